Background: an optimization exercise with open tools, aiming at small area and a short achievable clock period. Do not read the settings as production practice.
Function was checked by simulation only, so behaviour that the tests miss may differ from the original.
Runs are listed by start time; runs that overlapped did not see each other's results, and the first one shown may already differ from the original design.
Some runs may be left out. An edit can pass the tests and still lose a function that they never use.
Power is estimated from default activity; no workload was simulated.

==> design/flow/design.v <==
module mac #(
	parameter DW = 32,
	parameter NMAX = 64
) (
	input [DW-1:0]	data,
	input [DW-1:0] 	weight,
	output[DW-1:0]	result,
	output 					cnt_c,
	input 					ena,
	input 					clk,
	input 					rst_n
);
reg [DW-1:0]	partial_sum;
reg [5:0]			cnt;
wire [2*DW-1:0] product = data * weight;
wire [2*DW-1:0] partial_sum_nxt = partial_sum + product;
assign cnt_c = (cnt == (NMAX));
assign result = cnt_c ? partial_sum[DW-1:0] : 'b0;
always@(posedge clk) begin
	if (~rst_n) partial_sum <= 'b0;
	else if (cnt_c == 1'b1) partial_sum <= 'b0;
	else if (ena == 1'b1) partial_sum <= partial_sum_nxt[DW-1:0];
end
always@(posedge clk) begin
	if (~rst_n) cnt <= 'b0;
	else if (~ena) cnt <= 'b0;
	else begin
		if (cnt_c == 1'b1) cnt <= 'b0;
		else cnt <= cnt + 6'b1;
	end
end
endmodule
module relu#(
	parameter DW = 32,
	parameter POX=3
)(
	input [POX-1:0][DW-1:0] data,
	output[POX-1:0][DW-1:0] result
);
genvar i;
generate
	for(i = 0; i < POX; i++) begin
		assign result[i] = data[i][DW-1] ? 'b0 : data[i];
	end
endgenerate
endmodule
module mac_bank#(
	parameter DW = 32,
	parameter POX= 3,
	parameter NMAX= 9
)(
	input [POX-1:0][DW-1:0] data,
	input [DW-1:0]	weight,
	output [POX-1:0][DW-1:0] result,
	output [POX-1:0]		cnt_c,
	input 					clk,
	input 					rst_n,
	input 					ena
);
genvar i;
generate 
	for (i = 0; i < POX; i++) begin : macs
		mac#(.DW(DW),.NMAX(NMAX)) u_mac(
							 .clk,
							 .rst_n,
							 .ena,
							 .data(data[i]),
							 .weight,
							 .result(result[i]),
							 .cnt_c(cnt_c[i])
						 );
	end
endgenerate
endmodule
module dwpe #(
	parameter DW = 32,
	parameter POX = 16,
	parameter KSIZE = 3
)(
	input 					clk,
	input 					rst_n,
	input 					dwpe_ena,
	input [POX-1:0][DW-1:0] pixel_array,
	input [DW-1:0]	weight,
	output[POX-1:0][DW-1:0] result,
	output[POX-1:0]		result_valid
);
wire [POX-1:0][DW-1:0] mac_result;
mac_bank#(.DW(DW),
				 .POX(POX),
				 .NMAX(KSIZE**2)
				 ) u_mac_bank (
										 .clk,
										 .rst_n,
										 .ena(dwpe_ena),
										 .data(pixel_array),
										 .weight(weight),
										 .result(mac_result),
										 .cnt_c(result_valid)
									 );
relu#(.DW(DW),
		 .POX(POX)
		 ) u_relu (
						 .data(mac_result),
						 .result
					 );
endmodule
module dwpe_top #(
	parameter DW = 32,
	parameter POX = 5,
	parameter KSIZE = 3
)(
	input 					clk,
	input 					rst_n,
	input 					dwpe_ena,
	input [POX*DW-1:0]		pixel_array,
	input [DW-1:0]			weight,
	output[POX*DW-1:0]		result,
	output[POX-1:0]			result_valid
);
dwpe #(
	.DW(DW),
	.POX(POX),
	.KSIZE(KSIZE)
) u_dwpe (
	.clk,
	.rst_n,
	.dwpe_ena,
	.pixel_array(pixel_array),
	.weight,
	.result(result),
	.result_valid(result_valid)
);
endmodule
==> design/flow/run.sh <==
#!/bin/bash
# synth_recipe.tcl (not shown) runs the flow's synth.tcl, then flattens the netlist and writes it again
# the make line also repeats each setting of config.mk as NAME=value (left out here)
make -C /OpenROAD-flow-scripts/flow DESIGN_CONFIG=/design/flow/config.mk WORK_HOME=/design/flow/orfs CLKGATE_MAP_FILE= SYNTH_SCRIPT=/design/flow/synth_recipe.tcl finish
==> design/flow/config.mk <==
export PLATFORM = sky130hd
export DESIGN_NAME = dwpe_top
export DESIGN_NICKNAME = dwpe_top
export VERILOG_FILES = /design/flow/design.v
export SDC_FILE = /design/flow/constraint.sdc
export NUM_CORES = 4
export LEC_CHECK = 0
export CAP_MARGIN = 20
export CORE_MARGIN = 2
export CORE_UTILIZATION = 40
export PLACE_DENSITY = 0.6
export SLEW_MARGIN = 20
==> design/flow/constraint.sdc <==
create_clock -name core_clock -period 9.0 [get_ports {clk}]
set_input_delay 1.8000 -clock core_clock [delete_from_list [all_inputs] [get_ports {clk}]]
set_output_delay 1.8000 -clock core_clock [all_outputs]
set_load 0.01 [all_outputs]
==> results of run 1 <==
==> registers in the layout, indices dropped and copies added, names as in the netlist <==
| register | flops |
|---|---|
| u_dwpe.u_mac_bank.macs.u_mac.partial_sum | 160 |
| u_dwpe.u_mac_bank.macs.u_mac.cnt | 30 |
==> kinds of logic (layout without fill, tap and decap cells) <==
family	after synthesis	in the layout	synth area share, %
compound gates	388	388	2.89
xor+xnor	460	460	4.41
fa+ha+maj	2820	2820	56.6
buf+inv	3046	3491	12.6
flops	190	190	4.16
mux	112	112	1.23
other cells	1	15	0.00410
simple gates	3256	3256	18.2
==> metal layers <==
layer | global-route usage, % | vias up | routed length (um)
li1 | - | 30300 | -
met5 | 0 | - | 32
met1 | 32.9 | 35400 | 120000
met4 | 7.16 | 6 | 8310
met2 | 42.2 | 1620 | 136000
met3 | 2.57 | 297 | 11400
==> worst max path at each step <==
stage | endpoint | slack [ns] | start
after floorplan | u_dwpe.u_mac_bank.macs[3].u_mac.partial_sum[31] | 0.004 | weight[0]
after global placement | u_dwpe.u_mac_bank.macs[0].u_mac.partial_sum[31] | -0.30 | pixel_array[13]
after detailed placement | u_dwpe.u_mac_bank.macs[2].u_mac.partial_sum[30] | -0.35 | weight[3]
after CTS | u_dwpe.u_mac_bank.macs[2].u_mac.partial_sum[30] | 0.30 | weight[3]
after global routing | u_dwpe.u_mac_bank.macs[2].u_mac.partial_sum[29] | 0.02 | pixel_array[80]
final | u_dwpe.u_mac_bank.macs[3].u_mac.partial_sum[31] | 0.34 | pixel_array[113]
==> worst reg2reg max path: stages, from the launching register on <==
cell and delay, ns:
dfxtp_1 0.33, inv_1 0.11, fa_1 0.53, fa_1 0.55, inv_1 0.05, fa_1 0.49, inv_1 0.06, fa_1 0.54
inv_1 0.06, fa_1 0.49, fa_1 0.48, fa_1 0.53, inv_1 0.06, fa_1 0.48, inv_1 0.05, ha_1 0.28
buf_4 0.16, nand3_1 0.09, a21boi_0 0.14, a211oi_2 0.19, nand2_1 0.11, or4_4 0.49, a41o_1 0.26, a31oi_1 0.20
xnor2_1 0.15, a21oi_1 0.08
==> Yosys cell counts, types with 3 or more instances <==
| cell | number |
|---|---|
| inv_1 | 2466 |
| or3_1 | 10 |
| a211o_1 | 3 |
| and3_1 | 12 |
| nand3_1 | 32 |
| a21boi_0 | 4 |
| ha_1 | 630 |
| xnor2_1 | 353 |
| o22ai_1 | 15 |
| buf_4 | 10 |
| a211oi_1 | 23 |
| o21ai_1 | 5 |
| nor4b_1 | 5 |
| nand4_1 | 12 |
| buf_1 | 32 |
| a41o_1 | 3 |
| o211ai_1 | 7 |
| a31oi_1 | 20 |
| a31o_2 | 4 |
| mux2i_1 | 111 |
| fa_1 | 2190 |
| nand2_1 | 1180 |
| nor4_1 | 5 |
| o21bai_1 | 25 |
| and2_1 | 1602 |
| nor2b_1 | 9 |
| or2_2 | 4 |
| a221o_1 | 3 |
| a21oi_1 | 109 |
| a21o_1 | 61 |
| nor3_1 | 119 |
| o21a_1 | 16 |
| xor2_1 | 107 |
| nand2b_1 | 7 |
| clkbuf_1 | 536 |
| o21ai_2 | 4 |
| dfxtp_1 | 190 |
| o21ai_0 | 47 |
| nor2_1 | 252 |
| o31ai_1 | 5 |
==> repair_timing <==
| item | 4_1_cts | 5_1_grt |
|---|---|---|
| resized for setup | 0 | 4 |
| endpoints found under the setup margin | 0 | 6 |
| hold endpoints to repair | 0 | 0 |
==> final cells by class <==
cell class                      count  share of cell area [%]
Multi-Input combinational cell   7041                    73.8
Timing Repair Buffer              992                    9.33
Inverter                         2467                    8.97
Sequential cell                   190                    3.68
Tap cell                         3009                    3.65
Clock buffer                       19                   0.439
Clock inverter                     13                   0.116
Antenna cell                       10                  0.0242
==> through the flow <==
step / instance area (um^2) / util [%] / instances / setup slack, ns
2_1_floorplan: 91500 / - / 10300 / 0.00363
6_report: 103000 / 45.4 / 13700 / 0.339
5_1_grt: 103000 / 45.4 / 13700 / 0.0159
3_3_place_gp: 103000 / 45.2 / 13700 / -0.297
4_1_cts: 103000 / 45.4 / 13700 / 0.305
3_5_place_dp: 103000 / 45.2 / 13700 / -0.347
==> out/results.txt, run 1 <==
Tcrit/Tclk final: 96.2%
Residual DRC count: 0
Largest net degree at the start of global routing: 80
DRT Wirelength: 275,000 um
GP Congestion: 0.908
RSZ-0062 raised after global routing: false
Crit-path slowest cell: clkdlybuf4s50_1
Multi-input logic area: 76,200 um^2
Cts bufs inserted: 17
Hold Crit Start: u_dwpe.u_mac_bank.macs[1].u_mac.partial_sum[25]
R2R Setup Slk: 1.93 ns
Worst Path Buf+Inv: 7
Final Critical Period: 8.66 ns
H-tree level count: 4
Drt first pass iters: 5
Area share of the largest cell type after synthesis: 48.0%
Most common cell after layout, fill and taps aside: inv_1
Commonest non-fill, non-tap cells in the layout: 2,466 x inv_1, 2,190 x fa_1, 1,602 x and2_1, 1,179 x nand2_1, 630 x ha_1
CTS tree: built
Fmax: 115 MHz
GRT Total Usage: 24.6%
Reg area: 3800 um^2
ANT nets after route: 0
Reg2reg start: u_dwpe.u_mac_bank.macs[3].u_mac.partial_sum[21]
Synth area leaders: fa_1 48%, and2_1 11%, inv_1 10%, ha_1 8.6%, nand2_1 4.8%
Total gr overflow: 0
CP max stage delay: 0.58 ns
Wire per inst: 20.0 um
Final Hold Vio Count: 0
Arrival time at the worst endpoint: 9.14 ns
WHS: 0.456 ns
# Max-Cap Violations: 0
Share of layout cells above drive strength 1: 6.86%
Post-synth EDFFs: 0
Hold buffers post-CTS: 0
Vias per std cell: 4.92
Number of global-route vias before repair: 76,200
Setup violators final: 0
Clock buffer depth: 2
Clk latency of the worst-skew pair: 0.60 ns
Num Clock Sinks: 190
Worst Path Required: 9.48 ns
Largest area contributor in the netlist: fa_1
Area grow syn2layout: 12.9%
Startpoint types: input pin
Io pins: 360
Initial DRC count: 3,861
Post-synthesis register bit count: 190
Top_reg_cell synth: dfxtp_1
Starting density of the core: 40.2%
Die Y: 482 um
Nets@finish: 13,700
Post-CTS Setup Inserts: 0
Worst path most repeated cell: fa_1
Worst Hold End: u_dwpe.u_mac_bank.macs[1].u_mac.partial_sum[25]
Die area: 232,000 um^2
WP depth: 27
Worst Hold Path Cells: 2
HP Class: flop to flop
Mapped Cells: 10,300
Reg-to-reg endpoint: u_dwpe.u_mac_bank.macs[3].u_mac.partial_sum[31]
Mapped Area: 91,400 um^2
Syn Area/Cell: 8.90 um^2
Layout fillers: 22,000
Post-DP HPWL: 232,000 um
Status: no timing/DRC/antenna violations
Worst-Margin Slew: 1.08 ns
Post-synth ARST share: 0%
Clk Tree Root Cell: clkbuf_16
Port buffer count: 354
Crit path max-delay family: adder cells
Core area: 227,000 um^2
CTS clk-pin slew, worst paths: 0.09 ns
Synth warnings: 1
Setup Crit Path Kind: input pin to flop
Worst slew margin: 27.7%
Critical path endpoint category: flop
Worst-case reg-to-reg path depth: 25
CP max FO: 9
Setup TNS: 0 ns
Max-slew violations: 0
Register area share after synthesis: 4.16%
Row Count: 175
First-pass GRT wire length: 440,000 um
Antenna violations before repair: 17
Die width: 482 um
Final Skew: 0.0169 ns
Via count: 67,600
Synth cell types: 76
Power of run 1 is not shown: default switching activity piles up to over one toggle a cycle in this logic, so the estimate is an artifact.
==> inputs of run 2 (changes only) <==
==> design/flow/design.v (replaced) <==
module mac #(
	parameter DW = 32
) (
	input  [DW-1:0]   data,
	input  [DW/2-1:0] one,
	input  [DW/2-1:0] two,
	input  [DW/2-1:0] neg,
	input             keep,
	input             cnt_c,
	output [DW-1:0]   result,
	input             clk
);
reg  [DW-1:0] st0;
reg  [DW-1:0] st1;
wire [DW-1:0] fb0 = st0 & {DW{keep}};
wire [DW-1:0] fb1 = st1 & {DW{keep}};
wire [DW-1:0] nx0;
wire [DW-1:0] nx1;
wire [DW-1:0] pp [0:DW/2-1];
genvar j, k;
generate
	for (j = 0; j < DW/2; j = j + 1) begin : rows
		for (k = 0; k < DW - 2*j; k = k + 1) begin : bits
			if (k == 0)
				assign pp[j][k] = (one[j] & data[k]) ^ neg[j];
			else
				assign pp[j][k] = ((one[j] & data[k]) | (two[j] & data[k-1])) ^ neg[j];
		end
		if (j > 0)
			assign pp[j][DW-1:DW-2*j] = 'b0;
	end
endgenerate
wire s0, k0, s1, k1, s2, k2, s3, k3, s4, k4, s5, k5, s6, k6, s7, k7, s8, k8, s9, k9, s10, k10, s11, k11, s12, k12, s13, k13, s14, k14, s15, k15, s16, k16, s17, k17, s18, k18, s19, k19, s20, k20, s21, k21, s22, k22, s23, k23, s24, k24, s25, k25, s26, k26, s27, k27, s28, k28, s29, k29, s30, k30, s31, k31, s32, k32, s33, k33, s34, k34, s35, k35, s36, k36, s37, k37, s38, k38, s39, k39, s40, k40, s41, k41, s42, k42, s43, k43, s44, k44, s45, k45, s46, k46, s47, k47, s48, k48, s49, k49, s50, k50, s51, k51, s52, k52, s53, k53, s54, k54, s55, k55, s56, k56, s57, k57, s58, k58, s59, k59, s60, k60, s61, k61, s62, k62, s63, k63, s64, k64, s65, k65, s66, k66, s67, k67, s68, k68, s69, k69, s70, k70, s71, k71, s72, k72, s73, k73, s74, k74, s75, k75, s76, k76, s77, k77, s78, k78, s79, k79, s80, k80, s81, k81, s82, k82, s83, k83, s84, k84, s85, k85, s86, k86, s87, k87, s88, k88, s89, k89, s90, k90, s91, k91, s92, k92, s93, k93, s94, k94, s95, k95, s96, k96, s97, k97, s98, k98, s99, k99, s100, k100, s101, k101, s102, k102, s103, k103, s104, k104, s105, k105, s106, k106, s107, k107, s108, k108, s109, k109, s110, k110, s111, k111, s112, k112, s113, k113, s114, k114, s115, k115, s116, k116, s117, k117, s118, k118, s119, k119, s120, k120, s121, k121, s122, k122, s123, k123, s124, k124, s125, k125, s126, k126, s127, k127, s128, k128, s129, k129, s130, k130, s131, k131, s132, k132, s133, k133, s134, k134, s135, k135, s136, k136, s137, k137, s138, k138, s139, k139, s140, k140, s141, k141, s142, k142, s143, k143, s144, k144, s145, k145, s146, k146, s147, k147, s148, k148, s149, k149, s150, k150, s151, k151, s152, k152, s153, k153, s154, k154, s155, k155, s156, k156, s157, k157, s158, k158, s159, k159, s160, k160, s161, k161, s162, k162, s163, k163, s164, k164, s165, k165, s166, k166, s167, k167, s168, k168, s169, k169, s170, k170, s171, k171, s172, k172, s173, k173, s174, k174, s175, k175, s176, k176, s177, k177, s178, k178, s179, k179, s180, k180, s181, k181, s182, k182, s183, k183, s184, k184, s185, k185, s186, k186, s187, k187, s188, k188, s189, k189, s190, k190, s191, k191, s192, k192, s193, k193, s194, k194, s195, k195, s196, k196, s197, k197, s198, k198, s199, k199, s200, k200, s201, k201, s202, k202, s203, k203, s204, k204, s205, k205, s206, k206, s207, k207, s208, k208, s209, k209, s210, k210, s211, k211, s212, k212, s213, k213, s214, k214, s215, k215, s216, k216, s217, k217, s218, k218, s219, k219, s220, k220, s221, k221, s222, k222, s223, k223, s224, k224, s225, k225, s226, k226, s227, k227, s228, k228, s229, k229, s230, k230, s231, k231, s232, k232, s233, k233, s234, k234, s235, k235, s236, k236, s237, k237, s238, k238, s239, k239, s240, k240, s241, k241, s242, k242, s243, k243, s244, k244, s245, k245, s246, k246, s247, k247, s248, k248, s249, k249, s250, k250, s251, k251, s252, k252, s253, k253, s254, k254, s255, k255, s256, s257, s258, s259, s260, s261, s262, s263, s264, s265, s266, s267, s268, s269, s270, s271;
  fa u_fa0 (.a(neg[0]), .b(fb0[0]), .c(fb1[0]), .s(s0), .co(k0));
  assign nx0[0] = pp[0][0];
  assign nx1[0] = s0;
  fa u_fa1 (.a(fb0[1]), .b(fb1[1]), .c(pp[0][1]), .s(s1), .co(k1));
  assign nx0[1] = k0;
  assign nx1[1] = s1;
  fa u_fa2 (.a(neg[1]), .b(fb0[2]), .c(fb1[2]), .s(s2), .co(k2));
  fa u_fa3 (.a(pp[0][2]), .b(pp[1][0]), .c(s2), .s(s3), .co(k3));
  assign nx0[2] = k1;
  assign nx1[2] = s3;
  fa u_fa4 (.a(fb0[3]), .b(fb1[3]), .c(pp[0][3]), .s(s4), .co(k4));
  fa u_fa5 (.a(pp[1][1]), .b(k2), .c(s4), .s(s5), .co(k5));
  assign nx0[3] = k3;
  assign nx1[3] = s5;
  fa u_fa6 (.a(neg[2]), .b(fb0[4]), .c(fb1[4]), .s(s6), .co(k6));
  fa u_fa7 (.a(pp[0][4]), .b(pp[1][2]), .c(pp[2][0]), .s(s7), .co(k7));
  fa u_fa8 (.a(s6), .b(k4), .c(s7), .s(s8), .co(k8));
  assign nx0[4] = k5;
  assign nx1[4] = s8;
  fa u_fa9 (.a(fb0[5]), .b(fb1[5]), .c(pp[0][5]), .s(s9), .co(k9));
  fa u_fa10 (.a(pp[1][3]), .b(pp[2][1]), .c(k6), .s(s10), .co(k10));
  fa u_fa11 (.a(k7), .b(s9), .c(s10), .s(s11), .co(k11));
  assign nx0[5] = k8;
  assign nx1[5] = s11;
  fa u_fa12 (.a(neg[3]), .b(fb0[6]), .c(fb1[6]), .s(s12), .co(k12));
  fa u_fa13 (.a(pp[0][6]), .b(pp[1][4]), .c(pp[2][2]), .s(s13), .co(k13));
  fa u_fa14 (.a(pp[3][0]), .b(s12), .c(k9), .s(s14), .co(k14));
  fa u_fa15 (.a(s13), .b(k10), .c(s14), .s(s15), .co(k15));
  assign nx0[6] = k11;
  assign nx1[6] = s15;
  fa u_fa16 (.a(fb0[7]), .b(fb1[7]), .c(pp[0][7]), .s(s16), .co(k16));
  fa u_fa17 (.a(pp[1][5]), .b(pp[2][3]), .c(pp[3][1]), .s(s17), .co(k17));
  fa u_fa18 (.a(k12), .b(k13), .c(s16), .s(s18), .co(k18));
  fa u_fa19 (.a(s17), .b(k14), .c(s18), .s(s19), .co(k19));
  assign nx0[7] = k15;
  assign nx1[7] = s19;
  fa u_fa20 (.a(neg[4]), .b(fb0[8]), .c(fb1[8]), .s(s20), .co(k20));
  fa u_fa21 (.a(pp[0][8]), .b(pp[1][6]), .c(pp[2][4]), .s(s21), .co(k21));
  fa u_fa22 (.a(pp[3][2]), .b(pp[4][0]), .c(s20), .s(s22), .co(k22));
  fa u_fa23 (.a(k16), .b(k17), .c(s21), .s(s23), .co(k23));
  fa u_fa24 (.a(s22), .b(k18), .c(s23), .s(s24), .co(k24));
  assign nx0[8] = k19;
  assign nx1[8] = s24;
  fa u_fa25 (.a(fb0[9]), .b(fb1[9]), .c(pp[0][9]), .s(s25), .co(k25));
  fa u_fa26 (.a(pp[1][7]), .b(pp[2][5]), .c(pp[3][3]), .s(s26), .co(k26));
  fa u_fa27 (.a(pp[4][1]), .b(k20), .c(k21), .s(s27), .co(k27));
  fa u_fa28 (.a(s25), .b(s26), .c(k22), .s(s28), .co(k28));
  fa u_fa29 (.a(s27), .b(k23), .c(s28), .s(s29), .co(k29));
  assign nx0[9] = k24;
  assign nx1[9] = s29;
  fa u_fa30 (.a(neg[5]), .b(fb0[10]), .c(fb1[10]), .s(s30), .co(k30));
  fa u_fa31 (.a(pp[0][10]), .b(pp[1][8]), .c(pp[2][6]), .s(s31), .co(k31));
  fa u_fa32 (.a(pp[3][4]), .b(pp[4][2]), .c(pp[5][0]), .s(s32), .co(k32));
  fa u_fa33 (.a(s30), .b(k25), .c(k26), .s(s33), .co(k33));
  fa u_fa34 (.a(s31), .b(s32), .c(k27), .s(s34), .co(k34));
  fa u_fa35 (.a(s33), .b(k28), .c(s34), .s(s35), .co(k35));
  assign nx0[10] = k29;
  assign nx1[10] = s35;
  fa u_fa36 (.a(fb0[11]), .b(fb1[11]), .c(pp[0][11]), .s(s36), .co(k36));
  fa u_fa37 (.a(pp[1][9]), .b(pp[2][7]), .c(pp[3][5]), .s(s37), .co(k37));
  fa u_fa38 (.a(pp[4][3]), .b(pp[5][1]), .c(k30), .s(s38), .co(k38));
  fa u_fa39 (.a(k31), .b(k32), .c(s36), .s(s39), .co(k39));
  fa u_fa40 (.a(s37), .b(s38), .c(k33), .s(s40), .co(k40));
  fa u_fa41 (.a(s39), .b(k34), .c(s40), .s(s41), .co(k41));
  assign nx0[11] = k35;
  assign nx1[11] = s41;
  fa u_fa42 (.a(neg[6]), .b(fb0[12]), .c(fb1[12]), .s(s42), .co(k42));
  fa u_fa43 (.a(pp[0][12]), .b(pp[1][10]), .c(pp[2][8]), .s(s43), .co(k43));
  fa u_fa44 (.a(pp[3][6]), .b(pp[4][4]), .c(pp[5][2]), .s(s44), .co(k44));
  fa u_fa45 (.a(pp[6][0]), .b(s42), .c(k36), .s(s45), .co(k45));
  fa u_fa46 (.a(k37), .b(s43), .c(s44), .s(s46), .co(k46));
  fa u_fa47 (.a(k38), .b(s45), .c(k39), .s(s47), .co(k47));
  fa u_fa48 (.a(s46), .b(k40), .c(s47), .s(s48), .co(k48));
  assign nx0[12] = k41;
  assign nx1[12] = s48;
  fa u_fa49 (.a(fb0[13]), .b(fb1[13]), .c(pp[0][13]), .s(s49), .co(k49));
  fa u_fa50 (.a(pp[1][11]), .b(pp[2][9]), .c(pp[3][7]), .s(s50), .co(k50));
  fa u_fa51 (.a(pp[4][5]), .b(pp[5][3]), .c(pp[6][1]), .s(s51), .co(k51));
  fa u_fa52 (.a(k42), .b(k43), .c(k44), .s(s52), .co(k52));
  fa u_fa53 (.a(s49), .b(s50), .c(s51), .s(s53), .co(k53));
  fa u_fa54 (.a(k45), .b(s52), .c(k46), .s(s54), .co(k54));
  fa u_fa55 (.a(s53), .b(k47), .c(s54), .s(s55), .co(k55));
  assign nx0[13] = k48;
  assign nx1[13] = s55;
  fa u_fa56 (.a(neg[7]), .b(fb0[14]), .c(fb1[14]), .s(s56), .co(k56));
  fa u_fa57 (.a(pp[0][14]), .b(pp[1][12]), .c(pp[2][10]), .s(s57), .co(k57));
  fa u_fa58 (.a(pp[3][8]), .b(pp[4][6]), .c(pp[5][4]), .s(s58), .co(k58));
  fa u_fa59 (.a(pp[6][2]), .b(pp[7][0]), .c(s56), .s(s59), .co(k59));
  fa u_fa60 (.a(k49), .b(k50), .c(k51), .s(s60), .co(k60));
  fa u_fa61 (.a(s57), .b(s58), .c(s59), .s(s61), .co(k61));
  fa u_fa62 (.a(k52), .b(s60), .c(k53), .s(s62), .co(k62));
  fa u_fa63 (.a(s61), .b(k54), .c(s62), .s(s63), .co(k63));
  assign nx0[14] = k55;
  assign nx1[14] = s63;
  fa u_fa64 (.a(fb0[15]), .b(fb1[15]), .c(pp[0][15]), .s(s64), .co(k64));
  fa u_fa65 (.a(pp[1][13]), .b(pp[2][11]), .c(pp[3][9]), .s(s65), .co(k65));
  fa u_fa66 (.a(pp[4][7]), .b(pp[5][5]), .c(pp[6][3]), .s(s66), .co(k66));
  fa u_fa67 (.a(pp[7][1]), .b(k56), .c(k57), .s(s67), .co(k67));
  fa u_fa68 (.a(k58), .b(s64), .c(s65), .s(s68), .co(k68));
  fa u_fa69 (.a(s66), .b(k59), .c(k60), .s(s69), .co(k69));
  fa u_fa70 (.a(s67), .b(s68), .c(k61), .s(s70), .co(k70));
  fa u_fa71 (.a(k62), .b(s69), .c(s70), .s(s71), .co(k71));
  assign nx0[15] = k63;
  assign nx1[15] = s71;
  fa u_fa72 (.a(neg[8]), .b(fb0[16]), .c(fb1[16]), .s(s72), .co(k72));
  fa u_fa73 (.a(pp[0][16]), .b(pp[1][14]), .c(pp[2][12]), .s(s73), .co(k73));
  fa u_fa74 (.a(pp[3][10]), .b(pp[4][8]), .c(pp[5][6]), .s(s74), .co(k74));
  fa u_fa75 (.a(pp[6][4]), .b(pp[7][2]), .c(pp[8][0]), .s(s75), .co(k75));
  fa u_fa76 (.a(s72), .b(k64), .c(k65), .s(s76), .co(k76));
  fa u_fa77 (.a(k66), .b(s73), .c(s74), .s(s77), .co(k77));
  fa u_fa78 (.a(s75), .b(k67), .c(s76), .s(s78), .co(k78));
  fa u_fa79 (.a(k68), .b(s77), .c(k69), .s(s79), .co(k79));
  fa u_fa80 (.a(s78), .b(k70), .c(s79), .s(s80), .co(k80));
  assign nx0[16] = k71;
  assign nx1[16] = s80;
  fa u_fa81 (.a(fb0[17]), .b(fb1[17]), .c(pp[0][17]), .s(s81), .co(k81));
  fa u_fa82 (.a(pp[1][15]), .b(pp[2][13]), .c(pp[3][11]), .s(s82), .co(k82));
  fa u_fa83 (.a(pp[4][9]), .b(pp[5][7]), .c(pp[6][5]), .s(s83), .co(k83));
  fa u_fa84 (.a(pp[7][3]), .b(pp[8][1]), .c(k72), .s(s84), .co(k84));
  fa u_fa85 (.a(k73), .b(k74), .c(k75), .s(s85), .co(k85));
  fa u_fa86 (.a(s81), .b(s82), .c(s83), .s(s86), .co(k86));
  fa u_fa87 (.a(s84), .b(k76), .c(s85), .s(s87), .co(k87));
  fa u_fa88 (.a(k77), .b(s86), .c(k78), .s(s88), .co(k88));
  fa u_fa89 (.a(s87), .b(k79), .c(s88), .s(s89), .co(k89));
  assign nx0[17] = k80;
  assign nx1[17] = s89;
  fa u_fa90 (.a(neg[9]), .b(fb0[18]), .c(fb1[18]), .s(s90), .co(k90));
  fa u_fa91 (.a(pp[0][18]), .b(pp[1][16]), .c(pp[2][14]), .s(s91), .co(k91));
  fa u_fa92 (.a(pp[3][12]), .b(pp[4][10]), .c(pp[5][8]), .s(s92), .co(k92));
  fa u_fa93 (.a(pp[6][6]), .b(pp[7][4]), .c(pp[8][2]), .s(s93), .co(k93));
  fa u_fa94 (.a(pp[9][0]), .b(s90), .c(k81), .s(s94), .co(k94));
  fa u_fa95 (.a(k82), .b(k83), .c(s91), .s(s95), .co(k95));
  fa u_fa96 (.a(s92), .b(s93), .c(k84), .s(s96), .co(k96));
  fa u_fa97 (.a(k85), .b(s94), .c(k86), .s(s97), .co(k97));
  fa u_fa98 (.a(s95), .b(s96), .c(k87), .s(s98), .co(k98));
  fa u_fa99 (.a(s97), .b(k88), .c(s98), .s(s99), .co(k99));
  assign nx0[18] = k89;
  assign nx1[18] = s99;
  fa u_fa100 (.a(fb0[19]), .b(fb1[19]), .c(pp[0][19]), .s(s100), .co(k100));
  fa u_fa101 (.a(pp[1][17]), .b(pp[2][15]), .c(pp[3][13]), .s(s101), .co(k101));
  fa u_fa102 (.a(pp[4][11]), .b(pp[5][9]), .c(pp[6][7]), .s(s102), .co(k102));
  fa u_fa103 (.a(pp[7][5]), .b(pp[8][3]), .c(pp[9][1]), .s(s103), .co(k103));
  fa u_fa104 (.a(k90), .b(k91), .c(k92), .s(s104), .co(k104));
  fa u_fa105 (.a(k93), .b(s100), .c(s101), .s(s105), .co(k105));
  fa u_fa106 (.a(s102), .b(s103), .c(k94), .s(s106), .co(k106));
  fa u_fa107 (.a(s104), .b(k95), .c(k96), .s(s107), .co(k107));
  fa u_fa108 (.a(s105), .b(k97), .c(s106), .s(s108), .co(k108));
  fa u_fa109 (.a(s107), .b(k98), .c(s108), .s(s109), .co(k109));
  assign nx0[19] = k99;
  assign nx1[19] = s109;
  fa u_fa110 (.a(neg[10]), .b(fb0[20]), .c(fb1[20]), .s(s110), .co(k110));
  fa u_fa111 (.a(pp[0][20]), .b(pp[1][18]), .c(pp[2][16]), .s(s111), .co(k111));
  fa u_fa112 (.a(pp[3][14]), .b(pp[4][12]), .c(pp[5][10]), .s(s112), .co(k112));
  fa u_fa113 (.a(pp[6][8]), .b(pp[7][6]), .c(pp[8][4]), .s(s113), .co(k113));
  fa u_fa114 (.a(pp[9][2]), .b(pp[10][0]), .c(s110), .s(s114), .co(k114));
  fa u_fa115 (.a(k100), .b(k101), .c(k102), .s(s115), .co(k115));
  fa u_fa116 (.a(k103), .b(s111), .c(s112), .s(s116), .co(k116));
  fa u_fa117 (.a(s113), .b(s114), .c(k104), .s(s117), .co(k117));
  fa u_fa118 (.a(s115), .b(k105), .c(s116), .s(s118), .co(k118));
  fa u_fa119 (.a(k106), .b(s117), .c(k107), .s(s119), .co(k119));
  fa u_fa120 (.a(s118), .b(k108), .c(s119), .s(s120), .co(k120));
  assign nx0[20] = k109;
  assign nx1[20] = s120;
  fa u_fa121 (.a(fb0[21]), .b(fb1[21]), .c(pp[0][21]), .s(s121), .co(k121));
  fa u_fa122 (.a(pp[1][19]), .b(pp[2][17]), .c(pp[3][15]), .s(s122), .co(k122));
  fa u_fa123 (.a(pp[4][13]), .b(pp[5][11]), .c(pp[6][9]), .s(s123), .co(k123));
  fa u_fa124 (.a(pp[7][7]), .b(pp[8][5]), .c(pp[9][3]), .s(s124), .co(k124));
  fa u_fa125 (.a(pp[10][1]), .b(k110), .c(k111), .s(s125), .co(k125));
  fa u_fa126 (.a(k112), .b(k113), .c(s121), .s(s126), .co(k126));
  fa u_fa127 (.a(s122), .b(s123), .c(s124), .s(s127), .co(k127));
  fa u_fa128 (.a(k114), .b(k115), .c(s125), .s(s128), .co(k128));
  fa u_fa129 (.a(k116), .b(s126), .c(s127), .s(s129), .co(k129));
  fa u_fa130 (.a(k117), .b(k118), .c(s128), .s(s130), .co(k130));
  fa u_fa131 (.a(s129), .b(k119), .c(s130), .s(s131), .co(k131));
  assign nx0[21] = k120;
  assign nx1[21] = s131;
  fa u_fa132 (.a(neg[11]), .b(fb0[22]), .c(fb1[22]), .s(s132), .co(k132));
  fa u_fa133 (.a(pp[0][22]), .b(pp[1][20]), .c(pp[2][18]), .s(s133), .co(k133));
  fa u_fa134 (.a(pp[3][16]), .b(pp[4][14]), .c(pp[5][12]), .s(s134), .co(k134));
  fa u_fa135 (.a(pp[6][10]), .b(pp[7][8]), .c(pp[8][6]), .s(s135), .co(k135));
  fa u_fa136 (.a(pp[9][4]), .b(pp[10][2]), .c(pp[11][0]), .s(s136), .co(k136));
  fa u_fa137 (.a(s132), .b(k121), .c(k122), .s(s137), .co(k137));
  fa u_fa138 (.a(k123), .b(k124), .c(s133), .s(s138), .co(k138));
  fa u_fa139 (.a(s134), .b(s135), .c(s136), .s(s139), .co(k139));
  fa u_fa140 (.a(k125), .b(s137), .c(k126), .s(s140), .co(k140));
  fa u_fa141 (.a(k127), .b(s138), .c(s139), .s(s141), .co(k141));
  fa u_fa142 (.a(k128), .b(k129), .c(s140), .s(s142), .co(k142));
  fa u_fa143 (.a(s141), .b(k130), .c(s142), .s(s143), .co(k143));
  assign nx0[22] = k131;
  assign nx1[22] = s143;
  fa u_fa144 (.a(fb0[23]), .b(fb1[23]), .c(pp[0][23]), .s(s144), .co(k144));
  fa u_fa145 (.a(pp[1][21]), .b(pp[2][19]), .c(pp[3][17]), .s(s145), .co(k145));
  fa u_fa146 (.a(pp[4][15]), .b(pp[5][13]), .c(pp[6][11]), .s(s146), .co(k146));
  fa u_fa147 (.a(pp[7][9]), .b(pp[8][7]), .c(pp[9][5]), .s(s147), .co(k147));
  fa u_fa148 (.a(pp[10][3]), .b(pp[11][1]), .c(k132), .s(s148), .co(k148));
  fa u_fa149 (.a(k133), .b(k134), .c(k135), .s(s149), .co(k149));
  fa u_fa150 (.a(k136), .b(s144), .c(s145), .s(s150), .co(k150));
  fa u_fa151 (.a(s146), .b(s147), .c(s148), .s(s151), .co(k151));
  fa u_fa152 (.a(k137), .b(s149), .c(k138), .s(s152), .co(k152));
  fa u_fa153 (.a(k139), .b(s150), .c(s151), .s(s153), .co(k153));
  fa u_fa154 (.a(k140), .b(k141), .c(s152), .s(s154), .co(k154));
  fa u_fa155 (.a(s153), .b(k142), .c(s154), .s(s155), .co(k155));
  assign nx0[23] = k143;
  assign nx1[23] = s155;
  fa u_fa156 (.a(neg[12]), .b(fb0[24]), .c(fb1[24]), .s(s156), .co(k156));
  fa u_fa157 (.a(pp[0][24]), .b(pp[1][22]), .c(pp[2][20]), .s(s157), .co(k157));
  fa u_fa158 (.a(pp[3][18]), .b(pp[4][16]), .c(pp[5][14]), .s(s158), .co(k158));
  fa u_fa159 (.a(pp[6][12]), .b(pp[7][10]), .c(pp[8][8]), .s(s159), .co(k159));
  fa u_fa160 (.a(pp[9][6]), .b(pp[10][4]), .c(pp[11][2]), .s(s160), .co(k160));
  fa u_fa161 (.a(pp[12][0]), .b(s156), .c(k144), .s(s161), .co(k161));
  fa u_fa162 (.a(k145), .b(k146), .c(k147), .s(s162), .co(k162));
  fa u_fa163 (.a(s157), .b(s158), .c(s159), .s(s163), .co(k163));
  fa u_fa164 (.a(s160), .b(k148), .c(k149), .s(s164), .co(k164));
  fa u_fa165 (.a(s161), .b(s162), .c(k150), .s(s165), .co(k165));
  fa u_fa166 (.a(s163), .b(k151), .c(k152), .s(s166), .co(k166));
  fa u_fa167 (.a(s164), .b(s165), .c(k153), .s(s167), .co(k167));
  fa u_fa168 (.a(k154), .b(s166), .c(s167), .s(s168), .co(k168));
  assign nx0[24] = k155;
  assign nx1[24] = s168;
  fa u_fa169 (.a(fb0[25]), .b(fb1[25]), .c(pp[0][25]), .s(s169), .co(k169));
  fa u_fa170 (.a(pp[1][23]), .b(pp[2][21]), .c(pp[3][19]), .s(s170), .co(k170));
  fa u_fa171 (.a(pp[4][17]), .b(pp[5][15]), .c(pp[6][13]), .s(s171), .co(k171));
  fa u_fa172 (.a(pp[7][11]), .b(pp[8][9]), .c(pp[9][7]), .s(s172), .co(k172));
  fa u_fa173 (.a(pp[10][5]), .b(pp[11][3]), .c(pp[12][1]), .s(s173), .co(k173));
  fa u_fa174 (.a(k156), .b(k157), .c(k158), .s(s174), .co(k174));
  fa u_fa175 (.a(k159), .b(k160), .c(s169), .s(s175), .co(k175));
  fa u_fa176 (.a(s170), .b(s171), .c(s172), .s(s176), .co(k176));
  fa u_fa177 (.a(s173), .b(k161), .c(k162), .s(s177), .co(k177));
  fa u_fa178 (.a(s174), .b(k163), .c(s175), .s(s178), .co(k178));
  fa u_fa179 (.a(s176), .b(k164), .c(k165), .s(s179), .co(k179));
  fa u_fa180 (.a(s177), .b(s178), .c(k166), .s(s180), .co(k180));
  fa u_fa181 (.a(s179), .b(k167), .c(s180), .s(s181), .co(k181));
  assign nx0[25] = k168;
  assign nx1[25] = s181;
  fa u_fa182 (.a(neg[13]), .b(fb0[26]), .c(fb1[26]), .s(s182), .co(k182));
  fa u_fa183 (.a(pp[0][26]), .b(pp[1][24]), .c(pp[2][22]), .s(s183), .co(k183));
  fa u_fa184 (.a(pp[3][20]), .b(pp[4][18]), .c(pp[5][16]), .s(s184), .co(k184));
  fa u_fa185 (.a(pp[6][14]), .b(pp[7][12]), .c(pp[8][10]), .s(s185), .co(k185));
  fa u_fa186 (.a(pp[9][8]), .b(pp[10][6]), .c(pp[11][4]), .s(s186), .co(k186));
  fa u_fa187 (.a(pp[12][2]), .b(pp[13][0]), .c(s182), .s(s187), .co(k187));
  fa u_fa188 (.a(k169), .b(k170), .c(k171), .s(s188), .co(k188));
  fa u_fa189 (.a(k172), .b(k173), .c(s183), .s(s189), .co(k189));
  fa u_fa190 (.a(s184), .b(s185), .c(s186), .s(s190), .co(k190));
  fa u_fa191 (.a(s187), .b(k174), .c(s188), .s(s191), .co(k191));
  fa u_fa192 (.a(k175), .b(k176), .c(s189), .s(s192), .co(k192));
  fa u_fa193 (.a(s190), .b(k177), .c(k178), .s(s193), .co(k193));
  fa u_fa194 (.a(s191), .b(s192), .c(k179), .s(s194), .co(k194));
  fa u_fa195 (.a(s193), .b(k180), .c(s194), .s(s195), .co(k195));
  assign nx0[26] = k181;
  assign nx1[26] = s195;
  fa u_fa196 (.a(fb0[27]), .b(fb1[27]), .c(pp[0][27]), .s(s196), .co(k196));
  fa u_fa197 (.a(pp[1][25]), .b(pp[2][23]), .c(pp[3][21]), .s(s197), .co(k197));
  fa u_fa198 (.a(pp[4][19]), .b(pp[5][17]), .c(pp[6][15]), .s(s198), .co(k198));
  fa u_fa199 (.a(pp[7][13]), .b(pp[8][11]), .c(pp[9][9]), .s(s199), .co(k199));
  fa u_fa200 (.a(pp[10][7]), .b(pp[11][5]), .c(pp[12][3]), .s(s200), .co(k200));
  fa u_fa201 (.a(pp[13][1]), .b(k182), .c(k183), .s(s201), .co(k201));
  fa u_fa202 (.a(k184), .b(k185), .c(k186), .s(s202), .co(k202));
  fa u_fa203 (.a(s196), .b(s197), .c(s198), .s(s203), .co(k203));
  fa u_fa204 (.a(s199), .b(s200), .c(k187), .s(s204), .co(k204));
  fa u_fa205 (.a(k188), .b(s201), .c(s202), .s(s205), .co(k205));
  fa u_fa206 (.a(k189), .b(k190), .c(s203), .s(s206), .co(k206));
  fa u_fa207 (.a(s204), .b(k191), .c(k192), .s(s207), .co(k207));
  fa u_fa208 (.a(s205), .b(s206), .c(k193), .s(s208), .co(k208));
  fa u_fa209 (.a(s207), .b(k194), .c(s208), .s(s209), .co(k209));
  assign nx0[27] = k195;
  assign nx1[27] = s209;
  fa u_fa210 (.a(neg[14]), .b(fb0[28]), .c(fb1[28]), .s(s210), .co(k210));
  fa u_fa211 (.a(pp[0][28]), .b(pp[1][26]), .c(pp[2][24]), .s(s211), .co(k211));
  fa u_fa212 (.a(pp[3][22]), .b(pp[4][20]), .c(pp[5][18]), .s(s212), .co(k212));
  fa u_fa213 (.a(pp[6][16]), .b(pp[7][14]), .c(pp[8][12]), .s(s213), .co(k213));
  fa u_fa214 (.a(pp[9][10]), .b(pp[10][8]), .c(pp[11][6]), .s(s214), .co(k214));
  fa u_fa215 (.a(pp[12][4]), .b(pp[13][2]), .c(pp[14][0]), .s(s215), .co(k215));
  fa u_fa216 (.a(s210), .b(k196), .c(k197), .s(s216), .co(k216));
  fa u_fa217 (.a(k198), .b(k199), .c(k200), .s(s217), .co(k217));
  fa u_fa218 (.a(s211), .b(s212), .c(s213), .s(s218), .co(k218));
  fa u_fa219 (.a(s214), .b(s215), .c(k201), .s(s219), .co(k219));
  fa u_fa220 (.a(k202), .b(s216), .c(s217), .s(s220), .co(k220));
  fa u_fa221 (.a(k203), .b(s218), .c(k204), .s(s221), .co(k221));
  fa u_fa222 (.a(k205), .b(s219), .c(k206), .s(s222), .co(k222));
  fa u_fa223 (.a(s220), .b(s221), .c(k207), .s(s223), .co(k223));
  fa u_fa224 (.a(s222), .b(k208), .c(s223), .s(s224), .co(k224));
  assign nx0[28] = k209;
  assign nx1[28] = s224;
  fa u_fa225 (.a(fb0[29]), .b(fb1[29]), .c(pp[0][29]), .s(s225), .co(k225));
  fa u_fa226 (.a(pp[1][27]), .b(pp[2][25]), .c(pp[3][23]), .s(s226), .co(k226));
  fa u_fa227 (.a(pp[4][21]), .b(pp[5][19]), .c(pp[6][17]), .s(s227), .co(k227));
  fa u_fa228 (.a(pp[7][15]), .b(pp[8][13]), .c(pp[9][11]), .s(s228), .co(k228));
  fa u_fa229 (.a(pp[10][9]), .b(pp[11][7]), .c(pp[12][5]), .s(s229), .co(k229));
  fa u_fa230 (.a(pp[13][3]), .b(pp[14][1]), .c(k210), .s(s230), .co(k230));
  fa u_fa231 (.a(k211), .b(k212), .c(k213), .s(s231), .co(k231));
  fa u_fa232 (.a(k214), .b(k215), .c(s225), .s(s232), .co(k232));
  fa u_fa233 (.a(s226), .b(s227), .c(s228), .s(s233), .co(k233));
  fa u_fa234 (.a(s229), .b(s230), .c(k216), .s(s234), .co(k234));
  fa u_fa235 (.a(k217), .b(s231), .c(k218), .s(s235), .co(k235));
  fa u_fa236 (.a(s232), .b(s233), .c(k219), .s(s236), .co(k236));
  fa u_fa237 (.a(k220), .b(s234), .c(s235), .s(s237), .co(k237));
  fa u_fa238 (.a(k221), .b(s236), .c(k222), .s(s238), .co(k238));
  fa u_fa239 (.a(s237), .b(k223), .c(s238), .s(s239), .co(k239));
  assign nx0[29] = k224;
  assign nx1[29] = s239;
  fa u_fa240 (.a(neg[15]), .b(fb0[30]), .c(fb1[30]), .s(s240), .co(k240));
  fa u_fa241 (.a(pp[0][30]), .b(pp[1][28]), .c(pp[2][26]), .s(s241), .co(k241));
  fa u_fa242 (.a(pp[3][24]), .b(pp[4][22]), .c(pp[5][20]), .s(s242), .co(k242));
  fa u_fa243 (.a(pp[6][18]), .b(pp[7][16]), .c(pp[8][14]), .s(s243), .co(k243));
  fa u_fa244 (.a(pp[9][12]), .b(pp[10][10]), .c(pp[11][8]), .s(s244), .co(k244));
  fa u_fa245 (.a(pp[12][6]), .b(pp[13][4]), .c(pp[14][2]), .s(s245), .co(k245));
  fa u_fa246 (.a(pp[15][0]), .b(s240), .c(k225), .s(s246), .co(k246));
  fa u_fa247 (.a(k226), .b(k227), .c(k228), .s(s247), .co(k247));
  fa u_fa248 (.a(k229), .b(s241), .c(s242), .s(s248), .co(k248));
  fa u_fa249 (.a(s243), .b(s244), .c(s245), .s(s249), .co(k249));
  fa u_fa250 (.a(k230), .b(k231), .c(s246), .s(s250), .co(k250));
  fa u_fa251 (.a(s247), .b(k232), .c(k233), .s(s251), .co(k251));
  fa u_fa252 (.a(s248), .b(s249), .c(k234), .s(s252), .co(k252));
  fa u_fa253 (.a(k235), .b(s250), .c(s251), .s(s253), .co(k253));
  fa u_fa254 (.a(k236), .b(s252), .c(k237), .s(s254), .co(k254));
  fa u_fa255 (.a(s253), .b(k238), .c(s254), .s(s255), .co(k255));
  assign nx0[30] = k239;
  assign nx1[30] = s255;
  fa u_fa256 (.a(fb0[31]), .b(fb1[31]), .c(pp[0][31]), .s(s256), .co());
  fa u_fa257 (.a(pp[1][29]), .b(pp[2][27]), .c(pp[3][25]), .s(s257), .co());
  fa u_fa258 (.a(pp[4][23]), .b(pp[5][21]), .c(pp[6][19]), .s(s258), .co());
  fa u_fa259 (.a(pp[7][17]), .b(pp[8][15]), .c(pp[9][13]), .s(s259), .co());
  fa u_fa260 (.a(pp[10][11]), .b(pp[11][9]), .c(pp[12][7]), .s(s260), .co());
  fa u_fa261 (.a(pp[13][5]), .b(pp[14][3]), .c(pp[15][1]), .s(s261), .co());
  fa u_fa262 (.a(k240), .b(k241), .c(k242), .s(s262), .co());
  fa u_fa263 (.a(k243), .b(k244), .c(k245), .s(s263), .co());
  fa u_fa264 (.a(s256), .b(s257), .c(s258), .s(s264), .co());
  fa u_fa265 (.a(s259), .b(s260), .c(s261), .s(s265), .co());
  fa u_fa266 (.a(k246), .b(k247), .c(s262), .s(s266), .co());
  fa u_fa267 (.a(s263), .b(k248), .c(k249), .s(s267), .co());
  fa u_fa268 (.a(s264), .b(s265), .c(k250), .s(s268), .co());
  fa u_fa269 (.a(k251), .b(s266), .c(s267), .s(s269), .co());
  fa u_fa270 (.a(k252), .b(k253), .c(s268), .s(s270), .co());
  fa u_fa271 (.a(s269), .b(k254), .c(s270), .s(s271), .co());
  assign nx0[31] = k255;
  assign nx1[31] = s271;
always @(posedge clk) begin
	st0 <= nx0;
	st1 <= nx1;
end
wire [DW-1:0] sum = st0 + st1;
relu #(.DW(DW)) u_relu (
	.valid(cnt_c),
	.data(sum),
	.result(result)
);
endmodule
module fa (
	input  a,
	input  b,
	input  c,
	output s,
	output co
);
assign s  = a ^ b ^ c;
assign co = (a & b) | (a & c) | (b & c);
endmodule
module relu #(
	parameter DW = 32
)(
	input           valid,
	input  [DW-1:0] data,
	output [DW-1:0] result
);
assign result = (valid & ~data[DW-1]) ? data : {DW{1'b0}};
endmodule
module mac_bank #(
	parameter DW = 32,
	parameter POX = 5
)(
	input  [POX-1:0][DW-1:0] data,
	input  [DW/2-1:0]        one,
	input  [DW/2-1:0]        two,
	input  [DW/2-1:0]        neg,
	input                    keep,
	input                    cnt_c,
	output [POX-1:0][DW-1:0] result,
	input                    clk
);
genvar i;
generate
	for (i = 0; i < POX; i++) begin : macs
		mac #(.DW(DW)) u_mac (
			.data(data[i]),
			.one, .two, .neg,
			.keep,
			.cnt_c,
			.result(result[i]),
			.clk
		);
	end
endgenerate
endmodule
module dwpe #(
	parameter DW = 32,
	parameter POX = 5,
	parameter KSIZE = 3
)(
	input                    clk,
	input                    rst_n,
	input                    dwpe_ena,
	input  [POX-1:0][DW-1:0] pixel_array,
	input  [DW-1:0]          weight,
	output [POX-1:0][DW-1:0] result,
	output [POX-1:0]         result_valid
);
localparam NMAX = KSIZE*KSIZE;
reg  [3:0] cnt;
wire       cnt_c = (cnt == NMAX);
always @(posedge clk) begin
	if (~rst_n | ~dwpe_ena | cnt_c) cnt <= 4'd0;
	else cnt <= cnt + 4'd1;
end
wire keep = rst_n & ~cnt_c;
wire acc  = keep & dwpe_ena;
wire [DW:0] w = {weight, 1'b0};
wire [DW/2-1:0] one, two, neg;
genvar j;
generate
	for (j = 0; j < DW/2; j = j + 1) begin : booth
		wire b0 = w[2*j], b1 = w[2*j+1], b2 = w[2*j+2];
		assign one[j] = acc & (b1 ^ b0);
		assign two[j] = acc & ((b2 & ~b1 & ~b0) | (~b2 & b1 & b0));
		assign neg[j] = acc & b2 & ~(b1 & b0);
	end
endgenerate
mac_bank #(.DW(DW), .POX(POX)) u_mac_bank (
	.data(pixel_array),
	.one, .two, .neg,
	.keep,
	.cnt_c,
	.result,
	.clk
);
assign result_valid = {POX{cnt_c}};
endmodule
module dwpe_top #(
	parameter DW = 32,
	parameter POX = 5,
	parameter KSIZE = 3
)(
	input 					clk,
	input 					rst_n,
	input 					dwpe_ena,
	input [POX*DW-1:0]		pixel_array,
	input [DW-1:0]			weight,
	output[POX*DW-1:0]		result,
	output[POX-1:0]			result_valid
);
dwpe #(
	.DW(DW),
	.POX(POX),
	.KSIZE(KSIZE)
) u_dwpe (
	.clk,
	.rst_n,
	.dwpe_ena,
	.pixel_array(pixel_array),
	.weight,
	.result(result),
	.result_valid(result_valid)
);
endmodule
--- a/design/flow/config.mk
+++ b/design/flow/config.mk
@@ -11,2 +11,3 @@
 export PLACE_DENSITY = 0.6
 export SLEW_MARGIN = 20
+export SYNTH_HIERARCHICAL = 1
==> run 2 against run 1 <==
Compared with the run above: synthesized cell count is 33% lower; cell area is 24% lower; via count is 13% lower; first-iteration DRC count is 74% higher; worst hold slack better by 0.035 ns; cell count is 33% lower; critical path depth is 14 lower; utilization is 0.91 points lower; die area is 22% lower; area after synthesis is 22% lower; clock-buffer cell count is 41 higher; critical endpoint is now u_dwpe.u_mac_bank.macs[1].u_mac.st1[31].
==> out/results.txt, run 2 <==
Status: no timing/DRC/antenna violations (unchanged)
H-tree level count: 2 (was 4)
ANT nets after route: 0 (unchanged)
Clk Tree Root Cell: clkbuf_16 (unchanged)
Cts bufs inserted: 45 (was 17)
Hold buffers post-CTS: 0 (unchanged)
Share of layout cells above drive strength 1: 5.75% (was 6.86%)
RSZ-0062 raised after global routing: false (unchanged)
Synth area leaders: fa_1 38%, xnor2_1 18%, a22oi_1 14%, dfxtp_1 9.1%, ha_1 3.0% (was fa_1 48%, and2_1 11%, inv_1 10%, ha_1 8.6%, nand2_1 4.8%)
VDD IR max: 0.166 mV
Initial DRC count: 6,703 (was 3,861)
Mapped Area: 71,200 um^2 (was 91,400 um^2)
Clock buffer depth: 3 (was 2)
Arrival time at the worst endpoint: 7.41 ns (was 9.14 ns)
Xor/xnor cell area share of the yosys netlist: 18.5% (was 4.41%)
Die width: 426 um (was 482 um)
Register area share after synthesis: 9.11% (was 4.16%)
Total gr overflow: 0 (unchanged)
Commonest non-fill, non-tap cells in the layout: 1,441 x xnor2_1, 1,365 x fa_1, 1,285 x a22oi_1, 351 x clkdlybuf4s50_1, 325 x and2_1 (was 2,466 x inv_1, 2,190 x fa_1, 1,602 x and2_1, 1,179 x nand2_1, 630 x ha_1)
CP max FO: 57 (was 9)
Largest net degree at the start of global routing: 106 (was 80)
Setup TNS: 0 ns (unchanged)
Compound-cell area share of the yosys netlist: 18.4% (was 2.89%)
Worst slew margin: 16.8% (was 27.7%)
Residual DRC count: 0 (unchanged)
Mapped Cells: 6,932 (was 10,300)
Syn Area/Cell: 10.3 um^2 (was 8.90 um^2)
Starting density of the core: 40.3% (was 40.2%)
Largest area contributor in the netlist: fa_1 (unchanged)
HP Class: flop to flop (unchanged)
Post-CTS Setup Inserts: 0 (unchanged)
Most common cell after layout, fill and taps aside: xnor2_1 (was inv_1)
Worst-Margin Slew: 1.25 ns (was 1.08 ns)
Max-slew violations: 0 (unchanged)
GP Congestion: 0.928 (was 0.908)
Largest family of logic cells by synthesized area: adder cells (unchanged)
Synth cell types: 60 (was 76)
Io pins: 360 (unchanged)
Post-synthesis register bit count: 324 (was 190)
Post_cts resized: 0 (unchanged)
Post-synthesis adder-cell area fraction: 41.4% (was 56.6%)
# Max-Cap Violations: 0 (unchanged)
Fmax: 145 MHz (was 115 MHz)
Pleak: 30.2 nW
Post-synth ARST share: 0% (unchanged)
Final Skew: 0.0288 ns (was 0.0169 ns)
First-pass GRT wire length: 411,000 um (was 440,000 um)
Vias per std cell: 6.38 (was 4.92)
Die area: 181,000 um^2 (was 232,000 um^2)
Area share of the largest cell type after synthesis: 38.4% (was 48.0%)
Worst Path Required: 9.52 ns (was 9.48 ns)
PnR worst setup slack: 2.11 ns (was 0.339 ns)
GRT Total Usage: 30.0% (was 24.6%)
Multiplexer share of the synthesized area: 0% (was 1.23%)
Num Clock Sinks: 324 (was 190)
Startpoint types: input pin (unchanged)
CTS clk-pin slew, worst paths: 0.06 ns (was 0.09 ns)
Number of global-route vias before repair: 62,900 (was 76,200)
Post-synth EDFFs: 0 (unchanged)
Post-DP HPWL: 189,000 um (was 232,000 um)
Antenna violations before repair: 28 (was 17)
Final Hold Vio Count: 0 (unchanged)
Clk latency of the worst-skew pair: 0.66 ns (was 0.60 ns)
Placed cell area: 76,800 um^2 (was 103,000 um^2)
Top_reg_cell synth: dfxtp_1 (unchanged)
Pwr dens: 260 nW/um^2
DRT Wirelength: 276,000 um (was 275,000 um)
Nets@finish: 8,510 (was 13,700)
Most frequent cell after synthesis: xnor2_1 (was inv_1)
Via count: 58,600 (was 67,600)
Core area: 176,000 um^2 (was 227,000 um^2)
Biggest regs: u_dwpe.u_mac_bank.macs.u_mac.st0 (160), u_dwpe.u_mac_bank.macs.u_mac.st1 (160), u_dwpe.cnt (4) (was u_dwpe.u_mac_bank.macs.u_mac.partial_sum (160), u_dwpe.u_mac_bank.macs.u_mac.cnt (30))
Pre-CTS setup slack: 1.60 ns (was -0.347 ns)
Simple-Gate Fraction of Synth Area: 8.12% (was 18.2%)
Drt first pass iters: 6 (was 5)
Design area: 78,600 um^2 (was 103,000 um^2)
CTS tree: built (unchanged)
Port buffer count: 354 (unchanged)
Setup violators final: 0 (unchanged)
Wire per inst: 30.0 um (was 20.0 um)
Synth warnings: 8 (was 1)
Final core utilization: 44.5% (was 45.4%)
Critical path endpoint category: flop (unchanged)
Row Count: 154 (was 175)
Tcrit/Tclk final: 76.5% (was 96.2%)
Final Critical Period: 6.89 ns (was 8.66 ns)
Synth cell count leaders: 1,441 x xnor2_1, 1,365 x fa_1, 1,285 x a22oi_1 (was 2,466 x inv_1, 2,190 x fa_1, 1,602 x and2_1)
Setup Crit Path Kind: input pin to flop (unchanged)
Area grow syn2layout: 10.3% (was 12.9%)
Die Y: 426 um (was 482 um)
R2R Setup Slk: 3.03 ns (was 1.93 ns)
run 2: cell types whose count changed in the layout (fill, tap and decap cells not counted), sizes merged, moves of 467 or more:
| cell | change |
|---|---|
| and2 | -1259 |
| nand2 | -990 |
| a22oi | +1284 |
| xnor2 | +1088 |
| inv | -2432 |
| buf | -467 |
| fa | -825 |
run 2: worst max-delay path, cell delays in order:
cell and delay (ns):
clkdlybuf4s50_1 0.54, nand3_4 0.38, buf_4 0.40, a21oi_4 0.15, buf_4 0.80, a22oi_1 0.22
xnor2_1 0.24, fa_1 0.47, fa_1 0.48, fa_1 0.53, fa_1 0.40, fa_1 0.53
fa_1 0.42
run 2: per-layer routing:
metal	track usage (%)	vias up	part of all wire, %
met1	37.8	30100	38
li1	-	23600	-
met5	0	-	0.0065
met4	15.7	2	5.4
met2	48.2	3991	47
met3	6.33	868	9.7
run 2: layout make-up:
cell class | count | area [um^2]
fill | 16700 | 97900
multi-input combinational | 5811 | 61800
sequential | 324 | 6490
clock inverter | 21 | 388
inverter | 42 | 160
timing repair buffer | 554 | 5480
clock buffer | 60 | 1290
tap | 2340 | 2930
antenna | 25 | 62.6
run 2: cell families after synthesis:
group,count (synthesis)
flops,324
buf+inv,797
fa+ha+maj,1537
other cells,5
simple gates,962
compound gates,1805
xor+xnor,1502
run 2: through the flow:
step                total power, W  instances  hold WS [ns]
global route                0.0222       9175         0.512
finish                      0.0204       9177         0.491
detailed placement          0.0179       9071         0.477
floorplan                   0.0135       6932         0.433
global placement            0.0176       9071         0.446
CTS                         0.0203       9152         0.491
run 2: worst paths after layout:
kind / start / to / cells past startpoint
min: u_dwpe.cnt[0] / u_dwpe.cnt[0] / 1
min reg2reg: u_dwpe.cnt[0] / u_dwpe.cnt[0] / 1
max reg2reg: u_dwpe.cnt[1] / u_dwpe.u_mac_bank.macs[1].u_mac.st1[31] / 15
max: rst_n / u_dwpe.u_mac_bank.macs[1].u_mac.st1[31] / 13
run 2: where the power goes:
part           switching [W]  internal [W]
Sequential          0.000503       0.00233
Combinational        0.00874       0.00668
Clock               0.000824       0.00132
Total                 0.0101        0.0103
==> inputs of run 3 (changes only) <==
--- a/design/flow/config.mk
+++ b/design/flow/config.mk
@@ -10,4 +10,5 @@
 export CORE_UTILIZATION = 40
 export PLACE_DENSITY = 0.6
+export SETUP_SLACK_MARGIN = 3.5
 export SLEW_MARGIN = 20
 export SYNTH_HIERARCHICAL = 1
==> run 3 against run 2 <==
Compared with the run above: non-clock buffer count grew 455; sequential cell count is the same; wire length grew 24%; clock power shrank 9.8%; total power grew 12%; fmax grew 22%; cell count grew 5.5%; utilization grew 5.4 points; combinational power grew 17%; critical endpoint is now u_dwpe.u_mac_bank.macs[0].u_mac.st1[29]; largest cell class unchanged; highest routed layer unchanged.
==> out/results.txt, run 3 <==
CTS clk-pin slew, worst paths: 0.06 ns (about the same)
H-tree level count: 2 (unchanged)
Post-synth ARST share: 0% (unchanged)
Crit-path slowest cell: fa_1 (was buf_4)
First-pass GRT wire length: 466,000 um (was 411,000 um)
Number of global-route vias before repair: 65,800 (was 62,900)
Worst-path cell chain: buf_12 -> and3_4 -> buf_12 -> buf_12 -> and2_4 -> buf_12 -> buf_16 -> buf_12 -> a22oi_2 -> xnor2_2 -> fa_1 -> fa_1 -> fa_2 -> fa_2 -> fa_2 -> fa_1 (was clkdlybuf4s50_1 -> nand3_4 -> buf_4 -> a21oi_4 -> buf_4 -> a22oi_1 -> xnor2_1 -> fa_1 -> fa_1 -> fa_1 -> fa_1 -> fa_1 -> fa_1)
Design area: 88,200 um^2 (was 78,600 um^2)
Setup Crit Path Kind: input pin to flop (unchanged)
CTS tree: built (unchanged)
Worst slew margin: 16.9% (was 16.8%)
Final Skew: 0.0729 ns (was 0.0288 ns)
# Max-Cap Violations: 0 (unchanged)
Worst path most repeated cell: buf_12 (was fa_1)
HP Class: flop to flop (unchanged)
Largest net degree at the start of global routing: 155 (was 106)
Wire per inst: 35.3 um (was 30.0 um)
Layout fillers: 15,700 (was 16,700)
Clk latency of the worst-skew pair: 0.70 ns (was 0.66 ns)
Pre-CTS setup slack: 1.57 ns (was 1.60 ns)
Mapped Area: 71,200 um^2 (unchanged)
Die Y: 426 um (unchanged)
Post-DP HPWL: 190,000 um (was 189,000 um)
Synth cell count leaders: 1,441 x xnor2_1, 1,365 x fa_1, 1,285 x a22oi_1 (unchanged)
Worst Path Required: 9.54 ns (was 9.52 ns)
Hold buffers post-CTS: 0 (unchanged)
Drt first pass iters: 11 (was 6)
Clk Tree Root Cell: clkbuf_16 (unchanged)
Placed cell area: 77,800 um^2 (was 76,800 um^2)
Critical path endpoint category: flop (unchanged)
Crit path max-delay family: adder cells (unchanged)
Final Critical Period: 5.63 ns (was 6.89 ns)
PnR worst setup slack: 3.37 ns (was 2.11 ns)
Arrival time at the worst endpoint: 6.16 ns (was 7.41 ns)
Row Count: 154 (unchanged)
Status: no timing/DRC/antenna violations (unchanged)
Nets@finish: 9,002 (was 8,510)
Mapped Cells: 6,932 (unchanged)
GRT Total Usage: 35.2% (was 30.0%)
Share of layout cells above drive strength 1: 22.4% (was 5.75%)
Top_reg_cell synth: dfxtp_1 (unchanged)
Register area share after synthesis: 9.11% (unchanged)
Port buffer count: 354 (unchanged)
Worst-Margin Slew: 1.25 ns (about the same)
Area grow syn2layout: 23.8% (was 10.3%)
Fmax: 178 MHz (was 145 MHz)
ANT nets after route: 0 (unchanged)
Vias per std cell: 6.62 (was 6.38)
Startpoint types: input pin (unchanged)
Setup violators final: 0 (unchanged)
Antenna violations before repair: 41 (was 28)
Starting density of the core: 40.3% (unchanged)
Synth area leaders: fa_1 38%, xnor2_1 18%, a22oi_1 14%, dfxtp_1 9.1%, ha_1 3.0% (unchanged)
Largest area contributor in the netlist: fa_1 (unchanged)
CP max FO: 8 (was 57)
DRT Wirelength: 342,000 um (was 276,000 um)
Commonest non-fill, non-tap cells in the layout: 1,368 x xnor2_1, 1,241 x a22oi_1, 1,077 x fa_1, 362 x buf_4, 325 x and2_1 (was 1,441 x xnor2_1, 1,365 x fa_1, 1,285 x a22oi_1, 351 x clkdlybuf4s50_1, 325 x and2_1)
RSZ-0062 raised after global routing: true (was false)
CP max stage delay: 0.55 ns (was 0.80 ns)
Most common cell after layout, fill and taps aside: xnor2_1 (unchanged)
Biggest regs: u_dwpe.u_mac_bank.macs.u_mac.st0 (160), u_dwpe.u_mac_bank.macs.u_mac.st1 (160), u_dwpe.cnt (4) (unchanged)
Max-slew violations: 0 (unchanged)
Pwr dens: 260 nW/um^2 (about the same)
Post-synthesis register bit count: 324 (unchanged)
Syn Area/Cell: 10.3 um^2 (unchanged)
Die width: 426 um (unchanged)
Total gr overflow: 0 (unchanged)
Die area: 181,000 um^2 (unchanged)
Residual DRC count: 0 (unchanged)
Pleak: 34.5 nW (was 30.2 nW)
Synth warnings: 8 (unchanged)
Via count: 64,100 (was 58,600)
Num Clock Sinks: 324 (unchanged)
Cts bufs inserted: 45 (unchanged)
Core area: 176,000 um^2 (unchanged)
GP Congestion: 0.911 (was 0.928)
Post-synth EDFFs: 0 (unchanged)
Worst Path Buf+Inv: 6 (was 3)
Tcrit/Tclk final: 62.5% (was 76.5%)
Setup TNS: 0 ns (unchanged)
VDD IR max: 0.163 mV (was 0.166 mV)
Final Hold Vio Count: 0 (unchanged)
Synth cell types: 60 (unchanged)
Initial DRC count: 9,104 (was 6,703)
Area share of the largest cell type after synthesis: 38.4% (unchanged)
Io pins: 360 (unchanged)
Most frequent cell after synthesis: xnor2_1 (unchanged)
Clock buffer depth: 3 (unchanged)
-- run 3: cell counts after synthesis --
No cell type changed its count.
-- run 3: kinds of logic (layout without fill, tap and decap cells) --
logic type | Yosys count | count (layout) | synth area share, %
buffers and inverters | 797 | 1133 | 4.46
DFF | 324 | 324 | 9.11
xor gates and xnor gates | 1502 | 1502 | 18.5
adders and majority gates | 1537 | 1537 | 41.4
and+or+nand+nor | 962 | 989 | 8.12
other | 5 | 39 | 0.0264
AOI/OAI and AO/OA | 1805 | 1815 | 18.4
-- run 3: layout make-up --
cell class	instances	area [um^2]	area share, %
Timing Repair Buffer	1009	11800	13.4
Clock inverter	25	259	0.294
Sequential cell	324	6540	7.42
Multi-Input combinational cell	5848	65100	73.9
Tap cell	2340	2930	3.32
Inverter	42	160	0.182
Antenna cell	34	85.1	0.0965
Clock buffer	57	1260	1.43
-- run 3: where the power goes --
group / total (W) / switching (W) / internal (W)
clock network: 0.00193 / 0.000825 / 0.00111
logic: 0.0180 / 0.00976 / 0.00822
registers: 0.00298 / 0.000634 / 0.00234
-- run 3: repair_timing --
item | in CTS | in global routing
endpoints found under the setup margin | 374 | 266
gates cloned | 86 | 34
resized for setup | 806 | 551
pin swaps | 157 | 223
setup buffers | 248 | 134
hold endpoints to repair | 0 | 0
-- run 3: worst reg2reg max path: stages, from the launching register on --
cell      delay (ns)
dfxtp_1         0.38
ha_1            0.22
nand3b_4        0.28
and3_4          0.30
buf_12          0.14
buf_12          0.13
and2_4          0.17
buf_12          0.15
buf_16          0.17
buf_12          0.16
a22oi_2         0.22
xnor2_2         0.13
fa_1            0.52
fa_1            0.55
fa_2            0.37
fa_2            0.35
fa_2            0.53
fa_1            0.40
-- run 3: final timing paths --
path                  from                                 endpoint  slack, ns  depth (start not counted)
max               dwpe_ena  u_dwpe.u_mac_bank.macs[0].u_mac.st1[29]       3.37                         16
max reg2reg  u_dwpe.cnt[0]  u_dwpe.u_mac_bank.macs[0].u_mac.st1[29]       3.67                         17
min          u_dwpe.cnt[0]                            u_dwpe.cnt[0]       0.48                          1
min reg2reg  u_dwpe.cnt[0]                            u_dwpe.cnt[0]       0.48                          1
-- run 3: per-stage QoR --
stage	power, W	hold slack, ns	std cells	util, %
6_report	0.0229	0.485	9679	49.9
5_1_grt	0.0246	0.502	9673	49.9
4_1_cts	0.0218	0.481	9477	48.1
3_5_place_dp	0.0181	0.467	9061	44.1
3_3_place_gp	0.0178	0.448	9061	44.1
2_1_floorplan	0.0138	0.433	6932	-
-- run 3: routing by layer --
metal,part of all wire (%),global-route usage (%),vias up,routed length (um)
met1,34,41.4,32200,116000
met4,9.7,25.9,14,33200
met5,0.028,0.0529,-,95
li1,-,-,24600,-
met3,14,12.8,1634,46700
met2,43,52.7,5545,146000
==> inputs of run 4 (changes only) <==
--- a/design/flow/config.mk
+++ b/design/flow/config.mk
@@ -10,5 +10,5 @@
 export CORE_UTILIZATION = 40
 export PLACE_DENSITY = 0.6
-export SETUP_SLACK_MARGIN = 3.5
+export SETUP_SLACK_MARGIN = 2.5
 export SLEW_MARGIN = 20
 export SYNTH_HIERARCHICAL = 1
==> run 4 against run 3 <==
Compared with the run above: critical endpoint is now u_dwpe.u_mac_bank.macs[1].u_mac.st1[25]; via count down 8.2%; synthesized cell count unchanged; clock-buffer cell count up 9; highest routed layer unchanged; clock power up 5%; first-iteration DRC count down 26%; sequential share of layout area up 0.76 points; critical path depth down 4; largest cell class unchanged; wire length down 18%; worst hold slack worse by 0.014 ns; fmax down 13%; cell area down 10%.
==> out/results.txt, run 4 <==
Status: no timing/DRC/antenna violations (unchanged)
Nets@finish: 8,565 (was 9,002)
Via count: 58,800 (was 64,100)
Worst Path Buf+Inv: 2 (was 6)
Critical path endpoint category: flop (unchanged)
Final Hold Vio Count: 0 (unchanged)
Cts bufs inserted: 45 (unchanged)
Top_reg_cell synth: dfxtp_1 (unchanged)
CTS clk-pin slew, worst paths: 0.07 ns (was 0.06 ns)
GRT Total Usage: 30.5% (was 35.2%)
# Max-Cap Violations: 0 (unchanged)
Final core utilization: 45.0% (was 49.9%)
CTS tree: built (unchanged)
Mapped Cells: 6,932 (unchanged)
Crit-path slowest cell: and2_4 (was fa_1)
Post-synth ARST share: 0% (unchanged)
Most frequent cell after synthesis: xnor2_1 (unchanged)
Arrival time at the worst endpoint: 7.02 ns (was 6.16 ns)
Die area: 181,000 um^2 (unchanged)
Placed insts: 9,084 (was 9,061)
Drt first pass iters: 7 (was 11)
Max-slew violations: 0 (unchanged)
Final Critical Period: 6.49 ns (was 5.63 ns)
Post-synthesis adder-cell area fraction: 41.4% (unchanged)
Residual DRC count: 0 (unchanged)
Worst path most repeated cell: fa_1 (was buf_12)
Flop pwr share: 14.3% (was 13.0%)
Largest area contributor in the netlist: fa_1 (unchanged)
Synth area leaders: fa_1 38%, xnor2_1 18%, a22oi_1 14%, dfxtp_1 9.1%, ha_1 3.0% (unchanged)
Pwr dens: 255 nW/um^2 (was 260 nW/um^2)
Xor/xnor cell area share of the yosys netlist: 18.5% (unchanged)
Die Y: 426 um (unchanged)
Total gr overflow: 0 (unchanged)
Worst-path cell chain: clkdlybuf4s50_1 -> ha_1 -> and2_4 -> buf_4 -> a22oi_1 -> xnor2_1 -> fa_1 -> fa_1 -> fa_1 -> fa_1 -> fa_1 -> fa_1 (was buf_12 -> and3_4 -> buf_12 -> buf_12 -> and2_4 -> buf_12 -> buf_16 -> buf_12 -> a22oi_2 -> xnor2_2 -> fa_1 -> fa_1 -> fa_2 -> fa_2 -> fa_2 -> fa_1)
Setup TNS: 0 ns (unchanged)
Clk Tree Root Cell: clkbuf_16 (unchanged)
Synth cell types: 60 (unchanged)
Row Count: 154 (unchanged)
Hold buffers post-CTS: 0 (unchanged)
First-pass GRT wire length: 418,000 um (was 466,000 um)
Antenna violations before repair: 23 (was 41)
Setup violators final: 0 (unchanged)
Number of global-route vias before repair: 63,400 (was 65,800)
Fmax: 154 MHz (was 178 MHz)
ANT nets after route: 0 (unchanged)
Clock Power Share: 10.0% (was 8.4%)
Die width: 426 um (unchanged)
Register area share after synthesis: 9.11% (unchanged)
Initial DRC count: 6,750 (was 9,104)
Share of layout cells above drive strength 1: 6.54% (was 22.4%)
Switching power: 0.0100 W (was 0.0112 W)
HP Class: flop to flop (unchanged)
Synth warnings: 8 (unchanged)
GP Congestion: 0.960 (was 0.911)
Crit path max-delay family: adder cells (unchanged)
Sw Ratio: 49.7% (was 49.0%)
Internal power: 0.0102 W (was 0.0117 W)
VDD IR max: 0.180 mV (was 0.163 mV)
Clk latency of the worst-skew pair: 0.68 ns (was 0.70 ns)
Worst Path Required: 9.53 ns (was 9.54 ns)
Clock buffer depth: 3 (unchanged)
Area grow syn2layout: 11.4% (was 23.8%)
Vias per std cell: 6.37 (was 6.62)
Most common cell after layout, fill and taps aside: xnor2_1 (unchanged)
Post-DP HPWL: 193,000 um (was 190,000 um)
Biggest regs: u_dwpe.u_mac_bank.macs.u_mac.st0 (160), u_dwpe.u_mac_bank.macs.u_mac.st1 (160), u_dwpe.cnt (4) (unchanged)
Setup Crit Path Kind: input pin to flop (unchanged)
Area share of the largest cell type after synthesis: 38.4% (unchanged)
H-tree level count: 2 (unchanged)
Largest family of logic cells by synthesized area: adder cells (unchanged)
RSZ-0062 raised after global routing: true (unchanged)
Tcrit/Tclk final: 72.1% (was 62.5%)
Multiplexer share of the synthesized area: 0% (unchanged)
Final Skew: 0.0403 ns (was 0.0729 ns)
Starting density of the core: 40.3% (unchanged)
Core area: 176,000 um^2 (unchanged)
DRT Wirelength: 280,000 um (was 342,000 um)
CP max stage delay: 0.62 ns (was 0.55 ns)
Post-synthesis register bit count: 324 (unchanged)
Syn Area/Cell: 10.3 um^2 (unchanged)
Io pins: 360 (unchanged)
Port buffer count: 354 (unchanged)
Simple-Gate Fraction of Synth Area: 8.12% (unchanged)
Wire per inst: 30.4 um (was 35.3 um)
Synth cell count leaders: 1,441 x xnor2_1, 1,365 x fa_1, 1,285 x a22oi_1 (unchanged)
Mapped Area: 71,200 um^2 (unchanged)
Worst-Margin Slew: 1.20 ns (was 1.25 ns)
Worst slew margin: 19.9% (was 16.9%)
Post-synth EDFFs: 0 (unchanged)
Compound-cell area share of the yosys netlist: 18.4% (unchanged)
Num Clock Sinks: 324 (unchanged)
Largest net degree at the start of global routing: 107 (was 155)
Commonest non-fill, non-tap cells in the layout: 1,441 x xnor2_1, 1,365 x fa_1, 1,285 x a22oi_1, 348 x clkdlybuf4s50_1, 325 x and2_1 (was 1,368 x xnor2_1, 1,241 x a22oi_1, 1,077 x fa_1, 362 x buf_4, 325 x and2_1)
Startpoint types: input pin (unchanged)
Logic pwr share: 75.7% (was 78.6%)
Pleak: 30.6 nW (was 34.5 nW)
Layout Cells excl Fill: 9,227 (was 9,679)
CP max FO: 26 (was 8)
-- run 4: timing repair --
action | 4_1_cts | 5_1_grt
pin swaps | 13 | 4
gates cloned | 12 | 2
buffers inserted | 24 | 4
endpoints found under the hold margin | 0 | 0
setup endpoints to repair | 140 | 134
resized for setup | 14 | 10
-- run 4: area by class of cell --
| type | count | area (um^2) |
|---|---|---|
| Tap cell | 2340 | 2930 |
| Clock buffer | 66 | 1320 |
| Inverter | 42 | 160 |
| Antenna cell | 19 | 47.5 |
| Sequential cell | 324 | 6490 |
| Timing Repair Buffer | 596 | 6090 |
| Clock inverter | 16 | 314 |
| Fill cell | 16700 | 97200 |
| Multi-Input combinational cell | 5824 | 62000 |
-- run 4: stage by stage --
step | power, W | setup WS [ns] | area, um^2 | hold slack [ns]
after floorplan | 0.0135 | 2.48 | 71300 | 0.433
after detailed placement | 0.0179 | 1.64 | 77100 | 0.458
after CTS | 0.0201 | 2.51 | 79200 | 0.474
after global routing | 0.0221 | 2.48 | 79300 | 0.508
final | 0.0202 | 2.51 | 79300 | 0.471
after global placement | 0.0176 | 1.69 | 77100 | 0.448
-- run 4: cells by family (layout without fill, tap and decap cells) --
family	count (synthesis)	after routing
AO/OA/AOI/OAI	1805	1806
adder cells (fa/ha/maj)	1537	1537
XOR/XNOR	1502	1502
AND/OR/NAND/NOR	962	974
buffers and inverters	797	720
flip-flops	324	324
other	5	24
-- run 4: final timing paths --
| path | startpoint | end | slack [ns] | cells past startpoint |
|---|---|---|---|---|
| max reg2reg | u_dwpe.cnt[1] | u_dwpe.u_mac_bank.macs[1].u_mac.st1[25] | 3.45 | 14 |
| max | weight[13] | u_dwpe.u_mac_bank.macs[1].u_mac.st1[25] | 2.51 | 12 |
| min reg2reg | u_dwpe.cnt[0] | u_dwpe.cnt[0] | 0.47 | 1 |
| min | u_dwpe.cnt[0] | u_dwpe.cnt[0] | 0.47 | 1 |
-- run 4: power by group through the flow --
stage / Combinational [W] / Clock [W] / Sequential (W)
final: 0.0153 / 0.00202 / 0.00289
after global routing: 0.0171 / 0.00210 / 0.00292
after floorplan: 0.0110 / 0 / 0.00258
after global placement: 0.0147 / 0 / 0.00288
after detailed placement: 0.0150 / 0 / 0.00288
after CTS: 0.0152 / 0.00206 / 0.00286
-- run 4: metal layers --
metal | share of wire, % | wire length, um | GRT usage [%]
met1 | 37 | 103000 | 37.8
met2 | 46 | 130000 | 48.4
met3 | 10 | 28500 | 7.30
met4 | 6.6 | 18600 | 18.2
met5 | 0.018 | 50 | 0
==> inputs of run 5 (changes only) <==
==> design/flow/flow/run.sh (new file) <==
#!/bin/bash
# Layout: the standard ORFS flow, with the port buffers made of plain
# buffers (buf_2 instead of the delay buffer buffer_ports picks by default)
# and sizing free to change a cell's footprint.
set -euo pipefail
bash standard.sh \
	BUFFER_PORTS_ARGS="-buffer_cell sky130_fd_sc_hd__buf_2" \
	MATCH_CELL_FOOTPRINT=0 \
	finish > make.log 2>&1
==> design/flow/standard.sh (new file) <==
#!/bin/bash
# synth_recipe.tcl (not shown) runs the flow's synth.tcl, then flattens the netlist and writes it again
# the make line also repeats each setting of config.mk as NAME=value (left out here)
make -C /OpenROAD-flow-scripts/flow DESIGN_CONFIG=/design/flow/config.mk WORK_HOME=/design/flow/orfs CLKGATE_MAP_FILE= SYNTH_SCRIPT=/design/flow/synth_recipe.tcl "${@:-finish}"
--- a/design/flow/config.mk
+++ b/design/flow/config.mk
@@ -10,5 +10,5 @@
 export CORE_UTILIZATION = 40
 export PLACE_DENSITY = 0.6
-export SETUP_SLACK_MARGIN = 2.5
+export SETUP_SLACK_MARGIN = 3.5
 export SLEW_MARGIN = 20
 export SYNTH_HIERARCHICAL = 1
removed: design/flow/run.sh
==> run 5 against run 4 <==
Compared with the run above: global-route usage increased by 3.5 points; register-to-register slack gained 0.28 ns; wire length up 18%; clock-buffer cell count fell by 3; first-iteration DRC count increased by 33%; sequential power is 2% higher; die area stayed put; non-clock buffer count rose by 196; synthesized cell count unchanged; worst setup slack improved by 0.87 ns; fmax up 15%; sequential cell count stayed put.
==> out/results.txt, run 5 <==
Worst Path Buf+Inv: 3 (was 2)
Placed insts: 9,021 (was 9,084)
VDD IR max: 0.182 mV (was 0.180 mV)
Post-synthesis register bit count: 324 (unchanged)
Final Critical Period: 5.62 ns (was 6.49 ns)
Worst slew margin: 13.6% (was 19.9%)
Critical path endpoint category: flop (unchanged)
First-pass GRT wire length: 453,000 um (was 418,000 um)
Mapped Area: 71,200 um^2 (unchanged)
Post-synth ARST share: 0% (unchanged)
Synth cell types: 60 (unchanged)
Startpoint types: input pin (unchanged)
Fmax: 178 MHz (was 154 MHz)
Mapped Cells: 6,932 (unchanged)
Wire per inst: 34.9 um (was 30.4 um)
CP max FO: 10 (was 26)
Die Y: 426 um (unchanged)
Io pins: 360 (unchanged)
Worst-path cell chain: buf_8 -> and3_4 -> buf_4 -> and2_4 -> buf_8 -> a22oi_1 -> xnor2_1 -> fa_2 -> fa_1 -> fa_2 -> fa_2 -> fa_1 -> fa_2 (was clkdlybuf4s50_1 -> ha_1 -> and2_4 -> buf_4 -> a22oi_1 -> xnor2_1 -> fa_1 -> fa_1 -> fa_1 -> fa_1 -> fa_1 -> fa_1)
CP max stage delay: 0.61 ns (was 0.62 ns)
GRT Total Usage: 34.1% (was 30.5%)
Clk Tree Root Cell: clkbuf_16 (unchanged)
Num Clock Sinks: 324 (unchanged)
Top_reg_cell synth: dfxtp_1 (unchanged)
Status: no timing/DRC/antenna violations (unchanged)
Arrival time at the worst endpoint: 6.20 ns (was 7.02 ns)
Core area: 176,000 um^2 (unchanged)
Largest area contributor in the netlist: fa_1 (unchanged)
Final core utilization: 47.1% (was 45.0%)
Clock buffer depth: 3 (unchanged)
Crit-path slowest cell: fa_1 (was and2_4)
Total gr overflow: 0 (unchanged)
Crit path max-delay family: adder cells (unchanged)
H-tree level count: 2 (unchanged)
Cts bufs inserted: 48 (was 45)
Antenna violations before repair: 72 (was 23)
Placed cell area: 75,400 um^2 (was 77,100 um^2)
Area share of the largest cell type after synthesis: 38.4% (unchanged)
Most frequent cell after synthesis: xnor2_1 (unchanged)
GP Congestion: 0.924 (was 0.960)
Design area: 83,200 um^2 (was 79,300 um^2)
Vias per std cell: 6.62 (was 6.37)
Nets@finish: 8,786 (was 8,565)
Worst-Margin Slew: 1.29 ns (was 1.20 ns)
Layout Cells excl Fill: 9,481 (was 9,227)
# Max-Cap Violations: 0 (unchanged)
Max-slew violations: 0 (unchanged)
Via count: 62,800 (was 58,800)
Final Hold Vio Count: 0 (unchanged)
Commonest non-fill, non-tap cells in the layout: 1,411 x xnor2_1, 1,280 x a22oi_1, 1,205 x fa_1, 325 x and2_1, 321 x buf_2 (was 1,441 x xnor2_1, 1,365 x fa_1, 1,285 x a22oi_1, 348 x clkdlybuf4s50_1, 325 x and2_1)
Most common cell after layout, fill and taps aside: xnor2_1 (unchanged)
Post-synth EDFFs: 0 (unchanged)
DRT Wirelength: 331,000 um (was 280,000 um)
Port buffer count: 354 (unchanged)
Pwr dens: 268 nW/um^2 (was 255 nW/um^2)
Die width: 426 um (unchanged)
Share of layout cells above drive strength 1: 19.9% (was 6.54%)
Die area: 181,000 um^2 (unchanged)
Residual DRC count: 0 (unchanged)
Syn Area/Cell: 10.3 um^2 (unchanged)
Biggest regs: u_dwpe.u_mac_bank.macs.u_mac.st0 (160), u_dwpe.u_mac_bank.macs.u_mac.st1 (160), u_dwpe.cnt (4) (unchanged)
CTS clk-pin slew, worst paths: 0.06 ns (was 0.07 ns)
CTS tree: built (unchanged)
Synth warnings: 8 (unchanged)
Number of global-route vias before repair: 64,200 (was 63,400)
Clk latency of the worst-skew pair: 0.69 ns (was 0.68 ns)
HP Class: flop to flop (unchanged)
Tcrit/Tclk final: 62.5% (was 72.1%)
Pleak: 32.6 nW (was 30.6 nW)
RSZ-0062 raised after global routing: true (unchanged)
Setup TNS: 0 ns (unchanged)
Setup Crit Path Kind: input pin to flop (unchanged)
Largest net degree at the start of global routing: 131 (was 107)
Setup violators final: 0 (unchanged)
Layout fillers: 16,200 (was 16,700)
Row Count: 154 (unchanged)
Worst Path Required: 9.58 ns (was 9.53 ns)
Post-DP HPWL: 190,000 um (was 193,000 um)
Synth area leaders: fa_1 38%, xnor2_1 18%, a22oi_1 14%, dfxtp_1 9.1%, ha_1 3.0% (unchanged)
Starting density of the core: 40.3% (unchanged)
Register area share after synthesis: 9.11% (unchanged)
Worst path most repeated cell: fa_2 (was fa_1)
Initial DRC count: 8,963 (was 6,750)
ANT nets after route: 0 (unchanged)
Drt first pass iters: 10 (was 7)
Synth cell count leaders: 1,441 x xnor2_1, 1,365 x fa_1, 1,285 x a22oi_1 (unchanged)
R2R Setup Slk: 3.73 ns (was 3.45 ns)
Area grow syn2layout: 16.8% (was 11.4%)
Final Skew: 0.0474 ns (was 0.0403 ns)
## run 5: cell counts after synthesis
No cell type changed its count.
## run 5: kinds of logic after synthesis
family | Yosys count | share of synthesized area, %
AO/OA/AOI/OAI | 1805 | 18.4
flip-flops | 324 | 9.11
AND/OR/NAND/NOR | 962 | 8.12
other | 5 | 0.0264
XOR/XNOR | 1502 | 18.5
adder cells (fa/ha/maj) | 1537 | 41.4
buffers and inverters | 797 | 4.46
## run 5: final cells by class
cell class / instances / area, um^2 / area share [%]
multi-input combinational: 5846 / 64100 / 77.0
timing repair buffer: 792 / 7720 / 9.28
sequential: 324 / 6550 / 7.87
tap: 2340 / 2930 / 3.52
clock buffer: 63 / 1360 / 1.63
clock inverter: 23 / 265 / 0.319
inverter: 42 / 160 / 0.193
antenna: 51 / 128 / 0.153
## run 5: path summary, 6_finish.rpt
path | from | end | depth (start not counted)
max | rst_n | u_dwpe.u_mac_bank.macs[4].u_mac.st1[30] | 13
min | u_dwpe.cnt[0] | u_dwpe.cnt[0] | 1
max reg2reg | u_dwpe.cnt[1] | u_dwpe.u_mac_bank.macs[4].u_mac.st1[30] | 15
min reg2reg | u_dwpe.cnt[0] | u_dwpe.cnt[0] | 1
## run 5: stage by stage
stage / hold WS (ns) / setup WS (ns) / power (W)
detailed placement: 0.478 / 1.87 / 0.0179
CTS: 0.487 / 3.41 / 0.0213
floorplan: 0.433 / 2.99 / 0.0137
finish: 0.513 / 3.38 / 0.0223
global placement: 0.452 / 1.87 / 0.0177
global route: 0.527 / 3.38 / 0.0240
## run 5: layer usage
layer | wire (um) | vias to the layer above | global-route usage (%)
li1 | - | 24200 | -
met1 | 114000 | 31700 | 41.0
met2 | 144000 | 5221 | 51.5
met5 | 252 | - | 0
met3 | 42100 | 1561 | 10.0
met4 | 30800 | 34 | 25.6
## run 5: where the power goes
part           switching (W)  internal [W]
clock               0.000851       0.00120
sequential          0.000603       0.00235
combinational        0.00960       0.00769
total                 0.0111        0.0112
## run 5: what timing repair did
action,4_1_cts,5_1_grt
pin swaps,88,104
buffers inserted,154,83
setup endpoints to repair,329,231
hold buffers,0,0
gates cloned,57,29
resized for setup,277,301
==> inputs of run 6 (changes only) <==
--- a/design/flow/config.mk
+++ b/design/flow/config.mk
@@ -10,5 +10,5 @@
 export CORE_UTILIZATION = 40
 export PLACE_DENSITY = 0.6
-export SETUP_SLACK_MARGIN = 3.5
+export SETUP_SLACK_MARGIN = 3.0
 export SLEW_MARGIN = 20
 export SYNTH_HIERARCHICAL = 1
==> run 6 against run 5 <==
Compared with the run above: synthesized cell count did not move; global-route usage decreased by 2.9 points; critical path depth fell by 2; largest cell class unchanged.
==> out/results.txt, run 6 <==
Post-synthesis register bit count: 324 (unchanged)
Port buffer count: 354 (unchanged)
Clk Tree Root Cell: clkbuf_16 (unchanged)
CTS tree: built (unchanged)
Largest net degree at the start of global routing: 226 (was 131)
Status: no timing/DRC/antenna violations (unchanged)
Worst Path Required: 9.58 ns (about the same)
Num Clock Sinks: 324 (unchanged)
Register area share after synthesis: 9.11% (unchanged)
Vias per std cell: 6.49 (was 6.62)
Final Skew: 0.0940 ns (was 0.0474 ns)
ANT nets after route: 0 (unchanged)
Most frequent cell after synthesis: xnor2_1 (unchanged)
GRT Total Usage: 31.1% (was 34.1%)
Residual DRC count: 0 (unchanged)
H-tree level count: 2 (unchanged)
Setup TNS: 0 ns (unchanged)
Max-slew violations: 0 (unchanged)
Post-synth EDFFs: 0 (unchanged)
Row Count: 154 (unchanged)
DRT Wirelength: 295,000 um (was 331,000 um)
Number of global-route vias before repair: 63,200 (was 64,200)
Arrival time at the worst endpoint: 6.59 ns (was 6.20 ns)
Worst-Margin Slew: 1.46 ns (was 1.29 ns)
Tcrit/Tclk final: 66.8% (was 62.5%)
Fmax: 166 MHz (was 178 MHz)
Multi-input logic area: 62,300 um^2 (was 64,100 um^2)
Clock buffer depth: 3 (unchanged)
RSZ-0062 raised after global routing: false (was true)
Reg area: 6490 um^2 (was 6550 um^2)
WP depth: 11 (was 13)
Starting density of the core: 40.3% (unchanged)
Post-synth ARST share: 0% (unchanged)
Hold buffers post-CTS: 0 (unchanged)
Top_reg_cell synth: dfxtp_1 (unchanged)
Setup Crit Path Kind: input pin to flop (unchanged)
Worst path most repeated cell: fa_1 (was fa_2)
First-pass GRT wire length: 422,000 um (was 453,000 um)
Total gr overflow: 0 (unchanged)
CP max FO: 31 (was 10)
Synth cell count leaders: 1,441 x xnor2_1, 1,365 x fa_1, 1,285 x a22oi_1 (unchanged)
Commonest non-fill, non-tap cells in the layout: 1,436 x xnor2_1, 1,291 x fa_1, 1,285 x a22oi_1, 354 x buf_2, 325 x and2_1 (was 1,411 x xnor2_1, 1,280 x a22oi_1, 1,205 x fa_1, 325 x and2_1, 321 x buf_2)
Nets@finish: 8,511 (was 8,786)
Design area: 77,400 um^2 (was 83,200 um^2)
Crit-path slowest cell: a21oi_2 (was fa_1)
Area share of the largest cell type after synthesis: 38.4% (unchanged)
Critical path endpoint category: flop (unchanged)
Worst Hold Path Cells: 1 (unchanged)
HP Class: flop to flop (unchanged)
Core area: 176,000 um^2 (unchanged)
Via count: 59,700 (was 62,800)
Antenna violations before repair: 52 (was 72)
Startpoint types: input pin (unchanged)
Die area: 181,000 um^2 (unchanged)
Synth cell types: 60 (unchanged)
Final Hold Vio Count: 0 (unchanged)
Worst-case reg-to-reg path depth: 13 (was 15)
Largest area contributor in the netlist: fa_1 (unchanged)
Io pins: 360 (unchanged)
Final Critical Period: 6.01 ns (was 5.62 ns)
GP Congestion: 0.927 (was 0.924)
Worst-path cell chain: buf_2 -> nand3_4 -> buf_8 -> a21oi_2 -> a22oi_1 -> xnor2_1 -> fa_1 -> fa_1 -> fa_1 -> fa_1 -> fa_1 (was buf_8 -> and3_4 -> buf_4 -> and2_4 -> buf_8 -> a22oi_1 -> xnor2_1 -> fa_2 -> fa_1 -> fa_2 -> fa_2 -> fa_1 -> fa_2)
Mapped Area: 71,200 um^2 (unchanged)
Die width: 426 um (unchanged)
Post-DP HPWL: 183,000 um (was 190,000 um)
Worst slew margin: 2.73% (was 13.6%)
Initial DRC count: 7,926 (was 8,963)
Area grow syn2layout: 8.63% (was 16.8%)
# Max-Cap Violations: 0 (unchanged)
CP max stage delay: 1.09 ns (was 0.61 ns)
VDD IR max: 0.169 mV (was 0.182 mV)
Biggest regs: u_dwpe.u_mac_bank.macs.u_mac.st0 (160), u_dwpe.u_mac_bank.macs.u_mac.st1 (160), u_dwpe.cnt (4) (unchanged)
Share of layout cells above drive strength 1: 12.2% (was 19.9%)
Placed cell area: 74,800 um^2 (was 75,400 um^2)
WHS: 0.480 ns (was 0.513 ns)
Cts bufs inserted: 46 (was 48)
Worst Path Buf+Inv: 2 (was 3)
Clk latency of the worst-skew pair: 0.71 ns (was 0.69 ns)
Syn Area/Cell: 10.3 um^2 (unchanged)
Wire per inst: 32.1 um (was 34.9 um)
Drt first pass iters: 10 (unchanged)
Pleak: 30.5 nW (was 32.6 nW)
Most common cell after layout, fill and taps aside: xnor2_1 (unchanged)
Setup violators final: 0 (unchanged)
Crit path max-delay family: adder cells (unchanged)
Mapped Cells: 6,932 (unchanged)
Synth area leaders: fa_1 38%, xnor2_1 18%, a22oi_1 14%, dfxtp_1 9.1%, ha_1 3.0% (unchanged)
Layout fillers: 16,800 (was 16,200)
Die Y: 426 um (unchanged)
CTS clk-pin slew, worst paths: 0.06 ns (about the same)
Pwr dens: 260 nW/um^2 (was 268 nW/um^2)
Synth warnings: 8 (unchanged)
## run 6: area by class of cell
| cell class | instances | area share, % |
|---|---|---|
| multi-input cells | 5830 | 80.5 |
| repair buffers | 535 | 5.04 |
| flip-flops and latches | 324 | 8.38 |
| clock inverters | 22 | 0.291 |
| inverters | 42 | 0.207 |
| clock buffers | 57 | 1.62 |
| well taps | 2340 | 3.78 |
| diodes | 47 | 0.152 |
## run 6: what timing repair did
action,CTS,global route
pin swaps,6,12
gates resized for setup,16,44
buffers inserted,19,30
gates cloned,15,16
setup endpoints to repair,186,254
## run 6: stage by stage
step	util (%)	power (W)	cells	setup slack, ns
detailed placement	42.4	0.0178	8991	2.02
global placement	42.4	0.0176	8991	2.09
floorplan	-	0.0136	6932	2.98
global route	43.8	0.0219	9192	3.01
CTS	43.4	0.0199	9104	2.97
finish	43.8	0.0201	9197	2.99
## run 6: where the power goes
group	leakage (nW)	total, W	switching (W)	internal, W
sequential	2.71	0.00290	0.000564	0.00233
clock	0.709	0.00190	0.000852	0.00105
combinational	27.1	0.0153	0.00872	0.00662
total	30.5	0.0201	0.0101	0.0100
## run 6: worst reg2reg max path, cell delays in order (launching register included)
cell      delay, ns
dfxtp_1        0.36
inv_1          0.06
ha_1           0.21
nand3b_4       0.19
nand3_4        0.15
buf_8          0.28
a21oi_2        1.13
a22oi_1        0.20
xnor2_1        0.33
fa_1           0.48
fa_1           0.57
fa_1           0.49
fa_1           0.54
fa_1           0.40
## run 6: cells by family (layout without fill, tap and decap cells)
| kind of cell | count (synthesis) | after routing | synth area share [%] |
|---|---|---|---|
| xor+xnor | 1502 | 1502 | 18.5 |
| fa+ha+maj | 1537 | 1537 | 41.4 |
| flops | 324 | 324 | 9.11 |
| buf+inv | 797 | 656 | 4.46 |
| simple gates | 962 | 980 | 8.12 |
| other cells | 5 | 52 | 0.0264 |
| compound gates | 1805 | 1806 | 18.4 |
## run 6: final timing paths
| kind | slack [ns] | startpoint | to |
|---|---|---|---|
| worst max-delay path | 2.99 | rst_n | u_dwpe.u_mac_bank.macs[4].u_mac.st1[30] |
| worst min-delay path | 0.48 | u_dwpe.cnt[0] | u_dwpe.cnt[0] |
| worst max register to register | 3.49 | u_dwpe.cnt[1] | u_dwpe.u_mac_bank.macs[4].u_mac.st1[30] |
| worst min register to register | 0.48 | u_dwpe.cnt[0] | u_dwpe.cnt[0] |
## run 6: per-layer routing
metal,track usage [%],wire length (um),vias to the layer above
met2,48.5,133000,4513
met4,21.3,23900,6
met3,7.49,31800,1205
met1,38.2,106000,30400
met5,0.132,42,-
li1,-,-,23600
==> inputs of run 7 (changes only) <==
--- a/design/flow/config.mk
+++ b/design/flow/config.mk
@@ -6,9 +6,9 @@
 export NUM_CORES = 4
 export LEC_CHECK = 0
-export CAP_MARGIN = 20
+export CAP_MARGIN = 10
 export CORE_MARGIN = 2
 export CORE_UTILIZATION = 40
 export PLACE_DENSITY = 0.6
-export SETUP_SLACK_MARGIN = 3.0
-export SLEW_MARGIN = 20
+export SETUP_SLACK_MARGIN = 3.2
+export SLEW_MARGIN = 10
 export SYNTH_HIERARCHICAL = 1
==> run 7 against run 6 <==
Compared with the run above: critical endpoint is now u_dwpe.u_mac_bank.macs[3].u_mac.st1[31]; cell count rose by 0.36%; die area stayed put; clock power up 8%; sequential power is essentially flat; largest cell class unchanged; worst setup slack gained 0.13 ns; total power rose by 3.3%; clock-buffer cell count rose by 5; area after synthesis did not move; via count increased by 1.4%.
==> out/results.txt, run 7 <==
Hold Crit Start: u_dwpe.cnt[0] (unchanged)
Wire per inst: 33.1 um (was 32.1 um)
Layout Cells excl Fill: 9,230 (was 9,197)
# Max-Cap Violations: 0 (unchanged)
Internal power: 0.0104 W (was 0.0100 W)
Setup TNS: 0 ns (unchanged)
GP Congestion: 0.932 (was 0.927)
Flop pwr share: 14.1% (was 14.4%)
Crit-path slowest cell: buf_6 (was a21oi_2)
Initial DRC count: 7,691 (was 7,926)
Final Hold Vio Count: 0 (unchanged)
Hold buffers post-CTS: 0 (unchanged)
Largest net degree at the start of global routing: 111 (was 226)
Biggest regs: u_dwpe.u_mac_bank.macs.u_mac.st0 (160), u_dwpe.u_mac_bank.macs.u_mac.st1 (160), u_dwpe.cnt (4) (unchanged)
Clock Power Share: 9.9% (was 9.4%)
Worst-path cell chain: clkbuf_4 -> nand3_4 -> buf_12 -> a21oi_4 -> buf_12 -> buf_6 -> a22oi_1 -> xnor2_1 -> fa_1 -> fa_1 -> fa_1 -> fa_1 -> fa_1 (was buf_2 -> nand3_4 -> buf_8 -> a21oi_2 -> a22oi_1 -> xnor2_1 -> fa_1 -> fa_1 -> fa_1 -> fa_1 -> fa_1)
Critical path endpoint category: flop (unchanged)
Area grow syn2layout: 10.2% (was 8.63%)
Pre-CTS setup slack: 2.11 ns (was 2.02 ns)
CP max FO: 52 (was 31)
HP Class: flop to flop (unchanged)
Drt first pass iters: 8 (was 10)
Io pins: 360 (unchanged)
Post-synth EDFFs: 0 (unchanged)
Sw Ratio: 50.2% (was 50.3%)
Register area share after synthesis: 9.11% (unchanged)
Worst Path Required: 9.54 ns (was 9.58 ns)
Commonest non-fill, non-tap cells in the layout: 1,417 x xnor2_1, 1,285 x a22oi_1, 1,242 x fa_1, 353 x buf_2, 325 x and2_1 (was 1,436 x xnor2_1, 1,291 x fa_1, 1,285 x a22oi_1, 354 x buf_2, 325 x and2_1)
Reg2reg start: u_dwpe.cnt[1] (unchanged)
Worst-case reg-to-reg path depth: 15 (was 13)
Status: no timing/DRC/antenna violations (unchanged)
Clk latency of the worst-skew pair: 0.67 ns (was 0.71 ns)
Die Y: 426 um (unchanged)
Worst slew margin: 18.3% (was 2.73%)
Area share of the largest cell type after synthesis: 38.4% (unchanged)
H-tree level count: 2 (unchanged)
Post-synthesis register bit count: 324 (unchanged)
Setup violators final: 0 (unchanged)
Pwr dens: 265 nW/um^2 (was 260 nW/um^2)
Syn Area/Cell: 10.3 um^2 (unchanged)
Cts bufs inserted: 47 (was 46)
Antenna violations before repair: 67 (was 52)
Row Count: 154 (unchanged)
ANT nets after route: 0 (unchanged)
Worst-Margin Slew: 1.22 ns (was 1.46 ns)
Clk Tree Root Cell: clkbuf_16 (unchanged)
Final Critical Period: 5.88 ns (was 6.01 ns)
Total gr overflow: 0 (unchanged)
Post-synth ARST share: 0% (unchanged)
Setup Crit Path Kind: input pin to flop (unchanged)
R2R Setup Slk: 3.66 ns (was 3.49 ns)
GRT Total Usage: 32.3% (was 31.1%)
Max-slew violations: 0 (unchanged)
Worst Hold End: u_dwpe.cnt[0] (unchanged)
VDD IR max: 0.208 mV (was 0.169 mV)
Worst Hold Path Cells: 1 (unchanged)
Logic pwr share: 76.0% (was 76.2%)
CTS tree: built (unchanged)
Die width: 426 um (unchanged)
Worst Path Buf+Inv: 4 (was 2)
Tcrit/Tclk final: 65.3% (was 66.8%)
Layout fillers: 16,700 (was 16,800)
Starting density of the core: 40.3% (unchanged)
Vias per std cell: 6.56 (was 6.49)
Crit path max-delay family: adder cells (unchanged)
Core area: 176,000 um^2 (unchanged)
Top_reg_cell synth: dfxtp_1 (unchanged)
Total power: 0.0208 W (was 0.0201 W)
Clock buffer depth: 3 (unchanged)
Via count: 60,500 (was 59,700)
Fmax: 170 MHz (was 166 MHz)
Final Skew: 0.0390 ns (was 0.0940 ns)
Synth area leaders: fa_1 38%, xnor2_1 18%, a22oi_1 14%, dfxtp_1 9.1%, ha_1 3.0% (unchanged)
DRT Wirelength: 305,000 um (was 295,000 um)
Most frequent cell after synthesis: xnor2_1 (unchanged)
Synth cell types: 60 (unchanged)
Post-DP HPWL: 185,000 um (was 183,000 um)
Port buffer count: 354 (unchanged)
CTS clk-pin slew, worst paths: 0.07 ns (was 0.06 ns)
Num Clock Sinks: 324 (unchanged)
Residual DRC count: 0 (unchanged)
Pleak: 30.9 nW (was 30.5 nW)
Mapped Cells: 6,932 (unchanged)
Placed insts: 8,979 (was 8,991)
Synth warnings: 8 (unchanged)
Share of layout cells above drive strength 1: 13.7% (was 12.2%)
Reg-to-reg endpoint: u_dwpe.u_mac_bank.macs[3].u_mac.st1[31] (was u_dwpe.u_mac_bank.macs[4].u_mac.st1[30])
CP max stage delay: 0.63 ns (was 1.09 ns)
Arrival time at the worst endpoint: 6.42 ns (was 6.59 ns)
Mapped Area: 71,200 um^2 (unchanged)
Die area: 181,000 um^2 (unchanged)
RSZ-0062 raised after global routing: true (was false)
Switching power: 0.0104 W (was 0.0101 W)
Startpoint types: input pin (unchanged)
Number of global-route vias before repair: 63,700 (was 63,200)
WHS: 0.476 ns (was 0.480 ns)
First-pass GRT wire length: 434,000 um (was 422,000 um)
Synth cell count leaders: 1,441 x xnor2_1, 1,365 x fa_1, 1,285 x a22oi_1 (unchanged)
Largest area contributor in the netlist: fa_1 (unchanged)
Worst path most repeated cell: fa_1 (unchanged)
PnR worst setup slack: 3.12 ns (was 2.99 ns)
Most common cell after layout, fill and taps aside: xnor2_1 (unchanged)
Nets@finish: 8,540 (was 8,511)
run 7: cell count changes in the layout (fill, tap and decap cells not counted), sizes merged:
| cell | previous run | this run |
|---|---|---|
| clkinv | 10 | 11 |
| clkbuf | 70 | 79 |
| diode | 47 | 48 |
| bufinv | 2 | 7 |
| a311o | 5 | 10 |
| a21oi | 181 | 182 |
| clkinvlp | 7 | 1 |
| inv | 45 | 44 |
| buf | 522 | 540 |
run 7: what timing repair did:
| action | in CTS | in global routing |
|---|---|---|
| cloned | 25 | 18 |
| endpoints found under the hold margin | 0 | 0 |
| pin swaps | 5 | 22 |
| setup buffers | 15 | 62 |
| setup endpoints to repair | 290 | 241 |
| resized for setup | 60 | 67 |
run 7: metrics by stage:
| step | util [%] | cell area (um^2) |
|---|---|---|
| floorplan | - | 72200 |
| detailed placement | 42.5 | 75000 |
| global route | 44.4 | 78400 |
| finish | 44.5 | 78500 |
| CTS | 43.8 | 77200 |
| global placement | 42.5 | 75000 |
run 7: worst max path at each step:
| stage | end | start | slack, ns | cells after the start |
|---|---|---|---|---|
| 3_3_place_gp | u_dwpe.u_mac_bank.macs[2].u_mac.st1[21] | rst_n | 2.15 | 12 |
| 2_1_floorplan | u_dwpe.u_mac_bank.macs[0].u_mac.st1[28] | rst_n | 2.98 | 11 |
| 5_1_grt | u_dwpe.u_mac_bank.macs[3].u_mac.st1[31] | rst_n | 3.14 | 13 |
| 4_1_cts | u_dwpe.u_mac_bank.macs[2].u_mac.st1[31] | weight[14] | 3.12 | 12 |
| 6_report | u_dwpe.u_mac_bank.macs[3].u_mac.st1[31] | rst_n | 3.12 | 13 |
| 3_5_place_dp | u_dwpe.u_mac_bank.macs[2].u_mac.st1[21] | rst_n | 2.11 | 12 |
run 7: logic make-up (layout without fill, tap and decap cells):
family / Yosys count / after routing / synth area share (%)
adder cells (fa/ha/maj): 1537 / 1537 / 41.4
buffers and inverters: 797 / 682 / 4.46
other: 5 / 53 / 0.0264
flip-flops: 324 / 324 / 9.11
AO/OA/AOI/OAI: 1805 / 1812 / 18.4
XOR/XNOR: 1502 / 1502 / 18.5
AND/OR/NAND/NOR: 962 / 980 / 8.12
run 7: routing by layer:
layer	track usage, %	vias to the layer above	share of wire [%]
li1	-	23700	-
met5	0.0265	-	0.020
met3	8.19	1274	11
met1	39.8	30800	36
met4	21.7	10	7.6
met2	49.9	4768	45
run 7: area by class of cell:
type	count	area, um^2	area share [%]
Antenna cell	48	120	0.153
Clock buffer	62	1300	1.66
Clock inverter	21	309	0.394
Inverter	42	160	0.204
Multi-Input combinational cell	5836	62800	80.0
Sequential cell	324	6490	8.27
Tap cell	2340	2930	3.73
Timing Repair Buffer	557	4390	5.60
run 7: power groups by stage:
stage | sequential [W] | combinational, W | clock (W)
after CTS | 0.00290 | 0.0153 | 0.00208
after global placement | 0.00292 | 0.0147 | 0
final | 0.00293 | 0.0158 | 0.00206
after detailed placement | 0.00292 | 0.0150 | 0
after global routing | 0.00295 | 0.0175 | 0.00213
after floorplan | 0.00258 | 0.0111 | 0
==> inputs of run 8 (changes only) <==
--- a/design/flow/config.mk
+++ b/design/flow/config.mk
@@ -6,9 +6,10 @@
 export NUM_CORES = 4
 export LEC_CHECK = 0
-export CAP_MARGIN = 10
+export CAP_MARGIN = 5
 export CORE_MARGIN = 2
 export CORE_UTILIZATION = 40
 export PLACE_DENSITY = 0.6
 export SETUP_SLACK_MARGIN = 3.2
-export SLEW_MARGIN = 10
+export SLEW_MARGIN = 5
 export SYNTH_HIERARCHICAL = 1
+export TNS_END_PERCENT = 30
==> run 8 against run 7 <==
Compared with the run above: worst setup slack worse by 0.0093 ns; fmax is 0.16% lower; die area did not move; cell count grew 0.21%; total power rose by 0.18%; clock skew is essentially flat; first-iteration DRC count up 10%; clock-buffer cell count fell by 3; critical endpoint is now result[62]; global-route usage shrank 1.4 points; area after synthesis stayed put; register-to-register slack worse by 0.11 ns; clock power increased by 3%.
==> out/results.txt, run 8 <==
Mapped Area: 71,200 um^2 (unchanged)
Fmax: 170 MHz (about the same)
Biggest regs: u_dwpe.u_mac_bank.macs.u_mac.st0 (160), u_dwpe.u_mac_bank.macs.u_mac.st1 (160), u_dwpe.cnt (4) (unchanged)
H-tree level count: 2 (unchanged)
Die Y: 426 um (unchanged)
Nets@finish: 8,559 (was 8,540)
Synth cell count leaders: 1,441 x xnor2_1, 1,365 x fa_1, 1,285 x a22oi_1 (unchanged)
Final Critical Period: 5.89 ns (was 5.88 ns)
Area share of the largest cell type after synthesis: 38.4% (unchanged)
Placed insts: 8,975 (was 8,979)
Antenna violations before repair: 65 (was 67)
Post-synthesis register bit count: 324 (unchanged)
Layout Cells excl Fill: 9,249 (was 9,230)
CTS tree: built (unchanged)
Clock buffer depth: 3 (unchanged)
ANT nets after route: 0 (unchanged)
Number of global-route vias before repair: 62,900 (was 63,700)
VDD IR max: 0.190 mV (was 0.208 mV)
Top_reg_cell synth: dfxtp_1 (unchanged)
Synth cell types: 60 (unchanged)
Worst-Margin Slew: 1.30 ns (was 1.22 ns)
Clk Tree Root Cell: clkbuf_16 (unchanged)
Area grow syn2layout: 10.4% (was 10.2%)
Syn Area/Cell: 10.3 um^2 (unchanged)
Residual DRC count: 0 (unchanged)
Setup TNS: 0 ns (unchanged)
Setup Crit Path Kind: flop to output pin (was input pin to flop)
First-pass GRT wire length: 419,000 um (was 434,000 um)
Core area: 176,000 um^2 (unchanged)
Wire per inst: 33.5 um (was 33.1 um)
Final Hold Vio Count: 0 (unchanged)
Status: no timing/DRC/antenna violations (unchanged)
Vias per std cell: 6.59 (was 6.56)
Mapped Cells: 6,932 (unchanged)
Startpoint types: flop (was input pin)
Cts bufs inserted: 48 (was 47)
Most frequent cell after synthesis: xnor2_1 (unchanged)
Starting density of the core: 40.3% (unchanged)
Final Skew: 0.0392 ns (was 0.0390 ns)
Pwr dens: 265 nW/um^2 (about the same)
Num Clock Sinks: 324 (unchanged)
Critical path endpoint category: output pin (was flop)
Initial DRC count: 8,498 (was 7,691)
Register area share after synthesis: 9.11% (unchanged)
Pleak: 31.0 nW (was 30.9 nW)
Post-DP HPWL: 184,000 um (was 185,000 um)
Die width: 426 um (unchanged)
Total gr overflow: 0 (unchanged)
Row Count: 154 (unchanged)
RSZ-0062 raised after global routing: true (unchanged)
GRT Total Usage: 30.9% (was 32.3%)
GP Congestion: 0.936 (was 0.932)
Port buffer count: 354 (unchanged)
Commonest non-fill, non-tap cells in the layout: 1,420 x xnor2_1, 1,285 x a22oi_1, 1,245 x fa_1, 353 x buf_2, 325 x and2_1 (was 1,417 x xnor2_1, 1,285 x a22oi_1, 1,242 x fa_1, 353 x buf_2, 325 x and2_1)
Io pins: 360 (unchanged)
Largest area contributor in the netlist: fa_1 (unchanged)
Worst Path Required: 7.20 ns (was 9.54 ns)
Worst-path cell chain: ha_1 -> nand4_1 -> nor4_4 -> and3_1 -> a32o_2 -> nor4b_2 -> a211oi_2 -> a311o_2 -> and3b_2 -> buf_2 (was clkbuf_4 -> nand3_4 -> buf_12 -> a21oi_4 -> buf_12 -> buf_6 -> a22oi_1 -> xnor2_1 -> fa_1 -> fa_1 -> fa_1 -> fa_1 -> fa_1)
Crit path max-delay family: simple AND/OR/NAND/NOR gates (was adder cells)
Via count: 60,900 (was 60,500)
Tcrit/Tclk final: 65.4% (was 65.3%)
Synth area leaders: fa_1 38%, xnor2_1 18%, a22oi_1 14%, dfxtp_1 9.1%, ha_1 3.0% (unchanged)
Share of layout cells above drive strength 1: 13.9% (was 13.7%)
Post-synth ARST share: 0% (unchanged)
HP Class: flop to flop (unchanged)
CTS clk-pin slew, worst paths: 0.06 ns (was 0.07 ns)
Clk latency of the worst-skew pair: 0.69 ns (was 0.67 ns)
CP max FO: 16 (was 52)
Most common cell after layout, fill and taps aside: xnor2_1 (unchanged)
Arrival time at the worst endpoint: 4.09 ns (was 6.42 ns)
Max-slew violations: 0 (unchanged)
Largest net degree at the start of global routing: 106 (was 111)
Die area: 181,000 um^2 (unchanged)
Synth warnings: 8 (unchanged)
Crit-path slowest cell: ha_1 (was buf_6)
Worst Path Buf+Inv: 1 (was 4)
CP max stage delay: 0.46 ns (was 0.63 ns)
# Max-Cap Violations: 0 (unchanged)
Drt first pass iters: 9 (was 8)
Setup violators final: 0 (unchanged)
Post-synth EDFFs: 0 (unchanged)
DRT Wirelength: 310,000 um (was 305,000 um)
Worst slew margin: 13.6% (was 18.3%)
## run 8: cell counts after synthesis
Identical to the previous run, type by type.
## run 8: metal layers
metal	track usage, %	vias to the layer above	wire length [um]
li1	-	23700	-
met1	38.7	31000	112000
met2	48.9	4850	139000
met3	6.80	1286	35900
met4	18.0	16	23300
met5	0.0265	-	115
## run 8: what timing repair did
action                     4_1_cts  5_1_grt
cloned                           6       41
buffers inserted                15       80
resized for setup               17       70
hold buffers                     0        0
setup endpoints to repair      258      292
pin swaps                        6       33
## run 8: cells by family after synthesis
kind of cell / Yosys count / share of synthesized area (%)
adder cells (fa/ha/maj): 1537 / 41.4
flip-flops: 324 / 9.11
AO/OA/AOI/OAI: 1805 / 18.4
XOR/XNOR: 1502 / 18.5
AND/OR/NAND/NOR: 962 / 8.12
other: 5 / 0.0264
buffers and inverters: 797 / 4.46
## run 8: area by class of cell
type / count / area (um^2)
inverter: 42 / 160
timing repair buffer: 575 / 4520
tap: 2340 / 2930
antenna: 46 / 115
multi-input combinational: 5836 / 62700
sequential: 324 / 6490
clock inverter: 27 / 367
clock buffer: 59 / 1300
fill: 16700 / 97900
## run 8: worst register-to-register path: stages (launching register included)
cell and delay (ns):
dfxtp_1 0.39, ha_1 0.23, nand3b_4 0.31, nand3_4 0.28, buf_12 0.29, a21oi_4 0.11, buf_12 0.19, a22oi_1 0.57
xnor2_1 0.13, fa_1 0.46, fa_1 0.57, fa_2 0.48, fa_1 0.40, fa_1 0.51, fa_1 0.41
## run 8: power breakdown
group / leakage (nW) / switching (W) / internal [W]
clock: 0.807 / 0.000885 / 0.00123
sequential: 2.71 / 0.000579 / 0.00233
combinational: 27.5 / 0.00903 / 0.00678
total: 31.0 / 0.0105 / 0.0103
## run 8: path summary, 6_finish.rpt
path | startpoint | endpoint | slack, ns | cells after the start
setup / recovery | u_dwpe.u_mac_bank.macs[1].u_mac.st1[18] | result[62] | 3.11 | 10
hold / removal | u_dwpe.cnt[0] | u_dwpe.cnt[0] | 0.48 | 1
setup reg to reg | u_dwpe.cnt[0] | u_dwpe.u_mac_bank.macs[0].u_mac.st1[30] | 3.55 | 14
hold reg to reg | u_dwpe.cnt[0] | u_dwpe.cnt[0] | 0.48 | 1
## run 8: metrics by stage
step / util (%) / total power, W / hold WS [ns] / cell area [um^2] / setup slack [ns]
3_5_place_dp: 42.5 / 0.0178 / 0.460 / 75100 / 2.02
4_1_cts: 43.6 / 0.0201 / 0.472 / 77000 / 2.95
2_1_floorplan: - / 0.0137 / 0.433 / 72200 / 2.98
6_report: 44.5 / 0.0208 / 0.479 / 78600 / 3.11
3_3_place_gp: 42.5 / 0.0176 / 0.448 / 75100 / 2.05
5_1_grt: 44.5 / 0.0226 / 0.499 / 78600 / 3.08
==> inputs of run 9 (changes only) <==
==> design/flow/config.mk (replaced) <==
export PLATFORM = sky130hd
export DESIGN_NAME = dwpe_top
export DESIGN_NICKNAME = dwpe_top
export VERILOG_FILES = /design/flow/design.v
export SDC_FILE = /design/flow/constraint.sdc
export NUM_CORES = 4
export LEC_CHECK = 0
export CAP_MARGIN = 10
export CORE_MARGIN = 2
export CORE_UTILIZATION = 40
export PLACE_DENSITY = 0.6
export SETUP_SLACK_MARGIN = 3.6
export SLEW_MARGIN = 10
export SYNTH_HIERARCHICAL = 1
==> run 9 against run 8 <==
Compared with the run above: critical endpoint is now u_dwpe.u_mac_bank.macs[0].u_mac.st1[31]; first-iteration DRC count grew 11%; combinational power is 8% higher; total power increased by 5.9%; clock-buffer cell count rose by 1; critical path type is now input pin to flop; clock skew grew 0.023 ns; via count is 5.2% higher; register-to-register slack gained 0.06 ns; utilization rose by 3.1 points; area after synthesis unchanged; largest cell class unchanged; still clean on timing, DRC and antenna.
==> out/results.txt, run 9 <==
Status: no timing/DRC/antenna violations (unchanged)
Port buffer count: 354 (unchanged)
Pwr dens: 262 nW/um^2 (was 265 nW/um^2)
Placed insts: 8,985 (was 8,975)
Mapped Area: 71,200 um^2 (unchanged)
Largest area contributor in the netlist: fa_1 (unchanged)
Pleak: 32.9 nW (was 31.0 nW)
Startpoint types: input pin (was flop)
Most common cell after layout, fill and taps aside: xnor2_1 (unchanged)
ANT nets after route: 0 (unchanged)
DRT Wirelength: 344,000 um (was 310,000 um)
Starting density of the core: 40.3% (unchanged)
Commonest non-fill, non-tap cells in the layout: 1,405 x xnor2_1, 1,266 x a22oi_1, 1,125 x fa_1, 325 x and2_1, 322 x buf_2 (was 1,420 x xnor2_1, 1,285 x a22oi_1, 1,245 x fa_1, 353 x buf_2, 325 x and2_1)
Synth area leaders: fa_1 38%, xnor2_1 18%, a22oi_1 14%, dfxtp_1 9.1%, ha_1 3.0% (unchanged)
Final Critical Period: 5.62 ns (was 5.89 ns)
Mapped Cells: 6,932 (unchanged)
CTS tree: built (unchanged)
Io pins: 360 (unchanged)
R2R Setup Slk: 3.61 ns (was 3.55 ns)
Pre-CTS setup slack: 1.88 ns (was 2.02 ns)
Hold Crit Start: u_dwpe.cnt[0] (unchanged)
Synth cell count leaders: 1,441 x xnor2_1, 1,365 x fa_1, 1,285 x a22oi_1 (unchanged)
Share of layout cells above drive strength 1: 21.4% (was 13.9%)
RSZ-0062 raised after global routing: true (unchanged)
Die area: 181,000 um^2 (unchanged)
Post-DP HPWL: 183,000 um (was 184,000 um)
Reg2reg start: u_dwpe.cnt[1] (was u_dwpe.cnt[0])
Final Skew: 0.0618 ns (was 0.0392 ns)
Fmax: 178 MHz (was 170 MHz)
Worst-Margin Slew: 1.12 ns (was 1.30 ns)
Top_reg_cell synth: dfxtp_1 (unchanged)
First-pass GRT wire length: 449,000 um (was 419,000 um)
GRT Total Usage: 33.7% (was 30.9%)
Post-synth EDFFs: 0 (unchanged)
Max-slew violations: 0 (unchanged)
Clock buffer depth: 3 (unchanged)
CP max FO: 12 (was 16)
Setup TNS: 0 ns (unchanged)
Worst Path Required: 9.52 ns (was 7.20 ns)
Number of global-route vias before repair: 64,300 (was 62,900)
Most frequent cell after synthesis: xnor2_1 (unchanged)
Setup Crit Path Kind: input pin to flop (was flop to output pin)
Worst slew margin: 25.2% (was 13.6%)
Residual DRC count: 0 (unchanged)
Post-synth ARST share: 0% (unchanged)
Total gr overflow: 0 (unchanged)
Area grow syn2layout: 18.1% (was 10.4%)
Synth cell types: 60 (unchanged)
Register area share after synthesis: 9.11% (unchanged)
Arrival time at the worst endpoint: 6.14 ns (was 4.09 ns)
VDD IR max: 0.170 mV (was 0.190 mV)
Layout fillers: 16,000 (was 16,700)
Die width: 426 um (unchanged)
Initial DRC count: 9,416 (was 8,498)
Vias per std cell: 6.73 (was 6.59)
CP startpoint: rst_n (was u_dwpe.u_mac_bank.macs[1].u_mac.st1[18])
Clk latency of the worst-skew pair: 0.69 ns (about the same)
Setup violators final: 0 (unchanged)
Layout Cells excl Fill: 9,524 (was 9,249)
CTS clk-pin slew, worst paths: 0.07 ns (was 0.06 ns)
Largest net degree at the start of global routing: 113 (was 106)
Post-synthesis register bit count: 324 (unchanged)
Nets@finish: 8,832 (was 8,559)
Syn Area/Cell: 10.3 um^2 (unchanged)
GP Congestion: 0.957 (was 0.936)
Biggest regs: u_dwpe.u_mac_bank.macs.u_mac.st0 (160), u_dwpe.u_mac_bank.macs.u_mac.st1 (160), u_dwpe.cnt (4) (unchanged)
Synth warnings: 8 (unchanged)
Row Count: 154 (unchanged)
Clk Tree Root Cell: clkbuf_16 (unchanged)
Antenna violations before repair: 66 (was 65)
PnR worst setup slack: 3.38 ns (was 3.11 ns)
Wire per inst: 36.2 um (was 33.5 um)
Area share of the largest cell type after synthesis: 38.4% (unchanged)
HP Class: flop to flop (unchanged)
Core area: 176,000 um^2 (unchanged)
Drt first pass iters: 12 (was 9)
H-tree level count: 2 (unchanged)
Via count: 64,100 (was 60,900)
Die Y: 426 um (unchanged)
Cts bufs inserted: 45 (was 48)
# Max-Cap Violations: 0 (unchanged)
Final Hold Vio Count: 0 (unchanged)
Num Clock Sinks: 324 (unchanged)
Critical path endpoint category: flop (was output pin)
Tcrit/Tclk final: 62.4% (was 65.4%)
-- run 9: kinds of logic (layout without fill, tap and decap cells) --
| group | after synthesis | after routing | synth area share [%] |
|---|---|---|---|
| AND/OR/NAND/NOR | 962 | 1007 | 8.12 |
| adder cells (fa/ha/maj) | 1537 | 1537 | 41.4 |
| other | 5 | 54 | 0.0264 |
| buffers and inverters | 797 | 947 | 4.46 |
| AO/OA/AOI/OAI | 1805 | 1813 | 18.4 |
| flip-flops | 324 | 324 | 9.11 |
| XOR/XNOR | 1502 | 1502 | 18.5 |
-- run 9: power by group --
part / internal, W / total (W) / switching [W]
combinational: 0.00763 / 0.0171 / 0.00952
clock: 0.00113 / 0.00199 / 0.000859
sequential: 0.00234 / 0.00294 / 0.000599
total: 0.0111 / 0.0221 / 0.0110
-- run 9: final cells by class --
cell class	instances	area, um^2	area share (%)
Antenna cell	49	123	0.146
Clock buffer	60	1290	1.54
Clock inverter	22	256	0.305
Inverter	42	160	0.190
Multi-Input combinational cell	5864	64300	76.5
Sequential cell	324	6540	7.78
Tap cell	2340	2930	3.48
Timing Repair Buffer	823	8480	10.1
-- run 9: layer usage --
layer,wire length (um),global-route usage (%),vias up
met5,669,0,-
met4,34800,25.0,39
met3,49200,11.1,1784
met2,144000,50.4,5540
met1,115000,40.2,32400
li1,-,-,24300
-- run 9: worst max-delay path, stage by stage --
cell and delay, ns:
buf_16 0.12, nand3_4 0.11, buf_12 0.19, buf_6 0.19, a21oi_2 0.63, a22oi_1 0.23
xnor2_1 0.40, fa_1 0.50, fa_1 0.58, fa_1 0.46, fa_1 0.51, fa_1 0.40
-- run 9: final timing paths --
path                            cells past startpoint                                      end
worst min-delay path                                1                            u_dwpe.cnt[0]
worst max-delay path                               12  u_dwpe.u_mac_bank.macs[0].u_mac.st1[31]
worst max register to register                     14  u_dwpe.u_mac_bank.macs[0].u_mac.st1[31]
worst min register to register                      1                            u_dwpe.cnt[0]
-- run 9: per-stage QoR --
stage	hold slack (ns)	power [W]	util (%)	cell area (um^2)
floorplan	0.433	0.0137	-	72300
global placement	0.450	0.0175	42.5	74900
detailed placement	0.465	0.0178	42.5	75000
CTS	0.478	0.0210	45.0	79400
global route	0.488	0.0237	47.6	84100
finish	0.476	0.0221	47.7	84100
-- run 9: timing repair --
| action | CTS | global route |
|---|---|---|
| setup buffers | 103 | 180 |
| hold buffers | 0 | 0 |
| gates cloned | 62 | 63 |
| gates resized for setup | 299 | 437 |
| setup endpoints to repair | 346 | 291 |
| pin swaps | 88 | 199 |

==> afterwards: timing with drivers on the ports <==
Ports are ideal in the flow. The routed layouts listed here were re-timed in OpenROAD. Step 1: set_driving_cell puts a clkbuf_16 on clk and a buf_2 on each other input, an assumption about the parent block. Step 2 also shifts input and output timing later by t, the mid clock arrival at the registers, as if the neighbouring blocks saw the same clock. a / b / c = ideal / step 1 / step 2; a / b = the first two.
run | shift t [ns] | slack for setup (ns) | worst data-port slew with drivers (ns) | cell pins on the clock port's net
run 1 | 0.684 | 0.339 / 0.398 / -0.287 | 0.20 | 1
run 2 | 0.732 | 2.113 / 2.159 / 1.427 | 0.24 | 1
run 3 | 0.741 | 3.371 / 3.335 / 2.594 | 0.21 | 1
run 4 | 0.739 | 2.512 / 2.551 / 1.812 | 0.23 | 1
run 5 | 0.753 | 3.379 / 3.410 / 2.657 | 0.30 | 1
run 6 | 0.751 | 2.988 / 3.051 / 2.300 | 0.22 | 1
run 7 | 0.739 | 3.121 / 3.150 / 2.441 | 0.21 | 1
run 8 | 0.770 | 3.112 / 3.015 / 2.403 | 0.20 | 1
run 9 | 0.738 | 3.380 / 3.374 / 2.636 | 0.30 | 1
Met with ideal ports but missed after step 2: setup timing in run 1. For run 3, which loses most, drivers alone change the setup slack by -0.036 ns; drivers and shift together by -0.777 ns.
